Source: an optimization exercise on an open RTL-to-GDS flow (aim: small area). Production flows keep margins and buffers that such runs may drop.
The RTL was checked by simulation tests, not by an equivalence proof against the original design.
The runs stand in the order in which they began. Some may have run side by side, so a run need not build on the results above it, and the first need not be the original design.
Some runs may be left out. An edit can pass the tests and still lose a function that they never use.
The flow treats the clock pin as an ideal source, which a real chip does not have.
No activity file was given, so power comes from the tool's default toggle rates.

## flow/run.sh

```bash
#!/bin/bash
# synth_recipe.tcl (not shown) runs the flow's synth.tcl, then flattens the netlist and writes it again
# the make line also repeats each setting of config.mk as NAME=value (left out here)
make -C /OpenROAD-flow-scripts/flow DESIGN_CONFIG=/design/flow/config.mk WORK_HOME=/design/flow/orfs CLKGATE_MAP_FILE= SYNTH_SCRIPT=/design/flow/synth_recipe.tcl finish
```

## flow/design.v

```verilog
module ROPDetector (
	input iClk,
	input iRsn,
	input [31:0] iTRAMPOLINE_START,
	input [31:0] iTRAMPOLINE_END,
	input iFifo_Empty,
	input [31:0] iFifo_Data,
	output reg oFifo_RdEn,
	output reg oRopDetect
);
parameter H = 1'b1, L = 1'b0;
parameter MAX_STACK 					=	20;
parameter STACK_EMPTY_SP				=	0;
parameter TRAMPOLINE_FUNCTION_GAP			=	8;
parameter TRAMPOLINE_FUNCTION_CALL_RETURN_DISTANCE	=	4;
parameter MAX_STACKPOINTER_BIT				=	5;
parameter MAX_SIGNED_BIT				=	7;
integer i;
reg signed [MAX_SIGNED_BIT-1:0]	shadow_stack [MAX_STACK-1:0];	 
reg signed [MAX_SIGNED_BIT-1:0] last_call;			 
reg signed [MAX_SIGNED_BIT-1:0] command;			 
reg [MAX_STACKPOINTER_BIT-1:0]	shadow_stack_sp;		 
reg				decodeEn;			 
always @* begin
	command <= decode(iFifo_Data, iTRAMPOLINE_START, iTRAMPOLINE_END );
end
always @* begin
	if ( shadow_stack_sp > 0 && shadow_stack_sp <= MAX_STACK ) 
		last_call <= shadow_stack[ shadow_stack_sp - 1 ];
	else
		last_call <= 0;
end
always @ ( posedge iClk or negedge iRsn ) begin
	if(!iRsn) begin 
		for ( i = 0 ; MAX_STACK > i ; i = i+1 ) begin
			shadow_stack[i] <= 0;
		end
		oFifo_RdEn <= L;
		oRopDetect <= L;
		shadow_stack_sp <= STACK_EMPTY_SP;
		decodeEn <= L;
	end 
	else begin
		if ( iFifo_Empty ) begin
			oFifo_RdEn <= L;
		end else begin
			oFifo_RdEn <= H;
		end
		if ( oFifo_RdEn ) begin
			decodeEn <= H;
		end else begin
			decodeEn <= L;
		end
		if ( decodeEn ) begin	
			if ( command > 0 ) begin  
				shadow_stack_sp 		<= shadow_stack_sp + 1;
				if ( shadow_stack_sp < MAX_STACK )
					shadow_stack[shadow_stack_sp] 	<= command;
				oRopDetect 			<= L;
			end else if ( command < 0 ) begin  
				shadow_stack_sp <= shadow_stack_sp - 1;
				if( last_call != command * -1 ) begin
					oRopDetect 		<= H;
				end else begin
					oRopDetect 		<= L;
				end
			end else begin		 
					oRopDetect 		<= L;
			end
		end else begin
			oRopDetect <= L;
		end
	end 
end  
function integer decode;	 
input [31:0] fifo_data;
input [31:0] t_start;
input [31:0] t_end;
integer quotient, remainder;
begin
	if ( fifo_data >= t_start && fifo_data <= t_end ) begin
		quotient  =  (fifo_data - t_start) / TRAMPOLINE_FUNCTION_GAP;
		remainder =  (fifo_data - t_start) % TRAMPOLINE_FUNCTION_GAP;
		if( remainder  == 0 ) begin
			decode = quotient + 1;	 
		end else begin
			decode = -1*(quotient + 1); 	 
		end
	end else begin
		decode = 0;	 
	end
end
endfunction
endmodule
```

## flow/config.mk

```make
export PLATFORM = sky130hd
export DESIGN_NAME = ROPDetector
export DESIGN_NICKNAME = ROPDetector
export VERILOG_FILES = /design/flow/design.v
export SDC_FILE = /design/flow/constraint.sdc
export NUM_CORES = 4
export LEC_CHECK = 0
export CAP_MARGIN = 20
export CORE_MARGIN = 2
export CORE_UTILIZATION = 40
export SLEW_MARGIN = 20
```

## flow/constraint.sdc

```tcl
create_clock -name core_clock -period 12.0 [get_ports {iClk}]
set_input_delay 2.4000 -clock core_clock [delete_from_list [all_inputs] [get_ports {iClk}]]
set_output_delay 2.4000 -clock core_clock [all_outputs]
set_load 0.01 [all_outputs]
```

==> run notes, run 1 <==
run status complete, no violations; drt initial violations ~740; cell area power density 193.4 nW/um^2; area leader, netlist dfrtp_1; number of synthesized register bits 148; reg2reg start shadow_stack_sp[0]; Mapped Area 10080 sq um; net count after synthesis around 1.3k; Max H-tree Level 4; syn avg cell area 9.335 sq um; ys async rst share 1.000; period utilization 0.7186; vias in the first global route roughly 8.6k; Top FF cell, synth dfrtp_1; P&R area growth vs syn 18.57%; Detailed Place HPWL about 21000 microns; RSZ-0062 raised after global routing false; largest net degree at the start of global routing 81; final hold viol count 0; Final Instance Area 11950 sq um; CTS Buf Count 17; Initial Util 0.4039; fraction of layout cells with a size suffix above 1 0.1290; critical path type input port to flip-flop; Via density 5.735; Crit. End Element flip-flop; Hold Path Origin oFifo_RdEn; dpl ws 2.919 ns; TritonCTS clock tree yes; worst min path class flip-flop to flip-flop; CP delay by family, top simple AND/OR/NAND/NOR gates; nets 1334; Max stage delay on crit path 0.71 ns; worst path bufs/invs 4; Static Leak 5.307 nW; area of the multi-input gates approximately 5800 sq um; Port Buf Inserts 100; CTS root buffer clkbuf_16; antenna cells 0; Least-Margin Pin Slew 1.076 ns; Worst VDD drop approximately 0.00015 V; Tmin final 8.623 ns; MaxCap Viol Count 0; Via Count 8563; main area contributors after synthesis dfrtp_1, ha_1, mux2_2; dpl cell area 11320 sq um; clock buffer depth 2; # rows 58; number of antenna violations at the first check in global routing 0; Die Area 26490 sq um; Sequential Area between 3000 and 4000 sq um; Reg clk slew, reported paths 0.06 ns; most common cell in the synthesized netlist dfrtp_1; fin cells 1493; Worst EP required 12.32 ns; CP Cell Sequence clkdlybuf4s50_1 -> inv_1 -> ha_1 -> fa_1 -> and2b_1 -> o22a_1 -> a41oi_1 -> o21ai_0 -> a211oi_1 -> or3_1 -> buf_4 -> nor2_1 -> clkinv_1 -> ha_1 -> nand2_1 -> or2_2 -> ha_1 -> nand2_1 -> nor4_1 -> nand2_1 -> mux2_2; CP max-delay cell nor2_1; crit path launch iFifo_Data[0]; total track usage 0.2272; dpl cells approximately 1.5k; Placer Congestion 0.9521; 1st-pass router iterations 6; DIE HEIGHT 162.8 microns; Die Wd 162.8 microns; post-synthesis cell count 1080; Max Clock Freq 116.0 MHz; Final WS setup 3.377 ns; register area share after synthesis 0.3673; Post-CTS Hold Buffers 0; EDFF count, synth 0; final wirelength a little under 30000 microns; post-DR wirelength/cell 19.51 microns; first-pass GRT wire length 46830 microns; core area ~25000 sq um; fin util 0.4788; Final Skew ~0.0055 ns; Synth cell types 79; Setup-failing EPs final 0; post-synth top area share 0.3673; DRC 0; Crit Path Max Fanout 31; antenna-violating nets left 0; Worst setup SP type input port; IO Count 101; post-CTS setup buffer count 0; Worst-Skew Late Latency roughly 0.43 ns; arrival time at the worst endpoint 8.94 ns; CTS sink cnt 148; hold_ws 0.4010 ns; Final Slew Violations 0; post-cts resize count 0; synth cell count leaders dfrtp_1, nand2_1, mux2_2, ha_1, inv_1; Slew headroom 0.2814; # fillers 2415; total gr overflow 0; Fin Setup TNS 0 ns; PnR Total Power 2.312 mW; Synth Warn # 2
==> metal layers <==
layer / up-vias / wire (microns) / track usage
met5: - / 0 / 0
met4: 0 / 834 / 0.08689
met3: 42 / 2041 / 0.04915
met2: 315 / 13320 / 0.3634
met1: 4092 / 12940 / 0.3015
li1: 4114 / - / -
==> layout make-up <==
cell class / instances / share of cell area
Tap cell: 330 / 0.03454
Sequential cell: 148 / 0.3098
Clock inverter: 13 / 0.01444
Clock buffer: 19 / 0.03705
Timing Repair Buffer: 112 / 0.09138
Inverter: 83 / 0.02606
Multi-Input combinational cell: 788 / 0.4867
==> state kept, by name, summed over array words and instances (netlist names) <==
name	cells
oFifo_RdEn	1
decodeEn	1
oRopDetect	1
shadow_stack	140
shadow_stack_sp	5
==> report_power, final <==
part	leakage (nW)	internal, mW	switching (mW)	total (mW)
Combinational	2.99	0.369	0.625	0.994
Clock	0.287	0.336	0.222	0.557
Sequential	2.03	0.649	0.112	0.761
==> logic make-up (layout without fill, tap and decap cells) <==
logic type / count (synthesis) / after routing / share of synthesized area
compound gates: 301 / 301 / 0.2040
mux: 95 / 95 / 0.1055
flops: 148 / 148 / 0.3673
buf+inv: 144 / 227 / 0.05709
xor+xnor: 30 / 30 / 0.02755
simple gates: 277 / 277 / 0.1323
fa+ha+maj: 85 / 85 / 0.1062
==> worst register-to-register path, delay by kind of cell, from the launching register on <==
kind                       cells  cell delay [ns]
AOI/OAI and AO/OA              6             1.97
and+or+nand+nor                4             0.99
DFF                            1             0.62
adders and majority gates      1             0.54
muxes                          1             0.27
buffers and inverters          1             0.17
==> cells in the final DEF (no fill, tap or decap), drive strengths merged, types with 14 or more instances in the layout <==
| cell | n |
|---|---|
| nand3 | 23 |
| nor2 | 44 |
| nor3 | 17 |
| xnor2 | 17 |
| nand4 | 14 |
| a31oi | 15 |
| clkbuf | 19 |
| mux2 | 90 |
| nand2 | 112 |
| o21ai | 72 |
| clkdlybuf4s50 | 99 |
| a21oi | 49 |
| ha | 84 |
| o31ai | 22 |
| a22oi | 30 |
| dfrtp | 148 |
| inv | 86 |
==> final timing paths <==
path / slack (ns) / endpoint / depth (start not counted)
worst max-delay path: 3.38 / shadow_stack[18][5] / 21
worst min-delay path: 0.40 / decodeEn / 0
worst max register to register: 7.32 / oRopDetect / 13
worst min register to register: 0.40 / decodeEn / 0
max in group asynchronous: 8.63 / shadow_stack[7][0] / 2
min in group asynchronous: 2.02 / shadow_stack[19][2] / 1
==> run 2: changes to the inputs <==
==> flow/design.v (replaced) <==
module ROPDetector (
	input iClk,
	input iRsn,
	input [31:0] iTRAMPOLINE_START,
	input [31:0] iTRAMPOLINE_END,
	input iFifo_Empty,
	input [31:0] iFifo_Data,
	output reg oFifo_RdEn,
	output reg oRopDetect
);
reg        decodeEn;
reg  [4:0] sp;                   
reg  [5:0] stk [0:19];           
integer i;
wire       in_win = geq(iFifo_Data, iTRAMPOLINE_START) && geq(iTRAMPOLINE_END, iFifo_Data);
wire [9:0] d      = iFifo_Data[9:0] - iTRAMPOLINE_START[9:0];
wire       z      = (d[2:0] == 3'd0);    
wire       q6     = d[9];
wire [5:0] x      = d[8:3];
wire       xall   = &x;
wire [6:0] u      = q6 ? {1'b0, ~x} : ({1'b0, x} + 7'd1);
wire jump = !in_win || (q6 && xall);
wire call = !jump && (z ^ q6) && !(!q6 && xall);
wire ret  = !jump && !call;
reg  [5:0] last;
always @* begin
	last = 6'd0;
	for (i = 0; i < 20; i = i + 1)
		if (sp == i + 1) last = stk[i];
end
wire match = !u[6] && (last == u[5:0]);
always @(posedge iClk or negedge iRsn) begin
	if (!iRsn) begin
		oFifo_RdEn <= 1'b0;
		oRopDetect <= 1'b0;
		decodeEn   <= 1'b0;
		sp         <= 5'd0;
		for (i = 0; i < 20; i = i + 1)
			stk[i] <= 6'd0;
	end else begin
		oFifo_RdEn <= !iFifo_Empty;
		decodeEn   <= oFifo_RdEn;
		oRopDetect <= decodeEn && ret && !match;
		if (decodeEn && call) begin
			sp <= sp + 5'd1;
			for (i = 0; i < 20; i = i + 1)
				if (sp == i) stk[i] <= u[5:0];
		end else if (decodeEn && ret) begin
			sp <= sp - 5'd1;
		end
	end
end
function geq;
	input [31:0] a;
	input [31:0] b;
	integer k;
	reg c;
	begin
		c = 1'b1;
		for (k = 0; k < 32; k = k + 1)
			c = (a[k] & ~b[k]) | ((a[k] | ~b[k]) & c);
		geq = c;
	end
endfunction
endmodule
==> run 2 against run 1 <==
  * Wire length shrank 20%
  * Sequential cell count shrank 20
  * Worst hold slack lost 0.013 ns
  * Power shrank 21%
  * Non-clock buffer count is the same
  * Global-route usage shrank 0.75 points
  * Register-to-register slack gained 0.59 ns
  * Critical path depth shrank 5
  * Final cell count shrank 19%
  * Count of clock-buffer cells in the layout grew 4
  * Cell area shrank 15%
  * Area after synthesis shrank 17%
  * Largest cell class unchanged
==> run notes, run 2 <==
run status complete, no violations; Placer Congestion 0.8362 (-12%); # fillers 1945 (-19%); CTS root buffer clkbuf_16; Worst EP required 12.30 ns (-0.02 ns); Hold Path Origin oFifo_RdEn; fin cells 1205 (-19%); most common cell after layout, fill and taps aside dfrtp_1; antenna cells 0 (unchanged); Crit. End Element flip-flop; Synth cell types 83 (+5.1%); Final Slew Violations 0 (unchanged); Max Clock Freq 164.5 MHz (+42%); IO Count 101 (unchanged); flop2flop setup slack 7.91 ns (+0.59 ns); Crit Path Max Fanout 23 (-26%); clock buffer depth 2 (unchanged); DRC 0 (unchanged); nets 1049 (-21%); MaxCap Viol Count 0 (unchanged); Slew headroom 0.3478 (+0.06646); most common cell in the synthesized netlist dfrtp_1; largest net degree at the start of global routing 72 (-11%); post-synth top area share 0.3848 (+0.01751); DIE HEIGHT 148.2 microns (-8.9%); net count after synthesis 961 (-24%); WHS Endpoint decodeEn; PnR Total Power 1.832 mW (-21%); Top reg by flops stk; TritonCTS clock tree yes; Final Skew 0.006051 ns (+0.0005539 ns); cell area power density 180.4 nW/um^2 (-6.7%); max FFs per register 120 (-14%); area leader, netlist dfrtp_1; Post-CTS Hold Buffers 0 (unchanged); reg-to-reg endpoint oRopDetect; Static Leak 4.656 nW (-12%); Via density 5.676 (-1.0%); dpl cells 1175 (-20%); main area contributors after synthesis dfrtp_1, mux2_2, mux2_1; total gr overflow 0 (unchanged); RSZ-0062 raised after global routing false; Via Count 6839 (-20%); post-CTS setup buffer count 0 (unchanged); syn avg cell area 9.956 sq um (+6.6%); Synth Warn # 2 (unchanged); Tmin final 6.080 ns (-2.543 ns); critical path type input port to flip-flop; Die Wd 148.2 microns (-8.9%); first-pass GRT wire length 37830 microns (-19%); Worst VDD drop 0.0001016 V (-31%); arrival time at the worst endpoint 6.38 ns (-2.56 ns); Die Area 21980 sq um (-17%); commonest cells after routing, fill and taps aside dfrtp_1, clkdlybuf4s50_1, mux2_2, inv_1, nand2_1; Port Buf Inserts 100 (unchanged); Detailed Place HPWL 16820 microns (-22%); final wirelength 23320 microns (-20%); Cells on Worst Hold Path 0 (unchanged); largest registers stk x120, sp x5; drt initial violations 424 (-43%); CTS sink cnt 128 (-14%); Setup-failing EPs final 0 (unchanged); Top FF cell, synth dfrtp_1; fraction of layout cells with a size suffix above 1 0.1444 (+0.01541); reg2reg start sp[1]; # rows 52 (-10%); core area 20300 sq um (-19%); Final WS setup 5.920 ns (+2.543 ns); Max H-tree Level 4 (unchanged); Reg clk slew, reported paths 0.05 ns (about the same); post-DR wirelength/cell 19.36 microns (-0.81%); post-cts resize count 0 (unchanged); total track usage 0.2197 (-0.007483); post-synthesis cell count 836 (-23%); synth cell count leaders dfrtp_1, mux2_2, inv_1, nand2_1, mux2_1; Initial Util 0.4100 (+0.006141); final hold viol count 0 (unchanged); number of antenna violations at the first check in global routing 0 (unchanged); CTS Buf Count 17 (unchanged); antenna-violating nets left 0 (unchanged); Worst-Skew Late Latency 0.42 ns (about the same); R2R depth 11 (-2); EDFF count, synth 0 (unchanged); vias in the first global route 7060 (-18%); Least-Margin Pin Slew 0.9651 ns (-0.1106 ns); number of synthesized register bits 128 (-14%); dpl ws 5.512 ns (+2.593 ns); period utilization 0.5067 (-0.2119); P&R area growth vs syn 22.04%; Mapped Area 8323 sq um (-17%); 1st-pass router iterations 5 (-1); Worst setup SP type input port; Fin Setup TNS 0 ns (unchanged); ys async rst share 1.000 (unchanged); register area share after synthesis 0.3848 (+0.01751); worst min path class flip-flop to flip-flop
run 2: how the worst max path moves through the flow:
stage	slack (ns)	to	cells past startpoint	start
2_1_floorplan	6.51	stk[10][0]	15	iFifo_Data[0]
3_5_place_dp	5.51	stk[3][4]	16	iFifo_Data[0]
3_3_place_gp	5.59	stk[11][1]	16	iFifo_Data[0]
6_report	5.92	stk[3][4]	16	iFifo_Data[0]
5_1_grt	5.61	stk[3][4]	17	iTRAMPOLINE_START[1]
4_1_cts	5.92	stk[3][4]	17	iTRAMPOLINE_START[1]
run 2: area by class of cell:
type,count,area [sq um],share of cell area
Sequential cell,128,3203,0.3153
Multi-Input combinational cell,605,4755,0.4681
Inverter,60,225.2,0.02217
Tap cell,270,337.8,0.03326
Clock buffer,23,488.0,0.04804
Timing Repair Buffer,112,1089,0.1072
Clock inverter,7,60.06,0.005913
run 2: power breakdown:
group	switching [mW]	internal, mW	leakage (nW)
clock network	0.185	0.302	0.278
registers	0.0826	0.535	1.76
logic	0.421	0.307	2.62
run 2: cell families after synthesis:
logic type,after synthesis,share of synthesized area
xor gates and xnor gates,17,0.01789
and+or+nand+nor,223,0.1589
AOI/OAI and AO/OA,205,0.1711
adders and majority gates,42,0.05938
buffers and inverters,103,0.04826
muxes,118,0.1597
DFF,128,0.3848
run 2: worst max-delay path, cell delays in order:
cell and delay [ns]:
clkdlybuf4s50_1 0.48, inv_1 0.04, ha_1 0.20, fa_1 0.43, nand2b_1 0.19, nand2_1 0.07, a21oi_1 0.07, xnor2_1 0.29
ha_1 0.22, nor3b_1 0.31, o2111ai_2 0.20, a32oi_2 0.50, nor4_4 0.05, buf_4 0.27, nand2_1 0.29, mux2_2 0.38
run 2: per-layer routing:
layer / wire, microns / track usage
met1: 10880 / 0.3029
met2: 10890 / 0.3563
met5: 0 / 0
met3: 1172 / 0.04110
met4: 386 / 0.05905
run 2: metrics by stage:
| stage | area (sq um) | hold WS (ns) | utilization |
|---|---|---|---|
| 2_1_floorplan | 8323 | 0.4160 | - |
| 3_3_place_gp | 9603 | 0.3715 | 0.4731 |
| 3_5_place_dp | 9603 | 0.3732 | 0.4731 |
| 4_1_cts | 10150 | 0.3901 | 0.5001 |
| 5_1_grt | 10160 | 0.4033 | 0.5004 |
| 6_report | 10160 | 0.3878 | 0.5004 |
==> run 3: changes to the inputs <==
==> flow/flow/run.sh (new file) <==
#!/bin/bash
set -euo pipefail
W=$PWD
{
  echo "proc abc {args} {"
  echo "  set i [lsearch -exact \$args -script]"
  echo "  if {\$i >= 0} { set args [lreplace \$args [expr {\$i + 1}] [expr {\$i + 1}] $W/flow/area.abc] }"
  echo "  yosys abc {*}\$args"
  echo "}"
  cat synth_recipe.tcl
} > flow_synth.tcl
EXTRA="ADDER_MAP_FILE= 'BUFFER_PORTS_ARGS=-buffer_cell sky130_fd_sc_hd__buf_1'"
if [[ -f flow/cts_args ]]; then
  EXTRA="$EXTRA 'CTS_ARGS=$(cat flow/cts_args)'"
fi
sed -e "s#SYNTH_SCRIPT=[^ ]*#SYNTH_SCRIPT=$W/flow_synth.tcl $EXTRA#" standard.sh > flow_standard.sh
bash flow_standard.sh finish > flow_make.log 2>&1
==> flow/flow/area.abc (new file) <==
strash
dch -f
map -a
strash
dch -f
map -a
strash
dch -f
map -a
strash
dch -f
map -a
strash
dch -f
map -a
topo
==> flow/flow/cts_args (new file) <==
-sink_clustering_enable -repair_clock_nets -buf_list {sky130_fd_sc_hd__clkbuf_2 sky130_fd_sc_hd__clkbuf_4 sky130_fd_sc_hd__clkbuf_8} -dont_use_dummy_load
==> flow/standard.sh (new file) <==
#!/bin/bash
# synth_recipe.tcl (not shown) runs the flow's synth.tcl, then flattens the netlist and writes it again
# the make line also repeats each setting of config.mk as NAME=value (left out here)
make -C /OpenROAD-flow-scripts/flow DESIGN_CONFIG=/design/flow/config.mk WORK_HOME=/design/flow/orfs CLKGATE_MAP_FILE= SYNTH_SCRIPT=/design/flow/synth_recipe.tcl "${@:-finish}"
removed: flow/run.sh
==> run 3 against run 2 <==
  * Still clean on timing, DRC and antenna
  * Synthesized cell count grew 2.0%
  * Combinational power shrank 28%
  * Sequential cell count is the same
  * Final cell count shrank 0.66%
  * Critical path depth grew 21
  * Setup slack lost 1.4 ns
  * Count of clock-buffer cells in the layout shrank 6
  * Cell area shrank 25%
  * Critical path type unchanged
  * Highest routed layer unchanged
==> run notes, run 3 <==
R2R depth 15 (+4); metal1 wirelength 8659 microns (-20%); area leader, netlist dfrtp_1; Final Slew Violations 0 (unchanged); 1st-pass router iterations 5 (unchanged); main combinational cell family by area after synthesis compound AO/OA/AOI/OAI gates; total track usage 0.2277 (+0.007977); post-synth top area share 0.4780 (+0.09312); synth cell count leaders clkinv_1, nand2_1, dfrtp_1, nor2_1, o21ai_0; arrival time at the worst endpoint 7.83 ns (+1.45 ns); run status complete, no violations; commonest cells after routing, fill and taps aside clkinv_1, nand2_1, dfrtp_1, nor2_1; dpl cells 1180 (+0.43%); Detailed Place HPWL 14310 microns (-15%); DRC 0 (unchanged); final hold viol count 0 (unchanged); DR top layer met4; TritonCTS clock tree yes; largest registers stk x120, sp x5; Slew headroom 0.3057 (-0.04217); Synth Warn # 2 (unchanged); post-DR wirelength/cell 16.22 microns (-16%); total gr overflow 0 (unchanged); period utilization 0.6246 (+0.1179); most common cell after layout, fill and taps aside clkinv_1; number of synthesized register bits 128 (unchanged); Most common cell on crit path a21oi_1; fin cells 1197 (-0.66%); Crit. End Element flip-flop; CTS sink cnt 128 (unchanged); Die Area 17800 sq um (-19%); critical path type input port to flip-flop; Fin Setup TNS 0 ns (unchanged); IO Count 101 (unchanged); post-CTS setup buffer count 0 (unchanged); Post-CTS Hold Buffers 0 (unchanged); P&R area growth vs syn 14.26%; max FFs per register 120 (unchanged); Psw 0.5716 mW (-17%); Switching Fraction 0.3998 (+0.02369); DIE HEIGHT 133.4 microns (-10%); Least-Margin Pin Slew 1.034 ns (+0.06846 ns); flop2flop setup slack 7.82 ns (-0.09 ns); MaxCap Viol Count 0 (unchanged); CTS Buf Count 17 (unchanged); first-pass GRT wire length 31020 microns (-18%); drt initial violations 644 (+52%); Crit Path Max Fanout 26 (+13%); antenna-violating nets left 0 (unchanged); Top reg by flops stk; Hold Path Origin oFifo_RdEn; Pint 0.8582 mW (-25%); EDFF count, synth 0 (unchanged); ys async rst share 1.000 (unchanged); reg2reg start sp[4]; fraction of layout cells with a size suffix above 1 0.04504 (-0.09935); Cells on Worst Hold Path 0 (unchanged); register area share after synthesis 0.4780 (+0.09312); Comb power frac 0.367 (-0.030); Reg clk slew, reported paths 0.07 ns (+0.02 ns); Worst VDD drop 0.00009187 V (-9.6%); dpl cell area 7416 sq um (-23%); fin util 0.4650 (-0.03532); Worst-Skew Late Latency 0.45 ns (+0.03 ns); number of antenna violations at the first check in global routing 0 (unchanged); Worst setup SP type input port; # rows 47 (-9.6%); Placer Congestion 0.8886 (+6.3%); largest net degree at the start of global routing 72 (unchanged); Max H-tree Level 4 (unchanged); Top FF cell, synth dfrtp_1; CP max-delay cell nor3_1; Via Count 6305 (-7.8%); WHS Endpoint decodeEn; Worst EP required 12.34 ns (+0.04 ns); post-synthesis cell count 853 (+2.0%); post-cts resize count 0 (unchanged); sequential fraction of design power 0.442 (+0.105); clock buffer depth 2 (unchanged); final wirelength 19420 microns (-17%); CTS root buffer clkbuf_8; Die Wd 133.4 microns (-10%); Port Buf Inserts 100 (unchanged); Synth Area in Simple Gates 0.1509 (-0.008041); core area 16470 sq um (-19%); Synth Area in Compound Gates 0.2502 (+0.07911); net count after synthesis 952 (-0.94%); metal2 WL 8958 microns (-18%); Initial Util 0.4070 (-0.003019); syn avg cell area 7.856 sq um (-21%); most common cell in the synthesized netlist clkinv_1; Via density 5.267 (-7.2%); Synth Area in XOR/XNOR 0.01960 (+0.001715); vias in the first global route 5795 (-18%); Final Skew 0.02068 ns (+0.01463 ns); Setup-failing EPs final 0 (unchanged); nets 1078 (+2.8%); cell area power density 186.7 nW/um^2 (+3.5%); Tmin final 7.495 ns (+1.415 ns); worst min path class flip-flop to flip-flop; RSZ-0062 raised after global routing false; mux contribution to synthesized area 0.01008 (-0.1496); Static Leak 2.866 nW (-38%); Max Clock Freq 133.4 MHz (-19%); antenna cells 0 (unchanged); main area contributors after synthesis dfrtp_1, clkinv_1, nand2_1; Synth cell types 29 (-65%); Mapped Area 6701 sq um (-19%); post-synthesis adder-cell area fraction 0 (-0.05938); Max stage delay on crit path 0.80 ns (+0.30 ns); met3 WL 1433 microns (+22%); clock share of power 0.191 (-0.075); Final Instance Area 7657 sq um (-25%); reg-to-reg endpoint oRopDetect
-- run 3: cell count changes in the layout (fill, tap and decap cells not counted), moves of 62 or more --
cell	before	now
clkinv_1	1	163
buf_1	0	99
clkdlybuf4s50_1	99	0
nand2_1	53	137
nor2_1	24	106
mux2_2	69	6
o21ai_0	37	99
-- run 3: how the worst max path moves through the flow --
stage                endpoint           from  depth (start not counted)  slack [ns]
CTS                 stk[0][5]  iFifo_Data[1]                         37        4.60
finish              stk[0][5]  iFifo_Data[1]                         37        4.50
detailed placement  stk[0][5]  iFifo_Data[1]                         37        4.16
global placement    stk[0][5]  iFifo_Data[1]                         37        4.33
global route        stk[0][5]  iFifo_Data[1]                         37        3.71
floorplan           stk[0][5]  iFifo_Data[1]                         35        4.74
-- run 3: metrics by stage --
stage	power, mW	hold WS [ns]	worst slack [ns]
2_1_floorplan	0.9551	0.4160	4.744
3_3_place_gp	1.148	0.3615	4.334
3_5_place_dp	1.156	0.3708	4.163
4_1_cts	1.427	0.3849	4.604
5_1_grt	1.525	0.4043	3.711
6_report	1.430	0.3832	4.505
-- run 3: layout make-up --
class / count / area, sq um
clock buffer: 17 / 234.0
fill: 1699 / 8808
inverter: 163 / 611.8
multi-input combinational: 562 / 2902
sequential: 128 / 3203
tap: 220 / 275.3
timing repair buffer: 107 / 431.7
-- run 3: critical path: cells and delay by family --
| family | cells | cell delay [ns] |
|---|---|---|
| buffers and inverters | 3 | 0.42 |
| AND/OR/NAND/NOR | 7 | 1.39 |
| AO/OA/AOI/OAI | 26 | 3.19 |
| multiplexers | 1 | 0.42 |
-- run 3: power groups by stage --
stage	clock (mW)	sequential (mW)	combinational, mW
3_5_place_dp	0	0.636	0.520
6_report	0.274	0.632	0.524
2_1_floorplan	0	0.617	0.338
3_3_place_gp	0	0.633	0.514
5_1_grt	0.294	0.644	0.587
4_1_cts	0.276	0.630	0.521
-- run 3: cell families after synthesis --
logic type,Yosys count
and+or+nand+nor,260
xor gates and xnor gates,15
muxes,6
AOI/OAI and AO/OA,281
buffers and inverters,163
DFF,128
-- run 3: layer usage --
layer	vias to the layer above	track usage
met4	0	0.08392
met2	234	0.3551
li1	3134	-
met3	30	0.03577
met5	-	0
met1	2907	0.3224
==> run 4: changes to the inputs <==
==> flow/flow/area.abc (replaced) <==
strash
&get -n
&fraig -x
&put
dch -f
map -a
strash
dch -f
map -a
strash
dch -f
map -a
topo
==> flow/flow/cts_args (replaced) <==
-sink_clustering_enable -repair_clock_nets -buf_list {sky130_fd_sc_hd__clkbuf_2 sky130_fd_sc_hd__clkbuf_4} -sink_clustering_size 30 -dont_use_dummy_load
--- a/flow/config.mk
+++ b/flow/config.mk
@@ -7,5 +7,5 @@
 export LEC_CHECK = 0
 export CAP_MARGIN = 20
 export CORE_MARGIN = 2
-export CORE_UTILIZATION = 40
+export CORE_UTILIZATION = 80
 export SLEW_MARGIN = 20
==> run 4 against run 3 <==
  * The flow now stops in global placement
  * Synthesized cell count fell by 7.3%
  * Area after synthesis fell by 3.6%
==> run notes, run 4 <==
Synth Area in XOR/XNOR 0.02441 (+0.004810); run status stopped before the end; Synth Area in Compound Gates 0.2496 (-0.0006227); First Err [ERROR GPL-0301] Utilization 100.618 % exceeds 100%.; most common cell in the synthesized netlist nand2_1; main combinational cell family by area after synthesis compound AO/OA/AOI/OAI gates; Mapped Area 6457 sq um (-3.6%); # rows 32 (-32%); Initial Util 0.8313 (+0.4244); Top FF cell, synth dfrtp_1; Port Buf Inserts 100 (unchanged); number of synthesized register bits 128 (unchanged); Synth cell types 29 (unchanged); post-synth top area share 0.4960 (+0.01806); syn avg cell area 8.164 sq um (+3.9%); area leader, netlist dfrtp_1; synth cell count leaders nand2_1, o21ai_0, dfrtp_1, clkinv_1, nor2_1; ys async rst share 1.000 (unchanged); Synth Warn # 2 (unchanged); mux contribution to synthesized area 0 (-0.01008); main area contributors after synthesis dfrtp_1, nand2_1, o21ai_0; EDFF count, synth 0 (unchanged); Synth Area in Simple Gates 0.1825 (+0.03166); Die Wd 93.85 microns (-30%); IO Count 101 (unchanged); DIE HEIGHT 93.85 microns (-30%); post-synthesis adder-cell area fraction 0.001550 (+0.001550); last flow stage reached global placement; net count after synthesis 890 (-6.5%); register area share after synthesis 0.4960 (+0.01806); post-synthesis cell count 791 (-7.3%)
## run 4: cell families after synthesis
kind of cell,Yosys count
AND/OR/NAND/NOR,298
AO/OA/AOI/OAI,267
flip-flops,128
buffers and inverters,79
XOR/XNOR,18
adder cells (fa/ha/maj),1
==> run 5: changes to the inputs <==
--- a/flow/flow/run.sh
+++ b/flow/flow/run.sh
@@ -13,5 +13,6 @@
 if [[ -f flow/cts_args ]]; then
   EXTRA="$EXTRA 'CTS_ARGS=$(cat flow/cts_args)'"
 fi
+EXTRA="$EXTRA POST_CTS_TCL=$W/flow/post_cts.tcl"
 sed -e "s#SYNTH_SCRIPT=[^ ]*#SYNTH_SCRIPT=$W/flow_synth.tcl $EXTRA#" standard.sh > flow_standard.sh
 bash flow_standard.sh finish > flow_make.log 2>&1
==> flow/flow/cts_args (replaced) <==
-sink_clustering_enable -repair_clock_nets -buf_list {sky130_fd_sc_hd__clkbuf_4} -dont_use_dummy_load
==> flow/flow/post_cts.tcl (new file) <==
estimate_parasitics -placement
set changed 0
foreach inst [get_cells -quiet *] {
  set ref [get_property $inst ref_name]
  if {$ref ne "sky130_fd_sc_hd__clkbuf_4" && $ref ne "sky130_fd_sc_hd__clkbuf_2"} { continue }
  set pin [get_pins -quiet [get_full_name $inst]/X]
  if {$pin eq ""} { continue }
  set s 0
  foreach e {rise fall} { set v [get_property $pin slew_max_$e]; if {$v > $s} { set s $v } }
  if {$s > 0.10} {
    replace_cell $inst sky130_fd_sc_hd__clkbuf_8
    incr changed
  }
}
puts "post_cts: upsized $changed clock buffers"
estimate_parasitics -placement
detailed_placement
check_placement -verbose
--- a/flow/config.mk
+++ b/flow/config.mk
@@ -7,5 +7,5 @@
 export LEC_CHECK = 0
 export CAP_MARGIN = 20
 export CORE_MARGIN = 2
-export CORE_UTILIZATION = 80
+export CORE_UTILIZATION = 70
 export SLEW_MARGIN = 20
==> run 5 against run 4 <==
  * Now clean on timing, DRC and antenna
  * Synthesized cell count is the same
  * Area after synthesis did not move
==> run notes, run 5 <==
run status complete, no violations; dpl cells 1007; Sequential Area 3203 sq um; drt initial violations 634; antenna cells 0; Worst EP required ~12 ns; Via Count 6450; Die Wd 100.0 microns (+6.6%); total track usage 0.3710; Detailed Place HPWL 12620 microns; IO Count 101 (unchanged); Via density 6.299; worst min path class flip-flop to flip-flop; TritonCTS clock tree yes; Fin Setup TNS 0 ns; P&R area growth vs syn 11.16%; hold_ws 0.3843 ns; Top reg by flops stk; Tmin final 7.883 ns; Most common cell on crit path o21ai_0; EDFF count, synth 0 (unchanged); dpl ws around 3.7 ns; synth cell count leaders nand2_1, o21ai_0, dfrtp_1, clkinv_1, nor2_1; Port Buf Inserts 100 (unchanged); Max Clock Freq 126.9 MHz; main area contributors after synthesis dfrtp_1, nand2_1, o21ai_0; CP max-delay cell nand3_1; DRC 0; # rows 35 (+9.4%); period utilization 0.6569; Synth Warn # 2 (unchanged); Least-Margin Pin Slew 0.9036 ns; Setup-failing EPs final 0; arrival time at the worst endpoint 8.22 ns; first-pass GRT wire length around 29000 microns; post-DR wirelength/cell 17.10 microns; vias in the first global route 6100; number of synthesized register bits 128 (unchanged); MaxCap Viol Count 0; register area share after synthesis 0.4960 (unchanged); area of the multi-input gates 2958 sq um; most common cell in the synthesized netlist nand2_1; Final WS setup 4.117 ns; DIE HEIGHT 100.0 microns (+6.6%); # fillers 710; cell area power density 154.5 nW/um^2; number of antenna violations at the first check in global routing 0; Synth cell types 29 (unchanged); syn avg cell area 8.164 sq um (unchanged); Slew headroom 0.3930; Static Leak between 3 and 4 nW; nets 1014; Crit Path Max Fanout 21; total gr overflow 0; Reg clk slew, reported paths approximately 0.090 ns; Die Area around 10000 sq um; final hold viol count 0; most common cell after layout, fill and taps aside nand2_1; core area 9109 sq um; Final Slew Violations 0; Worst-Skew Late Latency 0.43 ns; Max stage delay on crit path 0.42 ns; antenna-violating nets left 0; commonest cells after routing, fill and taps aside nand2_1, o21ai_0, dfrtp_1, buf_1, clkinv_1; CTS sink cnt 128; Crit. End Element flip-flop; 1st-pass router iterations 12; final wirelength 17510 microns; Worst setup SP type input port; area leader, netlist dfrtp_1; Worst VDD drop 0.0001278 V; post-synthesis cell count 791 (unchanged); Mapped Area 6457 sq um (unchanged); largest net degree at the start of global routing 68; post-synth top area share 0.4960 (unchanged); max FFs per register 120; largest registers stk x120, sp x5; critical path type input port to flip-flop; net count after synthesis 890 (unchanged); Top FF cell, synth dfrtp_1; fraction of layout cells with a size suffix above 1 0.04053; ys async rst share 1.000 (unchanged); fin cells 1024; Initial Util 0.7089 (-0.1224); RSZ-0062 raised after global routing false; Final Skew around 0.034 ns; Placer Congestion 0.9534
## run 5: power breakdown
| part | internal (mW) | total [mW] | switching, mW |
|---|---|---|---|
| clock | 0.0832 | 0.217 | 0.134 |
| combinational | 0.102 | 0.325 | 0.223 |
| sequential | 0.511 | 0.567 | 0.0552 |
| total | 0.697 | 1.11 | 0.413 |
## run 5: logic make-up after synthesis
| family | after synthesis | share of synthesized area |
|---|---|---|
| compound gates | 267 | 0.2496 |
| fa+ha+maj | 1 | 0.001550 |
| buf+inv | 79 | 0.04592 |
| simple gates | 298 | 0.1825 |
| xor+xnor | 18 | 0.02441 |
| flops | 128 | 0.4960 |
## run 5: final timing paths
kind / cells after the start / start / end / slack, ns
min in group asynchronous: 1 / iRsn / stk[5][5] / 1.92
worst min-delay path: 0 / oFifo_RdEn / decodeEn / 0.38
worst min register to register: 0 / oFifo_RdEn / decodeEn / 0.38
worst max register to register: 16 / sp[0] / oRopDetect / 8.42
max in group asynchronous: 2 / iRsn / stk[11][4] / 8.85
worst max-delay path: 37 / iFifo_Data[1] / stk[0][1] / 4.12
## run 5: per-layer routing
metal  GRT usage  routed length (microns)  vias up
met5           0                        0        -
met4      0.1423                      601        0
met3     0.07939                     1775       74
met2      0.6081                     8338      365
li1            -                        -     3008
met1      0.4905                     6793     3003
## run 5: worst max-delay path: cells and delay by family
kind                   cells  cell delay, ns
AO/OA/AOI/OAI             25            3.88
buffers and inverters      4            0.51
AND/OR/NAND/NOR            8            1.41
## run 5: cell type report
class	count	area share
clock buffer	17	0.02214
inverter	79	0.04131
multi-input combinational	584	0.4121
sequential	128	0.4462
tap	111	0.01935
timing repair buffer	105	0.05892
## run 5: per-stage QoR
step                utilization  cell area, sq um  power [mW]
finish                   0.7880              7178       1.109
floorplan                     -              6457      0.7672
global placement         0.7699              7013      0.8686
global route             0.7880              7178       1.170
detailed placement       0.7699              7013      0.8891
==> run 6: changes to the inputs <==
--- a/flow/design.v
+++ b/flow/design.v
@@ -11,9 +11,16 @@
 reg        decodeEn;
 reg  [4:0] sp;                   
 reg  [5:0] stk [0:19];           
-integer i;
-wire       in_win = geq(iFifo_Data, iTRAMPOLINE_START) && geq(iTRAMPOLINE_END, iFifo_Data);
-wire [9:0] d      = iFifo_Data[9:0] - iTRAMPOLINE_START[9:0];
+integer i, k;
+wire       in_win;
+wire [9:0] d;
+ROPDetector_decode u_dec (
+	.data(iFifo_Data),
+	.t_start(iTRAMPOLINE_START),
+	.t_end(iTRAMPOLINE_END),
+	.in_win(in_win),
+	.d(d)
+);
 wire       z      = (d[2:0] == 3'd0);    
 wire       q6     = d[9];
 wire [5:0] x      = d[8:3];
@@ -25,8 +32,8 @@
 reg  [5:0] last;
 always @* begin
 	last = 6'd0;
-	for (i = 0; i < 20; i = i + 1)
-		if (sp == i + 1) last = stk[i];
+	for (k = 0; k < 20; k = k + 1)
+		last = last | (stk[k] & {6{sp == k + 1}});
 end
 wire match = !u[6] && (last == u[5:0]);
 always @(posedge iClk or negedge iRsn) begin
@@ -50,6 +57,23 @@
 		end
 	end
 end
+endmodule
+module ROPDetector_decode (
+	input  [31:0] data,
+	input  [31:0] t_start,
+	input  [31:0] t_end,
+	output        in_win,
+	output [9:0]  d
+);
+integer j;
+reg [32:0] bw;                   
+always @* begin
+	bw[0] = 1'b0;
+	for (j = 0; j < 32; j = j + 1)
+		bw[j+1] = (t_start[j] & ~data[j]) | ((t_start[j] | ~data[j]) & bw[j]);
+end
+assign in_win = !bw[32] && geq(t_end, data);
+assign d      = data[9:0] ^ t_start[9:0] ^ bw[9:0];
 function geq;
 	input [31:0] a;
 	input [31:0] b;
--- a/flow/flow/run.sh
+++ b/flow/flow/run.sh
@@ -5,11 +5,14 @@
   echo "proc abc {args} {"
   echo "  set i [lsearch -exact \$args -script]"
   echo "  if {\$i >= 0} { set args [lreplace \$args [expr {\$i + 1}] [expr {\$i + 1}] $W/flow/area.abc] }"
-  echo "  yosys abc {*}\$args"
+  echo "  set j [lsearch -exact \$args -script]"
+  echo "  set dargs [lreplace \$args [expr {\$j + 1}] [expr {\$j + 1}] $W/flow/decode.abc]"
+  echo "  yosys abc {*}\$args ROPDetector"
+  echo "  yosys abc {*}\$dargs ROPDetector_decode"
   echo "}"
   cat synth_recipe.tcl
 } > flow_synth.tcl
-EXTRA="ADDER_MAP_FILE= 'BUFFER_PORTS_ARGS=-buffer_cell sky130_fd_sc_hd__buf_1'"
+EXTRA="ADDER_MAP_FILE= SYNTH_KEEP_MODULES=ROPDetector_decode 'BUFFER_PORTS_ARGS=-buffer_cell sky130_fd_sc_hd__buf_1'"
 if [[ -f flow/cts_args ]]; then
   EXTRA="$EXTRA 'CTS_ARGS=$(cat flow/cts_args)'"
 fi
==> flow/flow/area.abc (replaced) <==
strash
&get -n
&fraig -x
&put
strash
&get -n
&st
&dch -f
&nf -p -R 1000 -F 8 -A 8 -C 32
&put
strash
&get -n
&st
&dch -f
&nf -p -R 1000 -F 8 -A 8 -C 32
&put
strash
&get -n
&st
&dch -f
&nf -p -R 1000 -F 8 -A 8 -C 32
&put
strash
&get -n
&st
&dch -f
&nf -p -R 1000 -F 8 -A 8 -C 32
&put
strash
&get -n
&st
&dch -f
&nf -p -R 1000 -F 8 -A 8 -C 32
&put
strash
&get -n
&st
&dch -f
&nf -p -R 1000 -F 8 -A 8 -C 32
&put
strash
&get -n
&st
&dch -f
&nf -p -R 1000 -F 8 -A 8 -C 32
&put
strash
&get -n
&st
&dch -f
&nf -p -R 1000 -F 8 -A 8 -C 32
&put
topo
==> flow/flow/decode.abc (new file) <==
strash
dch -f
map -a
topo
--- a/flow/config.mk
+++ b/flow/config.mk
@@ -7,5 +7,5 @@
 export LEC_CHECK = 0
 export CAP_MARGIN = 20
 export CORE_MARGIN = 2
-export CORE_UTILIZATION = 70
+export CORE_UTILIZATION = 55
 export SLEW_MARGIN = 20
==> run 6 against run 5 <==
  * Still clean
  * Combinational power is 32% higher
  * Worst hold slack better by 0.0022 ns
  * Final cell count is 2.4% lower
  * Area after synthesis is 1.8% lower
  * Sequential power is 17% higher
  * Clock power is 3% lower
  * Sequential share of layout area is 0.062 points lower
  * Power is 18% higher
  * Non-clock buffer count is 6 higher
  * Largest cell class unchanged
==> run notes, run 6 <==
Final Instance Area 7188 sq um (+0.14%); flop2flop setup slack 8.84 ns (+0.42 ns); run status complete, no violations; largest registers stk x120, sp x5; arrival time at the worst endpoint 9.36 ns (+1.14 ns); syn avg cell area 8.712 sq um (+6.7%); worst path bufs/invs 4 (unchanged); RSZ-0062 raised after global routing false; largest net degree at the start of global routing 84 (+24%); number of antenna violations at the first check in global routing 0 (unchanged); Least-Margin Pin Slew 1.019 ns (+0.1152 ns); Hold Path Origin oFifo_RdEn; fin util 0.6349 (-0.1531); core area 11320 sq um (+24%); P&R area growth vs syn 13.34%; Via Count 5968 (-7.5%); register area share after synthesis 0.5050 (+0.009003); TritonCTS clock tree yes; post-DR wirelength/cell 16.65 microns (-2.6%); post-synth top area share 0.5050 (+0.009003); synth cell count leaders nor2_1, dfrtp_1, a21oi_1, nand2_1, clkinv_1; Max Clock Freq 110.5 MHz (-13%); MaxCap Viol Count 0 (unchanged); GR Layer Usage met1 0.3709 (-0.1196); max FFs per register 120 (unchanged); Synth Warn # 3 (+1); ys async rst share 1.000 (unchanged); Die Wd 111.4 microns (+11%); CP delay by family, top compound AO/OA/AOI/OAI gates; Reg clk slew, reported paths 0.10 ns (about the same); vias in the first global route 5517 (-9.6%); commonest cells after routing, fill and taps aside nor2_1, dfrtp_1, a21oi_1, buf_1, nand2_1; antenna-violating nets left 0 (unchanged); reg-to-reg endpoint oRopDetect; Most common cell on crit path a21oi_1; reg2reg start sp[2]; worst min path class flip-flop to flip-flop; M3 GR Usage 0.07186 (-0.007531); total gr overflow 0 (unchanged); main area contributors after synthesis dfrtp_1, a21oi_1, nor2_1; number of synthesized register bits 128 (unchanged); EDFF count, synth 0 (unchanged); Crit. End Element flip-flop; Worst-Skew Late Latency 0.42 ns (about the same); WHS Endpoint decodeEn; Detailed Place HPWL 12050 microns (-4.5%); Crit Path Max Fanout 14 (-33%); Cells on Worst Hold Path 0 (unchanged); first-pass GRT wire length 27110 microns (-5.8%); Synth cell types 34 (+17%); Die Area 12410 sq um (+24%); Top reg by flops stk; Final Skew 0.03052 ns (-0.003137 ns); DRC 0 (unchanged); Setup-failing EPs final 0 (unchanged); Tmin final 9.046 ns (+1.162 ns); drt initial violations 594 (-6.3%); fraction of layout cells with a size suffix above 1 0.05140 (+0.01088); dpl cells 982 (-2.5%); antenna cells 0 (unchanged); Placer Congestion 0.9108 (-4.5%); final wirelength 16630 microns (-5.0%); most common cell in the synthesized netlist nor2_1; fin cells 999 (-2.4%); period utilization 0.7538 (+0.09687); CP max-delay cell nor2_1; dpl cell area 6990 sq um (-0.32%); post-synthesis cell count 728 (-8.0%); critical path type input port to flip-flop; gr busiest metal met2; Max stage delay on crit path 0.61 ns (+0.19 ns); net count after synthesis 827 (-7.1%); Fin Setup TNS 0 ns (unchanged); CTS sink cnt 128 (unchanged); met2 usage 0.4415 (-0.1666); Via density 5.974 (-5.2%); Static Leak 3.097 nW (+2.3%); Port Buf Inserts 100 (unchanged); CP Depth 42 (+14%); total track usage 0.2754 (-0.09560); final hold viol count 0 (unchanged); area leader, netlist dfrtp_1; cell area power density 181.7 nW/um^2 (+18%); Slew headroom 0.3156 (-0.07739); Initial Util 0.5602 (-0.1487); # rows 39 (+11%); Final Slew Violations 0 (unchanged); 1st-pass router iterations 9 (-3); DIE HEIGHT 111.4 microns (+11%); Worst VDD drop 0.0001012 V (-21%); Worst setup SP type input port; IO Count 101 (unchanged); Mapped Area 6342 sq um (-1.8%); R2R depth 10 (-6); Worst EP required 12.32 ns (about the same); nets 957 (-5.6%); most common cell after layout, fill and taps aside nor2_1; Top FF cell, synth dfrtp_1
[run 6: changes by cell type in the layout (fill, tap and decap cells not counted), moves of 7 or more]
cell | before | now
nand2_1 | 201 | 77
o21ai_0 | 141 | 40
a21oi_1 | 24 | 112
nor2_1 | 66 | 137
a222oi_1 | 0 | 26
a22oi_1 | 36 | 14
clkinv_1 | 79 | 59
nor3_1 | 3 | 10
nor3_2 | 0 | 7
[run 6: how the worst max path moves through the flow]
stage | endpoint | startpoint | slack, ns
after floorplan | stk[7][0] | iFifo_Data[1] | 3.82
after global placement | stk[13][5] | iFifo_Data[1] | 2.77
after detailed placement | stk[8][0] | iFifo_Data[1] | 2.63
after global routing | stk[7][1] | iFifo_Data[1] | 2.03
final | stk[7][1] | iFifo_Data[1] | 2.95
[run 6: logic make-up after synthesis]
family          share of synthesized area
compound gates                     0.2460
xor+xnor                          0.03176
simple gates                       0.1681
fa+ha+maj                        0.004735
flops                              0.5050
buf+inv                           0.03492
mux                              0.009470
[run 6: metrics by stage]
step	worst slack [ns]	hold slack, ns	power [mW]
6_report	2.954	0.3865	1.306
5_1_grt	2.033	0.3961	1.395
3_5_place_dp	2.625	0.3664	1.091
3_3_place_gp	2.773	0.3669	1.073
2_1_floorplan	3.824	0.4160	0.9268
[run 6: per-module statistics from Yosys, one instance, submodules excluded]
| module | cell area, sq um | cells inside | copies in the design |
|---|---|---|---|
| ROPDetector | 5355 | 537 | 1 |
| ROPDetector_decode | 987.2 | 191 | 1 |
[run 6: cell type report]
class | count | area [sq um]
Tap cell | 143 | 178.9
Multi-Input combinational cell | 541 | 2960
Sequential cell | 128 | 3203
Clock buffer | 17 | 152.6
Timing Repair Buffer | 111 | 471.7
Fill cell | 990 | 4133
Inverter | 59 | 221.5
[run 6: power breakdown]
part | total (mW) | internal, mW | leakage [nW] | switching [mW]
Clock | 0.211 | 0.0798 | 0.0886 | 0.131
Sequential | 0.666 | 0.569 | 1.71 | 0.0977
Combinational | 0.429 | 0.151 | 1.30 | 0.277
[run 6: layer usage]
layer | up-vias | wire length [microns]
met4 | 0 | 405
met3 | 34 | 1392
met2 | 284 | 7683
met5 | - | 0
li1 | 2883 | -
met1 | 2767 | 7151
==> run 7: changes to the inputs <==
==> flow/flow/decode.abc (replaced) <==
strash
&get -n
&fraig -x
&put
strash
&get -n
&st
&synch2
&dch -f
&nf -p -R 1000 -F 8 -A 8 -C 32
&put
strash
&get -n
&st
&dch -f
&nf -p -R 1000 -F 8 -A 8 -C 32
&put
strash
&get -n
&st
&dch -f
&nf -p -R 1000 -F 8 -A 8 -C 32
&put
topo
==> run 7 against run 6 <==
  * Still clean
  * Final cell count down 3.4%
  * Cell area down 0.54%
  * Power up 0.68%
  * Critical path depth down 4
  * Critical path type unchanged
  * Largest power group unchanged
  * Highest routed layer unchanged
==> run notes, run 7 <==
Final Skew 0.02963 ns (-0.0008947 ns); # rows 39 (unchanged); total track usage 0.2896 (+0.01420); Detailed Place HPWL 11940 microns (-0.87%); synth cell count leaders dfrtp_1, a21oi_1, nor2_1, nand2_1, o21ai_0; antenna cells 0 (unchanged); run status complete, no violations; syn avg cell area 9.172 sq um (+5.3%); CTS sink cnt 128 (unchanged); sequential fraction of design power 0.514 (+0.004); CP max-delay cell nor2_1; DIE HEIGHT 111.0 microns (-0.38%); WHS Endpoint decodeEn; reg-to-reg endpoint oRopDetect; Die Area 12310 sq um (-0.76%); Pint 0.8099 mW (+1.3%); cell area power density 184.0 nW/um^2 (+1.2%); Port Buf Inserts 100 (unchanged); MaxCap Viol Count 0 (unchanged); total gr overflow 0 (unchanged); final hold viol count 0 (unchanged); Worst setup SP type input port; TritonCTS clock tree yes; Via Count 5770 (-3.3%); IO Count 101 (unchanged); vias in the first global route 5742 (+4.1%); final wirelength 16730 microns (+0.58%); Synth Warn # 3 (unchanged); Initial Util 0.5582 (-0.002015); Cells on Worst Hold Path 0 (unchanged); PnR Total Power 1.315 mW (+0.68%); core area 11270 sq um (-0.43%); number of antenna violations at the first check in global routing 0 (unchanged); Crit. End Element flip-flop; Synth cell types 36 (+5.9%); first-pass GRT wire length 28210 microns (+4.1%); Final Slew Violations 0 (unchanged); RSZ-0062 raised after global routing false; commonest cells after routing, fill and taps aside dfrtp_1, a21oi_1, nor2_1, buf_1, nand2_1; Switching Fraction 0.3842 (-0.003561); post-synth top area share 0.5090 (+0.004017); EDFF count, synth 0 (unchanged); Most common cell on crit path maj3_1; post-DR wirelength/cell 17.34 microns (+4.1%); Fin Setup TNS 0 ns (unchanged); 1st-pass router iterations 10 (+1); Worst-Skew Late Latency 0.41 ns (about the same); R2R depth 12 (+2); Via density 5.979 (about the same); P&R area growth vs syn 13.62%; Slew headroom 0.2830 (-0.03256); antenna-violating nets left 0 (unchanged); Crit Path Max Fanout 14 (unchanged); critical path type input port to flip-flop; ys async rst share 1.000 (unchanged); clock share of power 0.158 (-0.004); Worst EP required 12.23 ns (-0.09 ns); flop2flop setup slack 8.89 ns (+0.05 ns); max FFs per register 120 (unchanged); period utilization 0.8843 (+0.1305); Comb power frac 0.328 (about the same); Max Clock Freq 94.24 MHz (-15%); Worst VDD drop 0.0001415 V (+40%); Placer Congestion 0.8885 (-2.4%); Static Leak 3.043 nW (-1.8%); largest net degree at the start of global routing 83 (-1.2%); area leader, netlist dfrtp_1; fraction of layout cells with a size suffix above 1 0.04501 (-0.006390); Top FF cell, synth dfrtp_1; DRC 0 (unchanged); register area share after synthesis 0.5090 (+0.004017); Top reg by flops stk; drt initial violations 508 (-14%); largest registers stk x120, sp x5; reg2reg start sp[4]; nets 923 (-3.6%); Psw 0.5053 mW (-0.25%); Tmin final 10.61 ns (+1.566 ns); worst min path class flip-flop to flip-flop; most common cell in the synthesized netlist dfrtp_1; Max stage delay on crit path 0.52 ns (-0.09 ns); Reg clk slew, reported paths 0.07 ns (-0.03 ns); number of synthesized register bits 128 (unchanged); main area contributors after synthesis dfrtp_1, a21oi_1, nor2_1; Setup-failing EPs final 0 (unchanged); net count after synthesis 785 (-5.1%); Least-Margin Pin Slew 1.073 ns (+0.05436 ns); Hold Path Origin oFifo_RdEn; arrival time at the worst endpoint 10.84 ns (+1.48 ns); most common cell after layout, fill and taps aside dfrtp_1; post-synthesis cell count 686 (-5.8%); Mapped Area 6292 sq um (-0.79%); Die Wd 111.0 microns (-0.38%)
run 7: worst max-delay path by stage:
| stage | from | end | slack, ns | cells past startpoint |
|---|---|---|---|---|
| global placement | iTRAMPOLINE_START[0] | stk[7][0] | 1.27 | 38 |
| floorplan | iTRAMPOLINE_START[0] | stk[7][1] | 1.96 | 37 |
| detailed placement | iTRAMPOLINE_START[0] | stk[7][0] | 0.99 | 38 |
| global route | iFifo_Data[1] | stk[7][0] | 0.58 | 38 |
| finish | iTRAMPOLINE_START[0] | stk[7][0] | 1.39 | 38 |
run 7: per-module statistics from Yosys (local to each module, per instance):
module,area [sq um],cells inside,flip-flops and latches
ROPDetector_decode,937.1,149,0
ROPDetector,5355,537,128
run 7: power by group through the flow:
stage,clock network [mW],registers (mW),logic [mW]
final,0.208,0.676,0.432
after global routing,0.229,0.693,0.487
after global placement,0,0.675,0.415
after detailed placement,0,0.679,0.426
after floorplan,0,0.651,0.292
run 7: logic make-up (layout without fill, tap and decap cells):
logic type | Yosys count | count (layout) | synth area share
AO/OA/AOI/OAI | 255 | 255 | 0.2555
AND/OR/NAND/NOR | 214 | 214 | 0.1432
flip-flops | 128 | 128 | 0.5090
buffers and inverters | 44 | 180 | 0.02625
XOR/XNOR | 28 | 28 | 0.03897
adder cells (fa/ha/maj) | 11 | 11 | 0.01750
multiplexers | 6 | 6 | 0.009545
run 7: routing by layer:
layer  global-route usage  vias up  part of all wire
met1               0.4037     2749              0.46
met2               0.4556      181              0.45
li1                     -     2812                 -
met5                    0        -                 0
met3              0.07326       28             0.065
met4              0.07833        0             0.020
run 7: layout make-up:
class                   count  area (sq um)
flip-flops and latches    128          3203
clock buffers              17         146.4
well taps                 143         178.9
repair buffers            119         531.8
fillers                  1011          4123
inverters                  44         165.2
multi-input cells         514          2924
run 7: critical path: cells and delay by family:
kind	cells	cell delay, ns
AOI/OAI and AO/OA	19	2.68
adders and majority gates	9	3.49
buffers and inverters	1	0.09
and+or+nand+nor	9	2.15
run 7: stage by stage:
stage            util  hold WS (ns)  area, sq um  instances  worst slack [ns]
2_1_floorplan       -        0.4160         6292        686             1.959
3_3_place_gp   0.6204        0.3619         6993        948             1.273
3_5_place_dp   0.6204        0.3708         6993        948            0.9895
5_1_grt        0.6343        0.3907         7149        965            0.5755
6_report       0.6343        0.3831         7149        965             1.389
==> run 8: changes to the inputs <==
==> flow/flow/decode.abc (replaced) <==
strash
dch -f
map -a
topo
--- a/flow/config.mk
+++ b/flow/config.mk
@@ -8,4 +8,5 @@
 export CAP_MARGIN = 20
 export CORE_MARGIN = 2
 export CORE_UTILIZATION = 55
+export GPL_TIMING_DRIVEN = 0
 export SLEW_MARGIN = 20
==> run 8 against run 7 <==
  * Wire length decreased by 2.2%
  * Maximum frequency increased by 11%
  * Synthesized cell count increased by 6.1%
  * Count of clock-buffer cells in the layout unchanged
  * Sequential power decreased by 2%
  * Critical endpoint is now stk[7][4]
  * Largest power group unchanged
  * Highest routed layer unchanged
==> run notes, run 8 <==
Slew headroom 0.3091 (+0.02607); fraction of layout cells with a size suffix above 1 0.05965 (+0.01464); Static Leak 3.119 nW (+2.5%); max FFs per register 120 (unchanged); antenna-violating nets left 0 (unchanged); post-synth top area share 0.5050 (-0.004017); Top reg by flops stk; Crit. End Element flip-flop; Worst EP required 12.25 ns (+0.02 ns); Final Slew Violations 0 (unchanged); Port Buf Inserts 100 (unchanged); cell area power density 179.5 nW/um^2 (-2.4%); ys async rst share 1.000 (unchanged); number of antenna violations at the first check in global routing 0 (unchanged); post-synthesis cell count 728 (+6.1%); PnR Total Power 1.309 mW (-0.47%); antenna cells 0 (unchanged); Max Clock Freq 104.7 MHz (+11%); Synth cell types 34 (-5.6%); # rows 39 (unchanged); Crit Path Max Fanout 14 (unchanged); area leader, netlist dfrtp_1; first-pass GRT wire length 27480 microns (-2.6%); syn avg cell area 8.712 sq um (-5.0%); Max stage delay on crit path 0.67 ns (+0.15 ns); CP delay by family, top compound AO/OA/AOI/OAI gates; Top FF cell, synth dfrtp_1; Final Instance Area 7295 sq um (+2.0%); core area 11320 sq um (+0.43%); DIE HEIGHT 111.4 microns (+0.38%); number of synthesized register bits 128 (unchanged); main area contributors after synthesis dfrtp_1, a21oi_1, nor2_1; Final WS setup 2.447 ns (+1.059 ns); Placer Congestion 0.8913 (+0.32%); dpl cell area 7132 sq um (+2.0%); Switching Fraction 0.3813 (-0.002936); Most common cell on crit path a21oi_1; Synth Warn # 3 (unchanged); DRC 0 (unchanged); largest net degree at the start of global routing 35 (-58%); TritonCTS clock tree yes; most common cell after layout, fill and taps aside nor2_1; Initial Util 0.5602 (+0.002015); RSZ-0062 raised after global routing false; final hold viol count 0 (unchanged); period utilization 0.7960 (-0.08825); Die Area 12410 sq um (+0.77%); Via Count 5892 (+2.1%); total gr overflow 0 (unchanged); MaxCap Viol Count 0 (unchanged); Die Wd 111.4 microns (+0.38%); Comb power frac 0.335 (+0.007); Tmin final 9.553 ns (-1.059 ns); Worst VDD drop 0.00009880 V (-30%); vias in the first global route 5672 (-1.2%); Mapped Area 6342 sq um (+0.80%); Pint 0.8099 mW (about the same); register area share after synthesis 0.5050 (-0.004017); synth cell count leaders nor2_1, dfrtp_1, a21oi_1, nand2_1, clkinv_1; nets 956 (+3.6%); area of the multi-input gates 3022 sq um (+3.3%); Psw 0.4991 mW (-1.2%); drt initial violations 556 (+9.4%); Least-Margin Pin Slew 1.028 ns (-0.04470 ns); Setup-failing EPs final 0 (unchanged); worst min path class flip-flop to flip-flop; arrival time at the worst endpoint 9.80 ns (-1.04 ns); largest registers stk x120, sp x5; Worst setup SP type input port; Detailed Place HPWL 12290 microns (+2.9%); run status complete, no violations; Final Skew 0.02584 ns (-0.003784 ns); # fillers 1017 (+0.59%); Via density 5.904 (-1.3%); net count after synthesis 827 (+5.4%); critical path type input port to flip-flop; IO Count 101 (unchanged); final wirelength 16360 microns (-2.2%); 1st-pass router iterations 6 (-4); clock share of power 0.160 (+0.002); most common cell in the synthesized netlist nor2_1; worst path bufs/invs 4 (+3); dpl ws 2.083 ns (+1.093 ns); dpl cells 981 (+3.5%); sequential fraction of design power 0.505 (-0.009); hold_ws 0.3873 ns (+0.004140 ns); post-DR wirelength/cell 16.39 microns (-5.4%); EDFF count, synth 0 (unchanged); commonest cells after routing, fill and taps aside nor2_1, dfrtp_1, a21oi_1, buf_1, nand2_1; fin util 0.6443 (+0.01009); Reg clk slew, reported paths 0.07 ns (about the same); CP max-delay cell nor2_1; Worst-Skew Late Latency 0.41 ns (about the same); fin cells 998 (+3.4%); total track usage 0.2761 (-0.01344); Fin Setup TNS 0 ns (unchanged); Sequential Area 3203 sq um (unchanged); CTS sink cnt 128 (unchanged); P&R area growth vs syn 15.01%
==> run 8: cell types whose count changed after synthesis, moves of 3 or more <==
cell	previous run	this run
a21o_1	3	0
a21oi_1	109	112
a22o_2	0	7
a22oi_1	17	14
clkinv_1	44	59
maj3_1	11	3
nand2_1	55	77
nor2_1	108	137
o21ai_0	45	40
o22ai_1	18	23
o2bb2ai_1	8	1
xnor2_1	14	5
xor2_1	14	18
==> run 8: per-module statistics from Yosys, one instance, submodules excluded <==
module	cells	area (sq um)	times used
ROPDetector	537	5355	1
ROPDetector_decode	191	987.2	1
==> run 8: cell type report <==
type	instances	area share
Inverter	59	0.03036
Clock buffer	17	0.02093
Tap cell	143	0.02453
Multi-Input combinational cell	541	0.4142
Sequential cell	128	0.4391
Timing Repair Buffer	110	0.07084
==> run 8: path summary, 6_finish.rpt <==
path / start / endpoint / slack, ns / cells past startpoint
hold reg to reg: oFifo_RdEn / decodeEn / 0.39 / 0
min in group asynchronous: iRsn / stk[1][3] / 2.06 / 1
setup reg to reg: sp[4] / oRopDetect / 8.81 / 9
setup / recovery: iFifo_Data[1] / stk[7][4] / 2.45 / 41
hold / removal: oFifo_RdEn / decodeEn / 0.39 / 0
max in group asynchronous: iRsn / stk[16][0] / 9.03 / 3
==> run 8: power groups by stage <==
stage	sequential, mW	combinational [mW]	clock, mW
3_3_place_gp	0.660	0.388	0
2_1_floorplan	0.642	0.285	0
3_5_place_dp	0.666	0.433	0
6_report	0.661	0.438	0.210
5_1_grt	0.677	0.492	0.230
==> run 8: kinds of logic after synthesis <==
logic type                 Yosys count  synth area share
buffers and inverters               59           0.03492
adders and majority gates            3          0.004735
and+or+nand+nor                    260            0.1681
muxes                                6          0.009470
AOI/OAI and AO/OA                  249            0.2460
DFF                                128            0.5050
xor gates and xnor gates            23           0.03176
==> run 8: worst register-to-register path, cell delays in order, from the launching register on <==
cell and delay [ns]:
dfrtp_1 0.53, nor2_1 0.14, nand2_1 0.22, nor3_1 0.85
a222oi_1 0.39, nand4_1 0.21, a211oi_1 0.07, xor2_1 0.18
nor4_1 0.29, a31oi_1 0.15
==> run 8: metal layers <==
metal | share of wire | GRT usage
met1 | 0.45 | 0.3805
met2 | 0.47 | 0.4402
met3 | 0.064 | 0.06478
met4 | 0.018 | 0.08560
met5 | 0 | 0
==> run 9: changes to the inputs <==
==> flow/flow/decode.abc (replaced) <==
strash
&get -n
&fraig -x
&put
strash
&get -n
&st
&synch2
&dch -f
&nf -p -R 1000 -F 8 -A 8 -C 32
&put
strash
&get -n
&st
&dch -f
&nf -p -R 1000 -F 8 -A 8 -C 32
&put
strash
&get -n
&st
&dch -f
&nf -p -R 1000 -F 8 -A 8 -C 32
&put
topo
==> run 9 against run 8 <==
  * Clock skew is 0.0019 ns higher
  * Area after synthesis down 0.79%
  * Count of clock-buffer cells in the layout is the same
  * First-iteration DRC count rose by 20%
  * Non-clock buffer count up 1
  * Global-route usage increased by 0.92 points
  * Largest power group unchanged
  * Still clean
==> run notes, run 9 <==
run status complete, no violations; Slew headroom 0.2706 (-0.03846); antenna-violating nets left 0 (unchanged); max FFs per register 120 (unchanged); main area contributors after synthesis dfrtp_1, a21oi_1, nor2_1; flop2flop setup slack 8.82 ns (about the same); Port Buf Inserts 100 (unchanged); 1st-pass router iterations 7 (+1); DIE HEIGHT 111.0 microns (-0.38%); arrival time at the worst endpoint 11.45 ns (+1.65 ns); most common cell after layout, fill and taps aside dfrtp_1; MaxCap Viol Count 0 (unchanged); largest registers stk x120, sp x5; Setup-failing EPs final 0 (unchanged); number of antenna violations at the first check in global routing 0 (unchanged); Final Slew Violations 0 (unchanged); vias in the first global route 5509 (-2.9%); Placer Congestion 0.8889 (-0.27%); antenna cells 0 (unchanged); syn avg cell area 9.172 sq um (+5.3%); Switching Fraction 0.3852 (+0.003943); Pint 0.8262 mW (+2.0%); worst setup path endpoint stk[9][4]; net count after synthesis 785 (-5.1%); R2R depth 11 (+2); area leader, netlist dfrtp_1; register area share after synthesis 0.5090 (+0.004017); Initial Util 0.5582 (-0.002015); reg-to-reg endpoint oRopDetect; ys async rst share 1.000 (unchanged); Comb power frac 0.338 (+0.003); Via density 6.056 (+2.6%); critical path type input port to flip-flop; final hold viol count 0 (unchanged); largest net degree at the start of global routing 30 (-14%); Worst-Skew Late Latency 0.41 ns (about the same); crit path launch iTRAMPOLINE_START[0]; reg2reg start sp[4]; post-synthesis cell count 686 (-5.8%); Reg clk slew, reported paths 0.09 ns (+0.02 ns); TritonCTS clock tree yes; period utilization 0.9325 (+0.1365); commonest cells after routing, fill and taps aside dfrtp_1, a21oi_1, nor2_1, buf_1, nand2_1; DRC 0 (unchanged); number of synthesized register bits 128 (unchanged); Least-Margin Pin Slew 1.086 ns (+0.05725 ns); drt initial violations 668 (+20%); total track usage 0.2853 (+0.009212); CP max-delay cell nor3_1; Most common cell on crit path maj3_1; clock share of power 0.161 (about the same); RSZ-0062 raised after global routing false; Max Clock Freq 89.36 MHz (-15%); hold_ws 0.3760 ns (-0.01122 ns); CTS sink cnt 128 (unchanged); P&R area growth vs syn 15.79%; sequential fraction of design power 0.501 (-0.004); Die Wd 111.0 microns (-0.38%); fraction of layout cells with a size suffix above 1 0.05528 (-0.004367); cell area power density 184.5 nW/um^2 (+2.8%); EDFF count, synth 0 (unchanged); Max stage delay on crit path 0.98 ns (+0.31 ns); post-synth top area share 0.5090 (+0.004017); Top FF cell, synth dfrtp_1; Crit Path Max Fanout 14 (unchanged); Worst VDD drop 0.0001381 V (+40%); Synth Warn # 3 (unchanged); # fillers 1003 (-1.4%); Via Count 5796 (-1.6%); Psw 0.5177 mW (+3.7%); final wirelength 16760 microns (+2.4%); Worst EP required 12.26 ns (about the same); first-pass GRT wire length 27820 microns (+1.3%); Detailed Place HPWL 12510 microns (+1.8%); PnR Total Power 1.344 mW (+2.7%); Crit. End Element flip-flop; IO Count 101 (unchanged); Worst setup SP type input port; Top reg by flops stk; post-DR wirelength/cell 17.51 microns (+6.8%); # rows 39 (unchanged); worst min path class flip-flop to flip-flop; Synth cell types 36 (+5.9%); Final Skew 0.02772 ns (+0.001873 ns); most common cell in the synthesized netlist dfrtp_1; Fin Setup TNS 0 ns (unchanged); Tmin final 11.19 ns (+1.638 ns); fin util 0.6464 (+0.002013); core area 11270 sq um (-0.43%); Die Area 12310 sq um (-0.76%); Mapped Area 6292 sq um (-0.79%); synth cell count leaders dfrtp_1, a21oi_1, nor2_1, nand2_1, o21ai_0; Static Leak 3.047 nW (-2.3%); total gr overflow 0 (unchanged); nets 915 (-4.3%)
## run 9: modules after synthesis, one instance, submodules excluded
| module | area [sq um] | cells | flops+latches | copies in the design |
|---|---|---|---|---|
| ROPDetector_decode | 937.1 | 149 | 0 | 1 |
| ROPDetector | 5355 | 537 | 128 | 1 |
## run 9: worst min path at each step
stage,startpoint,slack (ns),endpoint,depth (start not counted)
after floorplan,oFifo_RdEn,0.42,decodeEn,0
after global placement,oFifo_RdEn,0.36,decodeEn,0
after detailed placement,oFifo_RdEn,0.36,decodeEn,0
after global routing,oFifo_RdEn,0.39,decodeEn,0
final,oFifo_RdEn,0.38,decodeEn,0
## run 9: cells by family (layout without fill, tap and decap cells)
family / Yosys count / in the layout / share of synthesized area
AO/OA/AOI/OAI: 255 / 255 / 0.2555
AND/OR/NAND/NOR: 214 / 214 / 0.1432
flip-flops: 128 / 128 / 0.5090
buffers and inverters: 44 / 172 / 0.02625
XOR/XNOR: 28 / 28 / 0.03897
adder cells (fa/ha/maj): 11 / 11 / 0.01750
multiplexers: 6 / 6 / 0.009545
## run 9: routing by layer
layer / wire [microns] / part of all wire / vias up / track usage
li1: - / - / 2790 / -
met1: 7496 / 0.45 / 2769 / 0.4100
met2: 7747 / 0.46 / 215 / 0.4479
met3: 1234 / 0.074 / 22 / 0.06452
met4: 282 / 0.017 / 0 / 0.06417
met5: 0 / 0 / - / 0
## run 9: final cells by class
type | count | area (sq um) | share of cell area
Timing Repair Buffer | 111 | 568.0 | 0.07797
Clock buffer | 17 | 158.9 | 0.02181
Sequential cell | 128 | 3203 | 0.4396
Multi-Input combinational cell | 514 | 3012 | 0.4134
Tap cell | 143 | 178.9 | 0.02456
Inverter | 44 | 165.2 | 0.02267
## run 9: power by group through the flow
| stage | registers (mW) | clock network, mW | logic (mW) |
|---|---|---|---|
| after floorplan | 0.651 | 0 | 0.292 |
| after global placement | 0.671 | 0 | 0.398 |
| after detailed placement | 0.677 | 0 | 0.447 |
| after global routing | 0.691 | 0.235 | 0.506 |
| final | 0.673 | 0.216 | 0.454 |
## run 9: worst max-delay path, delay by kind of cell
| kind | cells | cell delay, ns |
|---|---|---|
| buf+inv | 1 | 0.09 |
| fa+ha+maj | 9 | 3.51 |
| compound gates | 19 | 2.93 |
| simple gates | 8 | 2.50 |
## run 9: per-stage QoR
step / instance area [sq um] / std cells / setup slack [ns]
floorplan: 6292 / 686 / 1.959
global placement: 6847 / 929 / 0.4669
detailed placement: 7109 / 940 / 0.4188
global route: 7286 / 957 / 0.08030
finish: 7286 / 957 / 0.8095
==> run 10: changes to the inputs <==
==> flow/config.mk (replaced) <==
export PLATFORM = sky130hd
export DESIGN_NAME = ROPDetector
export DESIGN_NICKNAME = ROPDetector
export VERILOG_FILES = /design/flow/design.v
export SDC_FILE = /design/flow/constraint.sdc
export NUM_CORES = 4
export LEC_CHECK = 0
export CAP_MARGIN = 5
export CORE_MARGIN = 2
export CORE_UTILIZATION = 55
export SLEW_MARGIN = 5
==> run 10 against run 9 <==
  * Still clean on timing, DRC and antenna
  * Clock power down 4%
  * Sequential share of layout area grew 0.86 points
  * Synthesized cell count did not move
  * Final cell count rose by 0.84%
  * Wire length fell by 0.45%
  * Area after synthesis did not move
  * Maximum frequency increased by 5.3%
  * Non-clock buffer count grew 8
  * Die area unchanged
  * Worst hold slack better by 0.0083 ns
  * Via count is 0.66% lower
==> run notes, run 10 <==
Worst VDD drop 0.0001407 V (+1.9%); ys async rst share 1.000 (unchanged); syn avg cell area 9.172 sq um (unchanged); register area share after synthesis 0.5090 (unchanged); net count after synthesis 785 (unchanged); first-pass GRT wire length 28210 microns (+1.4%); Via density 5.967 (-1.5%); Detailed Place HPWL 11940 microns (-4.5%); most common cell in the synthesized netlist dfrtp_1; DIE HEIGHT 111.0 microns (unchanged); final hold viol count 0 (unchanged); Synth Warn # 3 (unchanged); Reg clk slew, reported paths 0.07 ns (-0.02 ns); antenna-violating nets left 0 (unchanged); final wirelength 16680 microns (-0.45%); Final Skew 0.03126 ns (+0.003545 ns); Top FF cell, synth dfrtp_1; Crit Path Max Fanout 14 (unchanged); post-synth top area share 0.5090 (unchanged); dpl ws 0.9895 ns (+0.5707 ns); # rows 39 (unchanged); Max Clock Freq 94.10 MHz (+5.3%); Cells on Worst Hold Path 0 (unchanged); Worst EP required 12.23 ns (-0.03 ns); Die Wd 111.0 microns (unchanged); largest net degree at the start of global routing 83 (+180%); 1st-pass router iterations 9 (+2); Die Area 12310 sq um (unchanged); R2R depth 12 (+1); RSZ-0062 raised after global routing false; Mapped Area 6292 sq um (unchanged); Crit. End Element flip-flop; TritonCTS clock tree yes; vias in the first global route 5742 (+4.2%); Top reg by flops stk; total track usage 0.2896 (+0.004226); Worst-Skew Late Latency 0.41 ns (about the same); fraction of layout cells with a size suffix above 1 0.04501 (-0.01027); nets 923 (+0.87%); worst min path class flip-flop to flip-flop; Synth cell types 36 (unchanged); Slew headroom 0.2767 (+0.006110); commonest cells after routing, fill and taps aside dfrtp_1, a21oi_1, nor2_1, buf_1, nand2_1; critical path type input port to flip-flop; CTS sink cnt 128 (unchanged); run status complete, no violations; drt initial violations 585 (-12%); core area 11270 sq um (unchanged); Setup-failing EPs final 0 (unchanged); EDFF count, synth 0 (unchanged); Final WS setup 1.373 ns (+0.5639 ns); max FFs per register 120 (unchanged); arrival time at the worst endpoint 10.86 ns (-0.59 ns); largest registers stk x120, sp x5; antenna cells 0 (unchanged); post-DR wirelength/cell 17.29 microns (-1.3%); synth cell count leaders dfrtp_1, a21oi_1, nor2_1, nand2_1, o21ai_0; Worst setup SP type input port; total gr overflow 0 (unchanged); MaxCap Viol Count 0 (unchanged); Most common cell on crit path maj3_1; Placer Congestion 0.8885 (about the same); DRC 0 (unchanged); cell area power density 183.7 nW/um^2 (-0.38%); Max stage delay on crit path 0.53 ns (-0.45 ns); period utilization 0.8855 (-0.04699); CP max-delay cell nor2_1; Via Count 5758 (-0.66%); Port Buf Inserts 100 (unchanged); P&R area growth vs syn 13.56%; Initial Util 0.5582 (unchanged); Fin Setup TNS 0 ns (unchanged); area leader, netlist dfrtp_1; most common cell after layout, fill and taps aside dfrtp_1; post-synthesis cell count 686 (unchanged); Tmin final 10.63 ns (-0.5639 ns); main area contributors after synthesis dfrtp_1, a21oi_1, nor2_1; Least-Margin Pin Slew 1.083 ns (-0.003153 ns); Final Slew Violations 0 (unchanged); number of synthesized register bits 128 (unchanged); IO Count 101 (unchanged); Static Leak 3.042 nW (-0.17%); number of antenna violations at the first check in global routing 0 (unchanged)
==> run 10: cell count changes in the layout (fill, tap and decap cells not counted), sizes merged <==
cell	previous run	this run
buf	111	118
clkbuf	17	18
==> run 10: modules after synthesis (local to each module, per instance) <==
| module | cells inside | copies in the design | flops+latches |
|---|---|---|---|
| ROPDetector | 537 | 1 | 128 |
| ROPDetector_decode | 149 | 1 | 0 |
==> run 10: worst paths after layout <==
check	startpoint	to	slack, ns
min in group asynchronous	iRsn	stk[4][5]	1.91
min	oFifo_RdEn	decodeEn	0.38
min reg2reg	oFifo_RdEn	decodeEn	0.38
max reg2reg	sp[4]	oRopDetect	8.88
max	iTRAMPOLINE_START[0]	stk[7][0]	1.37
max in group asynchronous	iRsn	stk[15][3]	8.74
==> run 10: per-layer routing <==
layer  vias up  GRT usage  share of wire  wire, microns
met5         -          0              0              0
met4         0    0.07833          0.022            365
met3        28    0.07326          0.073           1223
met2       210     0.4556           0.45           7528
met1      2716     0.4037           0.45           7567
li1       2804          -              -              -
==> run 10: through the flow <==
step | cell area (sq um) | utilization | hold WS (ns) | cells | total power, mW
2_1_floorplan | 6292 | - | 0.4160 | 686 | 0.9425
3_3_place_gp | 6993 | 0.6204 | 0.3619 | 948 | 1.090
3_5_place_dp | 6993 | 0.6204 | 0.3708 | 948 | 1.106
5_1_grt | 7146 | 0.6339 | 0.3907 | 965 | 1.409
6_report | 7146 | 0.6339 | 0.3844 | 965 | 1.313
==> run 10: final cells by class <==
type,instances,area [sq um]
clock buffers,17,146.4
well taps,143,178.9
repair buffers,119,528.0
fillers,1009,4126
multi-input cells,514,2924
flip-flops and latches,128,3203
inverters,44,165.2
==> run 10: kinds of logic (layout without fill, tap and decap cells) <==
family / after synthesis / after routing / share of synthesized area
and+or+nand+nor: 214 / 214 / 0.1432
adders and majority gates: 11 / 11 / 0.01750
xor gates and xnor gates: 28 / 28 / 0.03897
buffers and inverters: 44 / 180 / 0.02625
AOI/OAI and AO/OA: 255 / 255 / 0.2555
muxes: 6 / 6 / 0.009545
DFF: 128 / 128 / 0.5090
==> run 10: worst max-delay path, delay by kind of cell <==
kind / cells / cell delay [ns]
buf+inv: 1 / 0.09
simple gates: 9 / 2.18
fa+ha+maj: 9 / 3.49
compound gates: 19 / 2.68
==> run 10: power by group <==
group / internal, mW / total, mW / leakage (nW) / switching (mW)
clock network: 0.0764 / 0.208 / 0.0860 / 0.131
registers: 0.575 / 0.675 / 1.71 / 0.100
logic: 0.158 / 0.430 / 1.25 / 0.272
total: 0.810 / 1.31 / 3.04 / 0.503
==> run 11: changes to the inputs <==
--- a/flow/config.mk
+++ b/flow/config.mk
@@ -5,7 +5,7 @@
 export SDC_FILE = /design/flow/constraint.sdc
 export NUM_CORES = 4
 export LEC_CHECK = 0
-export CAP_MARGIN = 5
+export CAP_MARGIN = 0
 export CORE_MARGIN = 2
 export CORE_UTILIZATION = 55
-export SLEW_MARGIN = 5
+export SLEW_MARGIN = 0
==> run 11 against run 10 <==
  * Cell area stayed put
  * Final cell count unchanged
  * Register-to-register slack about the same
  * Critical path depth is the same
  * Sequential cell count is the same
  * Sequential power about the same
  * Highest routed layer unchanged
  * Synthesized cell count unchanged
  * Critical path type unchanged
  * Still clean
  * First-iteration DRC count unchanged
==> run notes, run 11 <==
dpl ws 0.9895 ns (unchanged); Pint 0.8097 mW (unchanged); CP Depth 38 (unchanged); Setup-failing EPs final 0 (unchanged); Via density 5.967 (unchanged); final hold viol count 0 (unchanged); drt initial violations 585 (unchanged); syn avg cell area 9.172 sq um (unchanged); most common cell in the synthesized netlist dfrtp_1; ys async rst share 1.000 (unchanged); hold_ws 0.3844 ns (unchanged); core area 11270 sq um (unchanged); DIE HEIGHT 111.0 microns (unchanged); synth cell count leaders dfrtp_1, a21oi_1, nor2_1, nand2_1, o21ai_0; largest registers stk x120, sp x5; DRC 0 (unchanged); CP max-delay cell nor2_1; area leader, netlist dfrtp_1; Crit. End Element flip-flop; max FFs per register 120 (unchanged); EDFF count, synth 0 (unchanged); # rows 39 (unchanged); Initial Util 0.5582 (unchanged); Fin Setup TNS 0 ns (unchanged); Mapped Area 6292 sq um (unchanged); critical path type input port to flip-flop; net count after synthesis 785 (unchanged); Slew headroom 0.2767 (unchanged); crit path launch iTRAMPOLINE_START[0]; Final Skew 0.03126 ns (unchanged); total gr overflow 0 (unchanged); Worst setup SP type input port; Switching Fraction 0.3833 (unchanged); first-pass GRT wire length 28210 microns (unchanged); commonest cells after routing, fill and taps aside dfrtp_1, a21oi_1, nor2_1, buf_1, nand2_1; post-synthesis cell count 686 (unchanged); sequential fraction of design power 0.514 (about the same); Die Area 12310 sq um (unchanged); Detailed Place HPWL 11940 microns (unchanged); area of the multi-input gates 2924 sq um (unchanged); post-synth top area share 0.5090 (unchanged); P&R area growth vs syn 13.56% (unchanged); number of synthesized register bits 128 (unchanged); Final WS setup 1.373 ns (unchanged); Sequential Area 3203 sq um (unchanged); Hold Path Origin oFifo_RdEn; final wirelength 16680 microns (unchanged); Psw 0.5033 mW (unchanged); period utilization 0.8855 (unchanged); Worst-Skew Late Latency 0.41 ns (about the same); post-DR wirelength/cell 17.29 microns (unchanged); cell area power density 183.7 nW/um^2 (unchanged); Max stage delay on crit path 0.53 ns (about the same); nets 923 (unchanged); Worst VDD drop 0.0001407 V (unchanged); R2R depth 12 (unchanged); run status complete, no violations; Least-Margin Pin Slew 1.083 ns (unchanged); dpl cells 948 (unchanged); Port Buf Inserts 100 (unchanged); Top reg by flops stk; reg2reg start sp[4]; largest net degree at the start of global routing 83 (unchanged); dpl cell area 6993 sq um (unchanged); vias in the first global route 5742 (unchanged); Synth cell types 36 (unchanged); CP delay by family, top adder cells; CTS sink cnt 128 (unchanged); Placer Congestion 0.8885 (unchanged); Via Count 5758 (unchanged); register area share after synthesis 0.5090 (unchanged); Cells on Worst Hold Path 0 (unchanged); Die Wd 111.0 microns (unchanged); total track usage 0.2896 (unchanged); Tmin final 10.63 ns (unchanged); Static Leak 3.042 nW (unchanged); Comb power frac 0.328 (about the same); TritonCTS clock tree yes; 1st-pass router iterations 9 (unchanged); RSZ-0062 raised after global routing false; IO Count 101 (unchanged); main area contributors after synthesis dfrtp_1, a21oi_1, nor2_1; fraction of layout cells with a size suffix above 1 0.04501 (unchanged); # fillers 1009 (unchanged); antenna cells 0 (unchanged); Most common cell on crit path maj3_1; Crit Path Max Fanout 14 (unchanged); Top FF cell, synth dfrtp_1; Synth Warn # 3 (unchanged); MaxCap Viol Count 0 (unchanged); clock share of power 0.158 (about the same); Max Clock Freq 94.10 MHz (unchanged); worst path bufs/invs 1 (unchanged); most common cell after layout, fill and taps aside dfrtp_1; Final Instance Area 7146 sq um (unchanged); number of antenna violations at the first check in global routing 0 (unchanged); Worst EP required 12.23 ns (about the same); arrival time at the worst endpoint 10.86 ns (about the same); antenna-violating nets left 0 (unchanged); worst min path class flip-flop to flip-flop; fin cells 965 (unchanged); Final Slew Violations 0 (unchanged); Reg clk slew, reported paths 0.07 ns (about the same)
run 11: area by class of cell:
type,instances,share of cell area
well taps,143,0.02504
inverters,44,0.02311
multi-input cells,514,0.4092
repair buffers,119,0.07389
clock buffers,17,0.02049
flip-flops and latches,128,0.4483
run 11: power by group through the flow:
stage	Clock (mW)	Combinational, mW	Sequential, mW
finish	0.208	0.430	0.675
global route	0.229	0.486	0.693
detailed placement	0	0.426	0.679
global placement	0	0.415	0.675
floorplan	0	0.292	0.651
run 11: path summary, 6_finish.rpt:
path	end	slack (ns)
max	stk[7][0]	1.37
min	decodeEn	0.38
max reg2reg	oRopDetect	8.88
min reg2reg	decodeEn	0.38
max in group asynchronous	stk[15][3]	8.74
min in group asynchronous	stk[4][5]	1.91
run 11: per-stage QoR:
step | utilization | power (mW)
2_1_floorplan | - | 0.9425
3_3_place_gp | 0.6204 | 1.090
3_5_place_dp | 0.6204 | 1.106
5_1_grt | 0.6339 | 1.409
6_report | 0.6339 | 1.313
run 11: cells by family after synthesis:
kind of cell | Yosys count | synth area share
simple gates | 214 | 0.1432
buf+inv | 44 | 0.02625
xor+xnor | 28 | 0.03897
compound gates | 255 | 0.2555
fa+ha+maj | 11 | 0.01750
mux | 6 | 0.009545
flops | 128 | 0.5090
run 11: modules after synthesis (local to each module, per instance):
module,copies in the design,cells,cell area [sq um]
ROPDetector,1,537,5355
ROPDetector_decode,1,149,937.1
run 11: layer usage:
metal | up-vias | share of wire | GRT usage | wire length, microns
li1 | 2804 | - | - | -
met1 | 2716 | 0.45 | 0.4037 | 7567
met2 | 210 | 0.45 | 0.4556 | 7528
met3 | 28 | 0.073 | 0.07326 | 1223
met4 | 0 | 0.022 | 0.07833 | 365
met5 | - | 0 | 0 | 0
run 11: worst register-to-register path, delay by kind of cell (launching register included):
| family | cells | cell delay (ns) |
|---|---|---|
| buffers and inverters | 1 | 0.18 |
| flip-flops | 1 | 0.56 |
| AO/OA/AOI/OAI | 5 | 1.50 |
| XOR/XNOR | 1 | 0.18 |
| AND/OR/NAND/NOR | 5 | 0.60 |

==> re-timing with driven ports <==
The results above use ideal ports. As a check the final layouts listed here were re-extracted and re-timed, cells and wires unchanged.
Step 1 sets driving cells, clkbuf_16 on the clock port and buf_2 on the other inputs (assumed; they add their load-dependent delay and slew).
Step 2 moves the port delays by t, midway between the first and last clock arrival at a register: inputs arrive t later, outputs are due t later. That takes back most of the time a late clock gives input paths.
Slacks: ideal ports / drivers / drivers and shift; pairs: ideal ports / drivers.
| run | t, ns | setup WS [ns] | hold slack, ns | cell pins on the clock port's net |
|---|---|---|---|---|
| run 1 | 0.474 | 3.377 / 3.400 / 2.926 | 0.401 / 0.401 / 0.401 | 1 |
| run 2 | 0.459 | 5.920 / 5.933 / 5.475 | 0.388 / 0.388 / 0.388 | 1 |
| run 3 | 0.474 | 4.505 / 4.517 / 4.043 | 0.383 / 0.383 / 0.383 | 1 |
| run 5 | 0.444 | 4.117 / 4.124 / 3.680 | 0.384 / 0.384 / 0.384 | 1 |
| run 6 | 0.437 | 2.954 / 2.965 / 2.528 | 0.387 / 0.387 / 0.387 | 1 |
| run 7 | 0.427 | 1.389 / 1.399 / 0.972 | 0.383 / 0.383 / 0.383 | 1 |
| run 8 | 0.428 | 2.447 / 2.457 / 2.029 | 0.387 / 0.387 / 0.387 | 1 |
| run 9 | 0.432 | 0.810 / 0.823 / 0.390 | 0.376 / 0.376 / 0.376 | 1 |
| run 10 | 0.432 | 1.373 / 1.385 / 0.952 | 0.384 / 0.384 / 0.384 | 1 |
| run 11 | 0.432 | 1.373 / 1.385 / 0.952 | 0.384 / 0.384 / 0.384 | 1 |
After both steps every run listed still meets setup and hold. For run 3, which loses most, drivers alone change the setup slack by +0.012 ns; drivers and shift together by -0.462 ns.
